This is an optimization exercise on Yosys and OpenROAD, whose aim is small area, not a production implementation. Where RTL was checked, it was by simulation tests only, not by an equivalence proof against the original. The runs stand in the order in which they began. Some may have run side by side, so a run need not build on the results above it, and the first need not be the original design. The series may have gaps, and a smaller design here may also do less where the tests do not look. Only the layout flow was run in runs 1, 7 and 8; the RTL was not checked for function there. The clock port is modelled as an ideal driver; clocking choices that lean on that would not hold on a real chip. Power and IR drop assume default switching activity.

**design/flow/run.sh**
```bash
#!/bin/bash
# synth_recipe.tcl (not shown) runs the flow's synth.tcl, then flattens the netlist and writes it again
# the make line also repeats each setting of config.mk as NAME=value (left out here)
make -C /OpenROAD-flow-scripts/flow DESIGN_CONFIG=/design/flow/config.mk WORK_HOME=/design/flow/orfs CLKGATE_MAP_FILE= SYNTH_SCRIPT=/design/flow/synth_recipe.tcl finish
```
**design/flow/config.mk**
```make
export PLATFORM = sky130hd
export DESIGN_NAME = UART_TOP
export DESIGN_NICKNAME = UART_TOP
export VERILOG_FILES = /design/flow/design.v
export SDC_FILE = /design/flow/constraint.sdc
export NUM_CORES = 4
export LEC_CHECK = 0
export CAP_MARGIN = 20
export CORE_MARGIN = 2
export CORE_UTILIZATION = 40
export SLEW_MARGIN = 20
```
**design/flow/constraint.sdc**
```tcl
create_clock -name core_clock -period 10.0 [get_ports {sys_clk}]
set_input_delay 2.0000 -clock core_clock [delete_from_list [all_inputs] [get_ports {sys_clk}]]
set_output_delay 2.0000 -clock core_clock [all_outputs]
set_load 0.01 [all_outputs]
```
**design/flow/design.v**
```verilog
module BAUD_RATE_GEN(clk, rst, baud_tick);
input clk, rst;
output baud_tick;
reg [9:0] q;
wire fb = ~(q[9] ^ q[6]);
assign baud_tick = (q & 10'h3fd) == (10'h03c & 10'h3fd);
always @(posedge clk)
begin
    if (rst)
        q <= 10'h200;
    else if (baud_tick)
        q <= 10'h000;
    else
        q <= {q[8:0], fb};
end
endmodule
module DEBOUNCER(sys_clk, in, out);
input sys_clk, in;
output out;
reg [23:0] q;
wire fb = ~(q[23] ^ q[18]);
assign out = (q & 24'hfbdfff) == (24'ha691e4 & 24'hfbdfff);
always @(posedge sys_clk)
begin
    if (!in)
        q <= 24'h800000;
    else if (out)
        q <= 24'h000000;
    else
        q <= {q[22:0], fb};
end
endmodule
module UART_TX(clk, rst, baud_tick, tx_start, data_in, tx, tx_done);
input clk, rst, baud_tick, tx_start;
input [7:0] data_in;
output reg tx;
output tx_done;
reg [3:0] ph;
reg [3:0] bc;
reg [7:0] tx_data;
wire idle = ph[3] & ~ph[2] & ph[0];
assign tx_done = idle & ~ph[1];
always @(posedge clk)
begin
    if (rst)
        ph <= 4'd11;
    else if (idle)
    begin
        if (tx_start)
            ph <= 4'd15;
    end
    else if (baud_tick && bc == 4'd15)
        ph <= ph + 4'd1;
end
always @(posedge clk)
begin
    if (idle)
        bc <= 4'd0;
    else if (baud_tick)
        bc <= bc + 4'd1;
end
always @(posedge clk)
begin
    if (idle && tx_start)
        tx_data <= data_in;
end
always @(posedge clk)
begin
    if (ph[3])
        tx <= ~(ph[2] & ph[1] & ph[0]);
    else if (baud_tick)
        tx <= tx_data[ph[2:0]];
end
endmodule
module UART_RX(clk, rst, rx, baud_tick, rx_done, data_out);
input clk, rst, rx, baud_tick;
output rx_done;
output reg [7:0] data_out;
reg [3:0] ph;
reg [3:0] bc;
reg [7:0] rx_data;
wire idle = ph[3] & ~ph[2] & ph[0];
assign rx_done = idle & ~ph[1];
wire last = baud_tick && bc == 4'd15;
always @(posedge clk)
begin
    if (rst)
        ph <= 4'd11;
    else if (idle)
        ph <= rx ? 4'd11 : 4'd15;
    else if (last)
        ph <= ph + 4'd1;
end
always @(posedge clk)
begin
    if (idle)
        bc <= 4'd8;
    else if (baud_tick)
        bc <= bc + 4'd1;
end
always @(posedge clk)
begin
    if (last && !ph[3])
        rx_data <= {rx, rx_data[7:1]};
end
always @(posedge clk)
begin
    if (rst)
        data_out <= 8'd0;
    else if (baud_tick && ph == 4'd8)
        data_out <= rx_data;
end
endmodule
module MULTI_SEG_DISP(sys_clk, rst, din, dout, AN, display_out);
input sys_clk, rst;
input [7:0] din, dout;
output [7:0] AN;
output [7:0] display_out;
reg [16:0] p;
wire pfb = ~(p[16] ^ p[13]);
wire step = (p & 17'h1ffdf) == (17'h0546b & 17'h1ffdf);
always @(posedge sys_clk)
begin
    if (rst)
        p <= 17'h05de1;
    else if (step)
        p <= 17'h00000;
    else
        p <= {p[15:0], pfb};
end
reg [2:0] c;
wire [2:0] sel = c + {2'b00, step};
always @(posedge sys_clk)
begin
    if (rst)
        c <= 3'd0;
    else
        c <= sel;
end
assign AN = ~(8'b00000001 << c);
reg [4:0] t1, t2;
always @(posedge sys_clk)
begin
    t1[4] <= sel[2] ^ sel[1];
    t1[3:0] <= sel[2] ? (sel[0] ? dout[7:4] : dout[3:0])
                      : (sel[0] ? din[7:4] : din[3:0]);
    t2 <= t1;
end
reg [6:0] seg;
always @(*)
begin
    case (t2[3:0])
        4'h0: seg = 7'b0000001;
        4'h1: seg = 7'b1001111;
        4'h2: seg = 7'b0010010;
        4'h3: seg = 7'b0000110;
        4'h4: seg = 7'b1001100;
        4'h5: seg = 7'b0100100;
        4'h6: seg = 7'b0100000;
        4'h7: seg = 7'b0001111;
        4'h8: seg = 7'b0000000;
        4'h9: seg = 7'b0000100;
        4'ha: seg = 7'b0001000;
        4'hb: seg = 7'b1100000;
        4'hc: seg = 7'b0110001;
        4'hd: seg = 7'b1000010;
        4'he: seg = 7'b0110000;
        default: seg = 7'b0111000;
    endcase
end
assign display_out = {seg | {7{t2[4]}}, 1'b1};
endmodule
module UART_TOP #(parameter data_bits=8)(sys_clk,rst,data_in,start_btn,tx,tx_done,rx,data_out,rx_done,AN,display_out);
input sys_clk,rst,start_btn;
input [data_bits-1:0] data_in;
input rx;
output tx,tx_done,rx_done;
output[data_bits-1:0] data_out;
output [7:0]AN,display_out;
wire tx_start;
wire baud_tick;
DEBOUNCER DEBOUNCING_CKT(sys_clk,start_btn,tx_start);
BAUD_RATE_GEN BAUD_GEN(sys_clk,rst,baud_tick);
UART_TX TRANSMITTER(sys_clk,rst,baud_tick,tx_start,data_in,tx,tx_done);
UART_RX RECEIVER(sys_clk,rst,rx,baud_tick,rx_done,data_out);
MULTI_SEG_DISP SEVEN_SEG_DISP(sys_clk,rst,data_in,data_out,AN,display_out);
endmodule
```
==> results of run 1 <==
flip-flops by register name (all words and copies together), names as in the netlist, 5 cells and up:
name	cells
SEVEN_SEG_DISP.t1	5
RECEIVER.rx_data	8
RECEIVER.data_out	8
DEBOUNCING_CKT.q	24
SEVEN_SEG_DISP.seg	7
TRANSMITTER.tx_data	8
SEVEN_SEG_DISP.p	17
BAUD_GEN.q	10
per-stage QoR:
step,instances,instance area (sq um)
after floorplan,354,4120
after global placement,514,4600
after detailed placement,514,4600
after CTS,530,4790
after global routing,530,4790
final,530,4790
final cells by class:
cell class,count,area share
flip-flops and latches,108,0.486
multi-input cells,224,0.354
repair buffers,38,0.0788
well taps,136,0.0355
clock buffers,11,0.0295
clock inverters,5,0.00966
inverters,8,0.00626
cell usage after synthesis (all sizes together) (5+ instances only):
master | n | share of area
nor2b | 9 | 0.014
inv | 8 | 0.0073
dfxtp | 91 | 0.44
mux4 | 7 | 0.038
nor2 | 29 | 0.026
edfxtp | 17 | 0.12
nand3 | 8 | 0.0097
nor3 | 6 | 0.0085
clkbuf | 9 | 0.0082
nand3b | 8 | 0.015
ha | 13 | 0.039
buf | 5 | 0.0094
nor4 | 7 | 0.018
mux2i | 15 | 0.036
or2 | 13 | 0.020
nand2 | 10 | 0.0091
and2 | 35 | 0.053
xnor2 | 11 | 0.023
cell families after synthesis:
logic type	count (synthesis)
AO/OA/AOI/OAI	23
AND/OR/NAND/NOR	153
XOR/XNOR	12
multiplexers	22
adder cells (fa/ha/maj)	13
other	1
buffers and inverters	22
flip-flops	108
final timing paths:
check | startpoint | endpoint | slack, ps | cells past startpoint
max reg2reg | BAUD_GEN.q[8] | RECEIVER.rx_data[2] | 7560 | 3
min reg2reg | SEVEN_SEG_DISP.t1[4] | SEVEN_SEG_DISP.t2[4] | 340 | 0
max | SEVEN_SEG_DISP.c[1] | AN[2] | 6240 | 2
min | SEVEN_SEG_DISP.t1[4] | SEVEN_SEG_DISP.t2[4] | 340 | 0
report_power, final:
group          total, mW  internal, mW  switching, mW  leakage [nW]
logic             0.0346        0.0201         0.0146         0.820
clock network      0.249         0.102          0.147        0.0960
registers          0.455         0.449        0.00568         0.895
total              0.738         0.571          0.167          1.81
routing by layer:
layer	vias up	wire (um)	global-route usage	share of wire
met2	41	3240	0.223	0.46
met3	5	238	0.0390	0.034
met4	0	68	0.0489	0.0097
met5	-	0	0	0
li1	1297	-	-	-
met1	1202	3500	0.176	0.50
==> summary.txt, run 1 <==
row count 37; setup ws final 6240 ps; CP Cell Sequence or3b_2 -> clkdlybuf4s50_1; Worst slew margin 0.492; outcome no timing/DRC/antenna violations; clk buf depth 2; # resized after CTS 0; total CTS buffers 9; CTS Sinks 108; asr flop ratio synth 0; Die Y-Extent 106 um; htree depth 3; Clock Latency Late Sink 360 ps; Tcrit/Tclk final 0.376; critical path startpoint category register; Post-synth EDFFs 17; Slew Limit Fails 0; Avg Cell Area, Syn 11.6 sq um; ANT nets after route 0; DR WL/cell 13.3 um; GR Util All Layers 0.137; Area growth syn-to-layout 16.3%; minimum clock period 3760 ps; maximum VDD drop 0.0881 mV; die area 0.0111 sq mm; I/O pin cnt 39; number of global-route vias before repair 2505; PortBufs 37; main combinational cell family by area after synthesis simple AND/OR/NAND/NOR gates; setup TNS 0 ps; final WL 7.04 mm; mux contribution to synthesized area 0.0747; DRC violations left 0; Syn. warnings 5; layout cells sized above 1 0.117; Tightest Hold Check Type reg2reg; Root Driver clkbuf_8; most frequent cells in the layout 91 x dfxtp_1, 37 x clkdlybuf4s50_1, 35 x and2_1; Cells after Synth 354; CP bufs+invs 1; post-detail-place hpwl 5.00 mm; synthesis-stage register bit count 108; leakage 1.81 nW; Worst Setup End Kind output port; max incr delay on CP 490 ps; post-synthesis compound-gate area fraction 0.0407; hold slack 335 ps; via count 2545; GP Congestion 0.769; Critical Path Fanout Max 9; # Max-Cap Violations 0; Power, Total 738 uW; dpl ws 6620 ps; initial core utilization 0.405; Setup Buffers After CTS 0; most common cell after layout, fill and taps aside dfxtp_1; Worst EP arrival 1760 ps; Power Density 154 mW/mm^2; register area 0.00233 sq mm; XOR/XNOR Fraction of Synth Area 0.0255; Final setup violation count 0; Post-Synth Adder-Cell Area 0.0395; Synth Flop Type dfxtp_1; syn nets 379; clk_skew 16.6 ps; Post-Synth Simple-Gate Area 0.228; largest net degree at the start of global routing 38; Core Area 0.0102 sq mm; Slew @ Worst Pin 758 ps; CTS tree yes; Pre-antenna DRT Iters 4; RSZ-0062 raised after global routing no; final hold viol count 0; die span in x 106 um; layout filler cell count 936; CP delay by family, top buffers and inverters; mapped cell area 0.00412 sq mm; Fmax achieved 0.266 GHz; sequential-to-total area share from yosys stat 0.566; ant diodes 0; Yosys cell types 52; initial antenna violation count 0; DR vias/cell 4.80; required time worst endpoint 8000 ps; Multi-input gate area 0.00170 sq mm; Final Util 0.471; CP Class reg2out; first-pass GRT wire length 12.1 mm; DRT iter0 DRCs 113; CTS hold repair buffers 0; Slowest-stage cell, CP clkdlybuf4s50_1; final-stage net count 414; clock slew at reported path FFs 100 ps; gr ovfl total 0
==> inputs of run 2 (changes only) <==
--- a/design/flow/design.v
+++ b/design/flow/design.v
@@ -2,32 +2,42 @@
 input clk, rst;
 output baud_tick;
-reg [9:0] q;
+localparam [9:0] POL = 10'b1010101010;
+reg [9:0] r;
+wire [9:0] q = r ^ POL;
 wire fb = ~(q[9] ^ q[6]);
 assign baud_tick = (q & 10'h3fd) == (10'h03c & 10'h3fd);
-always @(posedge clk)
+reg [9:0] qn;
+always @(*)
 begin
     if (rst)
-        q <= 10'h200;
+        qn = 10'h200;
     else if (baud_tick)
-        q <= 10'h000;
+        qn = 10'h000;
     else
-        q <= {q[8:0], fb};
+        qn = {q[8:0], fb};
 end
+always @(posedge clk)
+    r <= qn ^ POL;
 endmodule
 module DEBOUNCER(sys_clk, in, out);
 input sys_clk, in;
 output out;
-reg [23:0] q;
+localparam [23:0] POL = 24'haaaaaa;
+reg [23:0] r;
+wire [23:0] q = r ^ POL;
 wire fb = ~(q[23] ^ q[18]);
 assign out = (q & 24'hfbdfff) == (24'ha691e4 & 24'hfbdfff);
-always @(posedge sys_clk)
+reg [23:0] qn;
+always @(*)
 begin
     if (!in)
-        q <= 24'h800000;
+        qn = 24'h800000;
     else if (out)
-        q <= 24'h000000;
+        qn = 24'h000000;
     else
-        q <= {q[22:0], fb};
+        qn = {q[22:0], fb};
 end
+always @(posedge sys_clk)
+    r <= qn ^ POL;
 endmodule
 module UART_TX(clk, rst, baud_tick, tx_start, data_in, tx, tx_done);
@@ -117,16 +127,21 @@
 output [7:0] AN;
 output [7:0] display_out;
+localparam [16:0] PPOL = 17'h0aaaa;
 reg [16:0] p;
-wire pfb = ~(p[16] ^ p[13]);
-wire step = (p & 17'h1ffdf) == (17'h0546b & 17'h1ffdf);
-always @(posedge sys_clk)
+wire [16:0] pq = p ^ PPOL;
+wire pfb = ~(pq[16] ^ pq[13]);
+wire step = (pq & 17'h1ffdf) == (17'h0546b & 17'h1ffdf);
+reg [16:0] pn;
+always @(*)
 begin
     if (rst)
-        p <= 17'h05de1;
+        pn = 17'h05de1;
     else if (step)
-        p <= 17'h00000;
+        pn = 17'h00000;
     else
-        p <= {p[15:0], pfb};
+        pn = {pq[15:0], pfb};
 end
+always @(posedge sys_clk)
+    p <= pn ^ PPOL;
 reg [2:0] c;
 wire [2:0] sel = c + {2'b00, step};
@@ -147,26 +162,16 @@
     t2 <= t1;
 end
-reg [6:0] seg;
-always @(*)
-begin
-    case (t2[3:0])
-        4'h0: seg = 7'b0000001;
-        4'h1: seg = 7'b1001111;
-        4'h2: seg = 7'b0010010;
-        4'h3: seg = 7'b0000110;
-        4'h4: seg = 7'b1001100;
-        4'h5: seg = 7'b0100100;
-        4'h6: seg = 7'b0100000;
-        4'h7: seg = 7'b0001111;
-        4'h8: seg = 7'b0000000;
-        4'h9: seg = 7'b0000100;
-        4'ha: seg = 7'b0001000;
-        4'hb: seg = 7'b1100000;
-        4'hc: seg = 7'b0110001;
-        4'hd: seg = 7'b1000010;
-        4'he: seg = 7'b0110000;
-        default: seg = 7'b0111000;
-    endcase
-end
+localparam [15:0] SEG7 = 16'h2812, SEG6 = 16'hd860, SEG5 = 16'hd004,
+                  SEG4 = 16'h8492, SEG3 = 16'h02ba, SEG2 = 16'h208e,
+                  SEG1 = 16'h1083;
+wire [15:0] hot;
+genvar h;
+generate
+    for (h = 0; h < 16; h = h + 1) begin : dec
+        assign hot[h] = (t2[3:0] == h);
+    end
+endgenerate
+wire [6:0] seg = {|(SEG7 & hot), |(SEG6 & hot), |(SEG5 & hot), |(SEG4 & hot),
+                  |(SEG3 & hot), |(SEG2 & hot), |(SEG1 & hot)};
 assign display_out = {seg | {7{t2[4]}}, 1'b1};
 endmodule
==> run 2 against run 1 <==
Against the previous run: combinational power down 6.9%; hold slack worse by 2.1 ps; clock-buffer cell count down 1; core utilization up 0.77 points; sequential share of layout area up 0.62 points; critical path type unchanged; highest routed layer unchanged.
==> summary.txt, run 2 <==
outcome no timing/DRC/antenna violations; Synth area leader dfxtp_1; clock slew at reported path FFs 90 ps; critical path startpoint category register; max incr delay on CP 550 ps; Power, Total 773 uW; CTS tree yes; die span in x 103 um; Yosys cell types 59; Worst slew margin 0.510; maximum VDD drop 0.0900 mV; layout cells sized above 1 0.0848; top post-synthesis cells by area dfxtp_1 45%, edfxtp_1 13%, nor2_1 4.1%; Critical Path Fanout Max 7; Reg with most FFs DEBOUNCING_CKT.r; Setup Buffers After CTS 0; number of global-route vias before repair 2384; most common cell in the netlist dfxtp_1; Pre-antenna DRT Iters 4; synthesis-stage register bit count 105; largest net degree at the start of global routing 40; die area 0.0106 sq mm; Power Density 168 mW/mm^2; Clock Latency Late Sink 360 ps; Post-synth EDFFs 17; Final setup violation count 0; DRC violations left 0; CTS Sinks 105; syn nets 371; most common cell after layout, fill and taps aside dfxtp_1; initial antenna violation count 0; asr flop ratio synth 0; most used cell, CP nor3_1; top flop regs DEBOUNCING_CKT.r (24), SEVEN_SEG_DISP.p (17), BAUD_GEN.r (10); ANT nets after route 0; row count 36; DR vias/cell 4.83; RSZ-0062 raised after global routing no; minimum clock period 4080 ps; DR WL/cell 13.0 um; Core Area 0.00964 sq mm; setup TNS 0 ps; final-stage net count 403; final hold viol count 0; Root Driver clkbuf_8; Slew Limit Fails 0; most frequent cells in the layout 88 x dfxtp_1, 43 x nor2_1, 37 x clkdlybuf4s50_1; Slew @ Worst Pin 732 ps; Tightest Hold Check Type reg2reg; GP Congestion 0.758; PortBufs 37; initial core utilization 0.407; Avg Cell Area, Syn 11.1 sq um; I/O pin cnt 39; Worst EP arrival 2080 ps; final WL 6.78 mm; # Max-Cap Violations 0; Die Y-Extent 103 um; CP Class reg2out; Slowest-stage cell, CP clkdlybuf4s50_1; CTS hold repair buffers 0; first-pass GRT wire length 11.7 mm; CP bufs+invs 2; Worst Setup End Kind output port; Final Util 0.478; leakage 1.82 nW; layout filler cell count 911; mapped cell area 0.00392 sq mm; clk buf depth 2; required time worst endpoint 8000 ps; DRT iter0 DRCs 85; sequential-to-total area share from yosys stat 0.579; Fmax achieved 0.245 GHz; htree depth 3; post-detail-place hpwl 4.77 mm; GR Util All Layers 0.143; CP delay by family, top buffers and inverters; clk_skew 11.7 ps; Cells after Synth 352; Tcrit/Tclk final 0.408; max reg flops 24; Syn. warnings 5; gr ovfl total 0; Commonest cells post-synth 88 x dfxtp_1, 43 x nor2_1, 29 x nand2_1; CP Cell Sequence inv_1 -> nor3_1 -> nor3_1 -> o21bai_1 -> clkdlybuf4s50_1; total CTS buffers 9; via count 2522; Area growth syn-to-layout 17.6%; ant diodes 0; # resized after CTS 0; Synth top area share 0.449; Synth Flop Type dfxtp_1
-- run 2: cell types whose count changed after synthesis, moves of 4 or more --
cell      before  now
nor3_1         5   11
a21oi_1        4   11
nor4b_1        4    0
nor2_1        29   43
o21bai_1       0    4
or2_2         13    1
nand2_1       10   29
and3_1         2    9
and2_1        35    0
mux2i_1       15   10
ha_1          13    7
-- run 2: through the flow --
stage / hold WS (ps) / cells / setup slack [ps] / area, sq um
floorplan: 310 / 352 / 6820 / 3920
global placement: 310 / 506 / 6340 / 4380
detailed placement: 313 / 506 / 6320 / 4380
CTS: 335 / 522 / 5910 / 4610
global route: 343 / 522 / 5670 / 4610
finish: 333 / 522 / 5920 / 4610
-- run 2: worst paths after layout --
| path | from | end | slack, ps | cells past startpoint |
|---|---|---|---|---|
| max reg2reg | SEVEN_SEG_DISP.p[4] | SEVEN_SEG_DISP.t1[3] | 7540 | 6 |
| min reg2reg | SEVEN_SEG_DISP.t1[4] | SEVEN_SEG_DISP.t2[4] | 330 | 0 |
| min | SEVEN_SEG_DISP.t1[4] | SEVEN_SEG_DISP.t2[4] | 330 | 0 |
| max | SEVEN_SEG_DISP.t2[2] | display_out[4] | 5920 | 5 |
-- run 2: cell type report --
| class | count | area (sq um) | share of cell area |
|---|---|---|---|
| Sequential cell | 105 | 2270 | 0.493 |
| Multi-Input combinational cell | 222 | 1530 | 0.332 |
| Timing Repair Buffer | 38 | 378 | 0.0819 |
| Tap cell | 133 | 166 | 0.0361 |
| Clock buffer | 10 | 128 | 0.0277 |
| Clock inverter | 6 | 108 | 0.0233 |
| Inverter | 8 | 30.0 | 0.00651 |
-- run 2: report_power, final --
group,switching (mW),internal (mW)
registers,0.00585,0.435
clock network,0.134,0.165
logic,0.0148,0.0173
-- run 2: per-layer routing --
| metal | vias up | part of all wire | GRT usage |
|---|---|---|---|
| li1 | 1298 | - | - |
| met1 | 1180 | 0.50 | 0.197 |
| met2 | 32 | 0.45 | 0.214 |
| met3 | 12 | 0.031 | 0.0366 |
| met4 | 0 | 0.021 | 0.0628 |
| met5 | - | 0 | 0 |
-- run 2: worst register-to-register path, delay by kind of cell, from the launching register on --
family | cells | cell delay, ps
simple gates | 2 | 890
mux | 1 | 430
fa+ha+maj | 2 | 370
xor+xnor | 1 | 330
flops | 1 | 320
-- run 2: logic make-up (layout without fill, tap and decap cells) --
logic type / Yosys count / count (layout) / share of synthesized area
compound gates: 36 / 36 / 0.0632
simple gates: 148 / 148 / 0.212
mux: 16 / 16 / 0.0600
fa+ha+maj: 8 / 8 / 0.0249
xor+xnor: 13 / 13 / 0.0290
other cells: 1 / 1 / 0.000956
buf+inv: 25 / 62 / 0.0303
flops: 105 / 105 / 0.579
==> inputs of run 3 (changes only) <==
==> design/flow/flow/run.sh (new file) <==
#!/bin/bash
# Own layout flow: the standard flow with three changes.
#  1. After the standard synthesis, the combinational gates are re-mapped for
#     area with yosys/ABC (resyn.tcl, area.abc). Every register instance of
#     the standard synthesis is kept unchanged (name, cell type, nets).
#  2. Port buffers are sky130_fd_sc_hd__buf_1 (every input and output port
#     still gets its own buffer).
#  3. CTS inserts no dummy clock loads.
# Each tool's full output goes to a log file in this folder.
set -euo pipefail
WORK=$(pwd)
RES=$WORK/orfs/results/$FLOW_PLATFORM/UART_TOP/base
LIB=$FLOW_HOME/platforms/$FLOW_PLATFORM/lib/sky130_fd_sc_hd__tt_025C_1v80.lib
YOSYS=$FLOW_HOME/../tools/install/yosys/bin/yosys
[ -x "$YOSYS" ] || YOSYS=yosys

bash standard.sh synth > $WORK/log_1_standard_synth.log 2>&1

cp $RES/1_2_yosys.v $WORK/standard_1_2_yosys.v
LIB=$LIB NETLIST=$WORK/standard_1_2_yosys.v TOP=$FLOW_TOP ABC_SCRIPT=$WORK/flow/area.abc \
  OUTNET=$WORK/resyn_1_2_yosys.v $YOSYS -c $WORK/flow/resyn.tcl > $WORK/log_2_resyn_yosys.log 2>&1
cp $WORK/resyn_1_2_yosys.v $RES/1_2_yosys.v
rm -f $RES/1_synth.odb $RES/1_synth.sdc

export BUFFER_PORTS_ARGS="-buffer_cell sky130_fd_sc_hd__buf_1"
export CTS_ARGS="-sink_clustering_enable -repair_clock_nets -dont_use_dummy_load -sink_clustering_size 100 -sink_clustering_max_diameter 500 -buf_list sky130_fd_sc_hd__clkbuf_16"
bash standard.sh > $WORK/log_3_standard_layout.log 2>&1
==> design/flow/flow/area.abc (new file) <==
strash
balance
rewrite
refactor
balance
rewrite
rewrite -z
balance
refactor -z
rewrite -z
balance
dch -f
amap
==> design/flow/flow/resyn.tcl (new file) <==
# Re-map the combinational logic of the standard synthesis netlist for area.
# Every register instance of the standard synthesis is kept as it is (same
# instance, cell type and nets); only the gates between registers change.
set lib $::env(LIB)
set net $::env(NETLIST)
yosys read_liberty -ignore_miss_func $lib
yosys blackbox sky130_fd_sc_hd__df* sky130_fd_sc_hd__edf* sky130_fd_sc_hd__sdf* sky130_fd_sc_hd__dl* sky130_fd_sc_hd__conb_1
yosys read_verilog $net
yosys hierarchy -top $::env(TOP)
yosys stat -liberty $lib
yosys flatten
yosys opt_clean -purge
yosys abc -liberty $lib -script $::env(ABC_SCRIPT) -dont_use *probe* -dont_use *lpflow* -dont_use *clkdly* -dont_use *dlygate* -dont_use *clkbuf* -dont_use *clkinv* -dont_use *dlymetal*
yosys opt_clean -purge
yosys hierarchy -top $::env(TOP) -purge_lib
yosys stat -liberty $lib
yosys write_verilog -noattr -nohex -nodec $::env(OUTNET)
==> design/flow/standard.sh (new file) <==
#!/bin/bash
# synth_recipe.tcl (not shown) runs the flow's synth.tcl, then flattens the netlist and writes it again
# the make line also repeats each setting of config.mk as NAME=value (left out here)
make -C /OpenROAD-flow-scripts/flow DESIGN_CONFIG=/design/flow/config.mk WORK_HOME=/design/flow/orfs CLKGATE_MAP_FILE= SYNTH_SCRIPT=/design/flow/synth_recipe.tcl "${@:-finish}"
removed: design/flow/run.sh
==> run 3 against run 2 <==
Against the previous run: still clean on timing, DRC and antenna; synthesized cell count is 2.6% higher; hold slack worse by 6.3 ps; register-to-register slack worse by 690 ps; largest power group unchanged.
==> summary.txt, run 3 <==
Final setup violation count 0; DRT iter0 DRCs 188; required time worst endpoint 8000 ps; hold_sp SEVEN_SEG_DISP.t1[4]; max reg flops 24; Comb pwr share 0.032; GR Util All Layers 0.159; outcome no timing/DRC/antenna violations; Final Instance Area 0.00407 sq mm; final hold viol count 0; total CTS buffers 9; CTS hold repair buffers 0; syn nets 373; first-pass GRT wire length 12.3 mm; Clock Latency Late Sink 340 ps; CP Cell Sequence inv_1 -> nor3_1 -> inv_1 -> nor2_1 -> buf_1; Avg Cell Area, Syn 9.84 sq um; CP Class reg2out; Net Sw Power 149 uW; RSZ-0062 raised after global routing no; Reg2Reg Depth 10; R2R Path End SEVEN_SEG_DISP.t1[3]; GP Congestion 0.854; die span in x 98.2 um; Reg with most FFs DEBOUNCING_CKT.r; Worst EP arrival 1690 ps; top flop regs DEBOUNCING_CKT.r (24), SEVEN_SEG_DISP.p (17), BAUD_GEN.r (10); Die Y-Extent 98.2 um; most used cell, CP inv_1; initial core utilization 0.409; Root Driver clkbuf_16; # Max-Cap Violations 0; Tightest Hold Check Type reg2reg; Slew @ Worst Pin 971 ps; Critical Path Fanout Max 5; clock power share 0.382; row count 34; DRC violations left 0; mapped cell area 0.00355 sq mm; die area 0.00965 sq mm; hold slack 327 ps; Internal 603 uW; leakage 1.52 nW; # resized after CTS 0; Reg power frac 0.586; largest net degree at the start of global routing 23; final-stage net count 423; DR vias/cell 5.23; clock slew at reported path FFs 60 ps; Setup Buffers After CTS 0; clk buf depth 2; initial antenna violation count 0; Area growth syn-to-layout 14.5%; most frequent cells in the layout 88 x dfxtp_1, 65 x nor2_1, 39 x inv_1; reg-to-reg slack, setup 6850 ps; post-detail-place hpwl 5.25 mm; minimum clock period 3690 ps; Pre-antenna DRT Iters 4; PortBufs 37; maximum VDD drop 0.102 mV; CP Launch Point TRANSMITTER.ph[3]; Tcrit/Tclk final 0.369; gr ovfl total 0; Worst Setup End Kind output port; Power Density 185 mW/mm^2; number of global-route vias before repair 2626; Final Util 0.468; clk_skew 23.0 ps; R2R Path Start SEVEN_SEG_DISP.p[13]; ant diodes 0; Cells after Synth 361; CTS Sinks 105; Slew Limit Fails 0; Fmax achieved 0.271 GHz; max incr delay on CP 470 ps; Core Area 0.00868 sq mm; final WL 7.19 mm; Worst slew margin 0.346; DR WL/cell 13.9 um; crit path to tx_done; Syn. warnings 5; layout cells sized above 1 0.0269; htree depth 3; via count 2706; Slowest-stage cell, CP nor3_1; Placed Area 0.00384 sq mm; most common cell after layout, fill and taps aside dfxtp_1; I/O pin cnt 39; critical path startpoint category register; ANT nets after route 0; CTS tree yes; setup TNS 0 ps; Net Sw Frac 0.198
[run 3: worst min-delay path by stage]
stage | endpoint | slack (ps) | depth (start not counted)
finish | SEVEN_SEG_DISP.t2[4] | 330 | 0
global route | SEVEN_SEG_DISP.t2[0] | 340 | 0
CTS | SEVEN_SEG_DISP.t2[4] | 330 | 0
detailed placement | SEVEN_SEG_DISP.t2[4] | 320 | 0
global placement | SEVEN_SEG_DISP.t2[1] | 310 | 0
floorplan | SEVEN_SEG_DISP.t2[0] | 310 | 0
[run 3: layout make-up]
class	count	area, sq um
fillers	856	4610
flip-flops and latches	105	2270
multi-input cells	217	1130
clock buffers	9	225
repair buffers	39	154
inverters	39	146
well taps	108	135
[run 3: power by group through the flow]
stage | Clock (mW) | Sequential [mW] | Combinational [mW]
floorplan | 0 | 0.448 | 0.0148
global placement | 0 | 0.450 | 0.0241
detailed placement | 0 | 0.450 | 0.0244
CTS | 0.296 | 0.440 | 0.0245
global route | 0.314 | 0.441 | 0.0277
finish | 0.288 | 0.440 | 0.0242
[run 3: per-layer routing]
layer | up-vias | GRT usage | part of all wire
li1 | 1354 | - | -
met1 | 1271 | 0.203 | 0.47
met2 | 73 | 0.260 | 0.47
met3 | 8 | 0.0508 | 0.046
met4 | 0 | 0.0495 | 0.012
met5 | - | 0 | 0
[run 3: worst max-delay path: cells and delay by family (launching register included)]
family	cells	cell delay, ps
DFF	1	360
buffers and inverters	3	430
and+or+nand+nor	2	580
[run 3: stage by stage]
step                      std cells  power (mW)  setup WS, ps
after detailed placement        508       0.474          6650
after CTS                       517       0.761          6280
final                           517       0.752          6310
after global routing            517       0.783          6110
after global placement          508       0.474          6690
after floorplan                 361       0.463          6820
==> inputs of run 4 (changes only) <==
--- a/design/flow/flow/run.sh
+++ b/design/flow/flow/run.sh
@@ -24,4 +24,4 @@
 
 export BUFFER_PORTS_ARGS="-buffer_cell sky130_fd_sc_hd__buf_1"
-export CTS_ARGS="-sink_clustering_enable -repair_clock_nets -dont_use_dummy_load -sink_clustering_size 100 -sink_clustering_max_diameter 500 -buf_list sky130_fd_sc_hd__clkbuf_16"
+export CTS_ARGS="-sink_clustering_enable -repair_clock_nets -dont_use_dummy_load -root_buf sky130_fd_sc_hd__clkbuf_8 -buf_list sky130_fd_sc_hd__clkbuf_4 -sink_clustering_size 12 -sink_clustering_max_diameter 60"
 bash standard.sh > $WORK/log_3_standard_layout.log 2>&1
==> run 4 against run 3 <==
Against the previous run: clock power is 31% lower; die area stayed put; sequential share of layout area is 1.4 points higher; fmax is 0.50% lower; critical path type unchanged; critical endpoint unchanged; largest cell class unchanged; largest power group unchanged.
==> summary.txt, run 4 <==
outcome no timing/DRC/antenna violations; post-detail-place hpwl 5.25 mm; gr ovfl total 0; max incr delay on CP 480 ps; I/O pin cnt 39; CP Cell Sequence inv_1 -> nor3_1 -> inv_1 -> nor2_1 -> buf_1; DRT iter0 DRCs 174; Power Density 168 mW/mm^2; top flop regs DEBOUNCING_CKT.r (24), SEVEN_SEG_DISP.p (17), BAUD_GEN.r (10); DRC violations left 0; GP Congestion 0.854; Final setup violation count 0; clock slew at reported path FFs 80 ps; clk buf depth 2; Slowest-stage cell, CP nor3_1; Worst Setup End Kind output port; max reg flops 24; final WL 7.16 mm; layout cells sized above 1 0.0269; Core Area 0.00868 sq mm; Root Driver clkbuf_8; Tightest Hold Check Type reg2reg; Setup Buffers After CTS 0; most used cell, CP inv_1; initial antenna violation count 0; Reg with most FFs DEBOUNCING_CKT.r; clk_skew 34.0 ps; CTS Sinks 105; Worst slew margin 0.350; first-pass GRT wire length 12.3 mm; row count 34; Pre-antenna DRT Iters 5; die span in x 98.2 um; Clock Latency Late Sink 360 ps; Syn. warnings 5; GR Util All Layers 0.159; CP bufs+invs 3; most frequent cells in the layout 88 x dfxtp_1, 65 x nor2_1, 39 x inv_1; maximum VDD drop 0.0681 mV; DR vias/cell 5.25; Die Y-Extent 98.2 um; Avg Cell Area, Syn 9.84 sq um; PortBufs 37; CP Class reg2out; hold slack 332 ps; # resized after CTS 0; # Max-Cap Violations 0; htree depth 3; most common cell after layout, fill and taps aside dfxtp_1; RSZ-0062 raised after global routing no; ant diodes 0; final hold viol count 0; Fmax achieved 0.270 GHz; Cells after Synth 361; final-stage net count 423; Slew @ Worst Pin 965 ps; Slew Limit Fails 0; critical path startpoint category register; initial core utilization 0.409; Area growth syn-to-layout 11.6%; via count 2716; setup TNS 0 ps; CTS hold repair buffers 0; Critical Path Fanout Max 6; die area 0.00965 sq mm; ANT nets after route 0; Worst EP arrival 1710 ps; required time worst endpoint 8000 ps; number of global-route vias before repair 2632; largest net degree at the start of global routing 23; CTS tree yes; CP delay by family, top simple AND/OR/NAND/NOR gates; mapped cell area 0.00355 sq mm; Tcrit/Tclk final 0.371; DR WL/cell 13.8 um; syn nets 373; minimum clock period 3710 ps; total CTS buffers 9; leakage 1.47 nW
run 4: through the flow:
step | setup slack (ps) | area, sq um | power (mW) | cells | utilization
2_1_floorplan | 6820 | 3550 | 0.463 | 361 | -
3_5_place_dp | 6650 | 3840 | 0.474 | 508 | 0.442
4_1_cts | 6250 | 3960 | 0.672 | 517 | 0.457
6_report | 6290 | 3960 | 0.664 | 517 | 0.457
5_1_grt | 6080 | 3960 | 0.695 | 517 | 0.457
3_3_place_gp | 6690 | 3840 | 0.474 | 508 | 0.442
run 4: metal layers:
| layer | track usage | vias to the layer above | share of wire |
|---|---|---|---|
| li1 | - | 1354 | - |
| met1 | 0.201 | 1264 | 0.47 |
| met2 | 0.256 | 83 | 0.47 |
| met3 | 0.0537 | 15 | 0.052 |
| met4 | 0.0548 | 0 | 0.016 |
| met5 | 0 | - | 0 |
run 4: power by group:
group / switching, mW / total, mW / internal (mW)
Clock: 0.119 / 0.200 / 0.0810
Combinational: 0.0159 / 0.0243 / 0.00837
Sequential: 0.00451 / 0.440 / 0.435
Total: 0.139 / 0.664 / 0.525
run 4: layout make-up:
cell class / instances / area, sq um
sequential: 105 / 2270
fill: 876 / 4710
inverter: 39 / 146
timing repair buffer: 39 / 154
multi-input combinational: 217 / 1130
tap: 108 / 135
clock buffer: 9 / 124
run 4: worst register-to-register path, stage by stage (launching register included):
cell     delay [ps]
dfxtp_1         370
nand2_1          80
or4_1           460
nor3_1          420
inv_1           320
nor2_1          230
inv_1            70
o21ai_0         350
inv_1           330
a22oi_1         260
o22ai_1         100
run 4: worst paths after layout:
kind / from / endpoint / slack [ps] / cells past startpoint
setup reg to reg: SEVEN_SEG_DISP.p[13] / SEVEN_SEG_DISP.t1[3] / 6860 / 10
hold reg to reg: SEVEN_SEG_DISP.t1[4] / SEVEN_SEG_DISP.t2[4] / 330 / 0
hold / removal: SEVEN_SEG_DISP.t1[4] / SEVEN_SEG_DISP.t2[4] / 330 / 0
setup / recovery: TRANSMITTER.ph[0] / tx_done / 6290 / 5
==> inputs of run 5 (changes only) <==
--- a/design/flow/flow/run.sh
+++ b/design/flow/flow/run.sh
@@ -24,4 +24,4 @@
 
 export BUFFER_PORTS_ARGS="-buffer_cell sky130_fd_sc_hd__buf_1"
-export CTS_ARGS="-sink_clustering_enable -repair_clock_nets -dont_use_dummy_load -root_buf sky130_fd_sc_hd__clkbuf_8 -buf_list sky130_fd_sc_hd__clkbuf_4 -sink_clustering_size 12 -sink_clustering_max_diameter 60"
+export CTS_ARGS="-sink_clustering_enable -repair_clock_nets -dont_use_dummy_load -buf_list {sky130_fd_sc_hd__clkbuf_2 sky130_fd_sc_hd__clkbuf_4 sky130_fd_sc_hd__clkbuf_8}"
 bash standard.sh > $WORK/log_3_standard_layout.log 2>&1
==> run 5 against run 4 <==
Against the previous run: via count unchanged; critical path depth unchanged; combinational power is essentially flat; still clean on timing, DRC and antenna.
==> summary.txt, run 5 <==
Tcrit/Tclk final 0.371; Root Driver clkbuf_8; Worst slew margin 0.350; DRC violations left 0; Net Sw Power 139 uW; die span in x 98.2 um; DR vias/cell 5.25; ant diodes 0; Worst Setup End Kind output port; mapped cell area 0.00355 sq mm; minimum clock period 3710 ps; final hold viol count 0; hold path endpoint SEVEN_SEG_DISP.t2[4]; clock slew at reported path FFs 80 ps; most common cell after layout, fill and taps aside dfxtp_1; maximum VDD drop 0.0681 mV; layout filler cell count 876; number of global-route vias before repair 2632; Avg Cell Area, Syn 9.84 sq um; required time worst endpoint 8000 ps; Setup Buffers After CTS 0; gr ovfl total 0; Slew Limit Fails 0; htree depth 3; Cells after Synth 361; CTS hold repair buffers 0; max reg flops 24; leakage 1.47 nW; critical path startpoint category register; clock power share 0.301; DRT iter0 DRCs 174; R2R Path End SEVEN_SEG_DISP.t1[3]; final std cells w/o fill 517; reg-to-reg slack, setup 6860 ps; hold_sp SEVEN_SEG_DISP.t1[4]; CTS tree yes; Slew @ Worst Pin 965 ps; Final setup violation count 0; CP Class reg2out; syn nets 373; I/O pin cnt 39; Inst Count DP 508; Comb pwr share 0.037; Critical Path Fanout Max 6; largest net degree at the start of global routing 23; post-detail-place hpwl 5.25 mm; clk_skew 34.0 ps; Internal 525 uW; total CTS buffers 9; GP Congestion 0.854; setup TNS 0 ps; Area growth syn-to-layout 11.6%; first-pass GRT wire length 12.3 mm; Syn. warnings 5; # resized after CTS 0; Reg with most FFs DEBOUNCING_CKT.r; Clock Latency Late Sink 360 ps; Worst EP arrival 1710 ps; final WL 7.16 mm; Pre-antenna DRT Iters 5; outcome no timing/DRC/antenna violations; GR Util All Layers 0.159; final-stage net count 423; clk buf depth 2; R2R Path Start SEVEN_SEG_DISP.p[13]; Reg2Reg Depth 10; Power Density 168 mW/mm^2; DR WL/cell 13.8 um; layout cells sized above 1 0.0269; Tightest Hold Check Type reg2reg; Core Area 0.00868 sq mm; CP Launch Point TRANSMITTER.ph[0]; ANT nets after route 0; via count 2716; Net Sw Frac 0.210; Die Y-Extent 98.2 um; Worst Hold Path Cells 0; die area 0.00965 sq mm; row count 34; Fmax achieved 0.270 GHz; most frequent cells in the layout 88 x dfxtp_1, 65 x nor2_1, 39 x inv_1; # Max-Cap Violations 0; top flop regs DEBOUNCING_CKT.r (24), SEVEN_SEG_DISP.p (17), BAUD_GEN.r (10); PortBufs 37; initial core utilization 0.409; initial antenna violation count 0; RSZ-0062 raised after global routing no; Reg power frac 0.662; CTS Sinks 105
[run 5: per-layer routing]
metal	GRT usage	wire, um	vias to the layer above
li1	-	-	1354
met1	0.201	3330	1264
met4	0.0548	115	0
met3	0.0537	371	15
met2	0.256	3340	83
met5	0	0	-
[run 5: layout make-up]
cell class | instances | area [sq um] | share of cell area
Inverter | 39 | 146 | 0.0369
Timing Repair Buffer | 39 | 154 | 0.0388
Clock buffer | 9 | 124 | 0.0313
Multi-Input combinational cell | 217 | 1130 | 0.286
Tap cell | 108 | 135 | 0.0341
Sequential cell | 105 | 2270 | 0.573
[run 5: how the worst max path moves through the flow]
stage	to	cells past startpoint
final	tx_done	5
after global routing	tx_done	5
after CTS	tx_done	5
after detailed placement	tx_done	5
after global placement	tx_done	5
after floorplan	display_out[4]	4
[run 5: critical path, cell delays in order, from the launching register on]
cell and delay [ps]:
dfxtp_1 350, inv_1 100, nor3_1 480, inv_1 140, nor2_1 110, buf_1 170
[run 5: power by group through the flow]
stage	Sequential, mW	Combinational (mW)	Clock, mW
finish	0.440	0.0243	0.200
CTS	0.440	0.0245	0.207
detailed placement	0.450	0.0244	0
global placement	0.450	0.0241	0
global route	0.441	0.0276	0.226
floorplan	0.448	0.0148	0
[run 5: through the flow]
step                      cell area [sq um]  utilization  power (mW)  hold slack (ps)  worst slack [ps]
after floorplan                        3550            -       0.463              310              6820
after global placement                 3840        0.442       0.474              313              6690
after detailed placement               3840        0.442       0.474              315              6650
after CTS                              3960        0.457       0.672              337              6250
after global routing                   3960        0.457       0.695              335              6080
final                                  3960        0.457       0.664              332              6290
==> inputs of run 6 (changes only) <==
--- a/design/flow/flow/run.sh
+++ b/design/flow/flow/run.sh
@@ -24,4 +24,4 @@
 
 export BUFFER_PORTS_ARGS="-buffer_cell sky130_fd_sc_hd__buf_1"
-export CTS_ARGS="-sink_clustering_enable -repair_clock_nets -dont_use_dummy_load -buf_list {sky130_fd_sc_hd__clkbuf_2 sky130_fd_sc_hd__clkbuf_4 sky130_fd_sc_hd__clkbuf_8}"
+export CTS_ARGS="-sink_clustering_enable -repair_clock_nets -dont_use_dummy_load"
 bash standard.sh > $WORK/log_3_standard_layout.log 2>&1
==> run 6 against run 5 <==
Against the previous run: hold slack stayed put; core utilization stayed put; register-to-register slack hardly changed; sequential cell count stayed put; still clean; sequential share of layout area stayed put; clock skew stayed put; design area stayed put; via count stayed put; clock-buffer cell count stayed put; final cell count stayed put; non-clock buffer count stayed put; critical path type unchanged.
==> summary.txt, run 6 <==
outcome no timing/DRC/antenna violations; layout cells sized above 1 0.0269; final hold viol count 0; Slowest-stage cell, CP nor3_1; initial antenna violation count 0; Fmax achieved 0.270 GHz; CTS hold repair buffers 0; CTS tree yes; leakage 1.47 nW; DRC violations left 0; Tcrit/Tclk final 0.371; Setup Buffers After CTS 0; Top Usage Layer GRT met2; CP delay by family, top simple AND/OR/NAND/NOR gates; I/O pin cnt 39; CTS Sinks 105; die span in x 98.2 um; Core Area 0.00868 sq mm; clock slew at reported path FFs 80 ps; PortBufs 37; Area growth syn-to-layout 11.6%; minimum clock period 3710 ps; die area 0.00965 sq mm; max incr delay on CP 480 ps; Reg power frac 0.662; maximum VDD drop 0.0681 mV; largest net degree at the start of global routing 23; most common cell after layout, fill and taps aside dfxtp_1; critical path startpoint category register; met1 GRT Util 0.201; DR WL/cell 13.8 um; first-pass GRT wire length 12.3 mm; CP Cell Sequence inv_1 -> nor3_1 -> inv_1 -> nor2_1 -> buf_1; Tightest Hold Check Type reg2reg; number of global-route vias before repair 2632; Pre-antenna DRT Iters 5; Die Y-Extent 98.2 um; top flop regs DEBOUNCING_CKT.r (24), SEVEN_SEG_DISP.p (17), BAUD_GEN.r (10); row count 34; Slew @ Worst Pin 965 ps; post-detail-place hpwl 5.25 mm; Cells after Synth 361; Internal 525 uW; Worst Setup End Kind output port; mapped cell area 0.00355 sq mm; final WL 7.16 mm; met2 usage 0.256; DRT iter0 DRCs 174; Final setup violation count 0; clk_skew 34.0 ps; total CTS buffers 9; DR vias/cell 5.25; setup TNS 0 ps; via count 2716; # Max-Cap Violations 0; Avg Cell Area, Syn 9.84 sq um; Net Sw Power 139 uW; Power Density 168 mW/mm^2; met3 usage 0.0537; ANT nets after route 0; clk buf depth 2; Root Driver clkbuf_8; ant diodes 0; Worst slew margin 0.350; syn nets 373; Inst Count DP 508; Clock Latency Late Sink 360 ps; Critical Path Fanout Max 6; most frequent cells in the layout 88 x dfxtp_1, 65 x nor2_1, 39 x inv_1; Slew Limit Fails 0; final-stage net count 423; required time worst endpoint 8000 ps; GR Util All Layers 0.159; Reg with most FFs DEBOUNCING_CKT.r; Syn. warnings 5; Worst EP arrival 1710 ps; CP bufs+invs 3; Net Sw Frac 0.210; Comb pwr share 0.037; GP Congestion 0.854; CP Class reg2out; final std cells w/o fill 517; # resized after CTS 0; RSZ-0062 raised after global routing no; htree depth 3; gr ovfl total 0; clock power share 0.301; most used cell, CP inv_1; initial core utilization 0.409; max reg flops 24
==> run 6: power by group through the flow <==
stage                     clock network [mW]  registers [mW]  logic [mW]
after CTS                              0.207           0.440      0.0245
after floorplan                            0           0.448      0.0148
after global placement                     0           0.450      0.0241
final                                  0.200           0.440      0.0243
after global routing                   0.226           0.441      0.0276
after detailed placement                   0           0.450      0.0244
==> run 6: worst paths after layout <==
path / cells past startpoint / slack [ps] / from / end
worst min register to register: 0 / 330 / SEVEN_SEG_DISP.t1[4] / SEVEN_SEG_DISP.t2[4]
worst max-delay path: 5 / 6290 / TRANSMITTER.ph[0] / tx_done
worst min-delay path: 0 / 330 / SEVEN_SEG_DISP.t1[4] / SEVEN_SEG_DISP.t2[4]
worst max register to register: 10 / 6860 / SEVEN_SEG_DISP.p[13] / SEVEN_SEG_DISP.t1[3]
==> run 6: metal layers <==
layer	share of wire	up-vias
li1	-	1354
met1	0.47	1264
met2	0.47	83
met3	0.052	15
met4	0.016	0
met5	0	-
==> run 6: through the flow <==
step | power (mW) | cell area [sq um] | worst slack, ps | utilization | hold WS [ps]
after global routing | 0.695 | 3960 | 6080 | 0.457 | 335
after CTS | 0.672 | 3960 | 6250 | 0.457 | 337
final | 0.664 | 3960 | 6290 | 0.457 | 332
after global placement | 0.474 | 3840 | 6690 | 0.442 | 313
after detailed placement | 0.474 | 3840 | 6650 | 0.442 | 315
after floorplan | 0.463 | 3550 | 6820 | - | 310
==> run 6: area by class of cell <==
type,instances,area (sq um)
Clock buffer,9,124
Fill cell,876,4710
Inverter,39,146
Multi-Input combinational cell,217,1130
Sequential cell,105,2270
Tap cell,108,135
Timing Repair Buffer,39,154
==> run 6: worst register-to-register path, stage by stage (launching register included) <==
cell	delay, ps
dfxtp_1	370
nand2_1	80
or4_1	460
nor3_1	420
inv_1	320
nor2_1	230
inv_1	70
o21ai_0	350
inv_1	330
a22oi_1	260
o22ai_1	100
==> inputs of run 7 (changes only) <==
--- a/design/flow/design.v
+++ b/design/flow/design.v
@@ -49,10 +49,10 @@
 reg [3:0] bc;
 reg [7:0] tx_data;
-wire idle = ph[3] & ~ph[2] & ph[0];
-assign tx_done = idle & ~ph[1];
+wire idle = ph[3] & ~ph[1] & ph[0];
+assign tx_done = idle & ~ph[2];
 always @(posedge clk)
 begin
     if (rst)
-        ph <= 4'd11;
+        ph <= 4'd13;
     else if (idle)
     begin
@@ -72,5 +72,5 @@
 always @(posedge clk)
 begin
-    if (idle && tx_start)
+    if (idle)
         tx_data <= data_in;
 end
@@ -90,13 +90,13 @@
 reg [3:0] bc;
 reg [7:0] rx_data;
-wire idle = ph[3] & ~ph[2] & ph[0];
-assign rx_done = idle & ~ph[1];
+wire idle = ph[3] & ~ph[1] & ph[0];
+assign rx_done = idle & ~ph[2];
 wire last = baud_tick && bc == 4'd15;
 always @(posedge clk)
 begin
     if (rst)
-        ph <= 4'd11;
+        ph <= 4'd13;
     else if (idle)
-        ph <= rx ? 4'd11 : 4'd15;
+        ph <= rx ? 4'd13 : 4'd15;
     else if (last)
         ph <= ph + 4'd1;
--- a/design/flow/config.mk
+++ b/design/flow/config.mk
@@ -8,4 +8,5 @@
 export CAP_MARGIN = 20
 export CORE_MARGIN = 2
-export CORE_UTILIZATION = 40
+export CORE_UTILIZATION = 60
+export PLACE_DENSITY = 0.7
 export SLEW_MARGIN = 20
==> run 7 against run 6 <==
Against the previous run: still clean; sequential power about the same; fmax up 1.3%; design area fell by 1.9%; clock-buffer cell count unchanged; area after synthesis shrank 0.46%; worst setup slack improved by 49 ps; sequential cell count did not move; core utilization grew 24 points; register-to-register slack worse by 130 ps; first-iteration DRC count fell by 32%; synthesized cell count increased by 0.28%; critical path type unchanged; critical endpoint is now rx_done; largest cell class unchanged; highest routed layer unchanged.
==> summary.txt, run 7 <==
die span in x 80.8 um; DR vias/cell 5.45; GP Congestion 0.820; Worst EP arrival 1660 ps; DRT iter0 DRCs 118; total CTS buffers 9; Top Usage Layer GRT met2; row count 27; Pre-antenna DRT Iters 4; Worst Setup End Kind output port; outcome no timing/DRC/antenna violations; Power Density 170 mW/mm^2; leakage 1.50 nW; Tightest Hold Check Type reg2reg; Cells after Synth 362; setup TNS 0 ps; most common cell after layout, fill and taps aside dfxtp_1; critical path startpoint category register; gr ovfl total 0; Slew @ Worst Pin 1020 ps; met1 GRT Util 0.312; Power, Total 662 uW; Tcrit/Tclk final 0.366; setup ws final 6340 ps; Area growth syn-to-layout 9.98%; I/O pin cnt 39; final std cells w/o fill 480; syn nets 374; clk buf depth 2; CP Launch Point RECEIVER.ph[3]; Final Instance Area 0.00389 sq mm; R2R Path Start BAUD_GEN.r[5]; RSZ-0062 raised after global routing no; required time worst endpoint 8000 ps; ant diodes 0; Root Driver clkbuf_8; Critical Path Fanout Max 4; clock slew at reported path FFs 90 ps; initial core utilization 0.630; # resized after CTS 0; initial antenna violation count 0; GR Util All Layers 0.224; # Max-Cap Violations 0; clk_skew 24.5 ps; top flop regs DEBOUNCING_CKT.r (24), SEVEN_SEG_DISP.p (17), BAUD_GEN.r (10); final hold viol count 0; CTS hold repair buffers 0; post-detail-place hpwl 4.94 mm; Final Util 0.693; Fmax achieved 0.273 GHz; PortBufs 37; Reg with most FFs DEBOUNCING_CKT.r; maximum VDD drop 0.110 mV; met2 usage 0.338; CP Class reg2out; final WL 6.78 mm; DR WL/cell 14.1 um; dpl ws 6320 ps; ANT nets after route 0; mapped cell area 0.00353 sq mm; Final setup violation count 0; CTS Sinks 105; Placed Area 0.00376 sq mm; Die Y-Extent 80.8 um; Slew Limit Fails 0; Syn. warnings 5; Worst slew margin 0.314; layout cells sized above 1 0.0221; Avg Cell Area, Syn 9.76 sq um; most frequent cells in the layout 88 x dfxtp_1, 67 x nor2_1, 49 x nand2_1; htree depth 3; number of global-route vias before repair 2420; die area 0.00652 sq mm; CTS tree yes; Inst Count DP 471; first-pass GRT wire length 11.0 mm; largest net degree at the start of global routing 22; minimum clock period 3660 ps; max reg flops 24; met3 usage 0.0756; via count 2616; hold_sp SEVEN_SEG_DISP.t1[1]; hold slack 327 ps; Setup Buffers After CTS 0; Clock Latency Late Sink 350 ps; DRC violations left 0; final-stage net count 422; Core Area 0.00561 sq mm
## run 7: final timing paths
kind	slack, ps	depth (start not counted)	endpoint
worst max-delay path	6340	5	rx_done
worst min-delay path	330	0	SEVEN_SEG_DISP.t2[1]
worst max register to register	6730	6	RECEIVER.rx_data[0]
worst min register to register	330	0	SEVEN_SEG_DISP.t2[1]
## run 7: area by class of cell
| class | count | area, sq um |
|---|---|---|
| timing repair buffer | 37 | 139 |
| inverter | 35 | 131 |
| sequential | 105 | 2270 |
| clock buffer | 9 | 124 |
| tap | 72 | 90.1 |
| multi-input combinational | 222 | 1130 |
| fill | 474 | 1720 |
## run 7: metal layers
layer,vias up,wire (um)
li1,1337,-
met1,1204,3400
met2,69,2950
met3,6,362
met4,0,74
met5,-,0
## run 7: power breakdown
group / switching [mW] / total, mW / internal (mW)
combinational: 0.0150 / 0.0230 / 0.00801
sequential: 0.00523 / 0.442 / 0.437
clock: 0.116 / 0.197 / 0.0810
## run 7: worst max-delay path, stage by stage (launching register included)
cell     delay, ps
dfxtp_1        390
inv_1           90
nor3_1         430
inv_1          130
nor2_1         110
buf_1          160
==> inputs of run 8 (changes only) <==
--- a/design/flow/config.mk
+++ b/design/flow/config.mk
@@ -8,5 +8,5 @@
 export CAP_MARGIN = 20
 export CORE_MARGIN = 2
-export CORE_UTILIZATION = 60
-export PLACE_DENSITY = 0.7
+export CORE_UTILIZATION = 80
+export PLACE_DENSITY = 0.9
 export SLEW_MARGIN = 20
==> run 8 against run 7 <==
Against the previous run: sequential power about the same; first-iteration DRC count grew 97%; worst setup slack lost 89 ps; synthesized cell count unchanged; area after synthesis stayed put; still clean.
==> summary.txt, run 8 <==
outcome no timing/DRC/antenna violations; Net Sw Frac 0.216; Tcrit/Tclk final 0.375; mapped cell area 0.00353 sq mm; RSZ-0062 raised after global routing no; ant diodes 0; PortBufs 37; layout filler cell count 179; CTS tree yes; total CTS buffers 9; top flop regs DEBOUNCING_CKT.r (24), SEVEN_SEG_DISP.p (17), BAUD_GEN.r (10); post-detail-place hpwl 5.16 mm; DR WL/cell 16.7 um; # resized after CTS 0; Worst slew margin 0.349; Final Instance Area 0.00386 sq mm; initial core utilization 0.823; Net Sw Power 145 uW; row count 24; number of global-route vias before repair 2629; clk_skew 29.9 ps; Reg2Reg Depth 6; Worst EP arrival 1750 ps; setup TNS 0 ps; critical path startpoint category register; Reg power frac 0.660; largest net degree at the start of global routing 22; first-pass GRT wire length 12.4 mm; CP Class reg2out; R2R Path End RECEIVER.rx_data[2]; htree depth 3; die span in x 70.5 um; Slew @ Worst Pin 967 ps; Area growth syn-to-layout 9.27%; DRC violations left 0; Root Driver clkbuf_8; final-stage net count 422; max reg flops 24; # Max-Cap Violations 0; Fmax achieved 0.267 GHz; crit path to display_out[3]; Final setup violation count 0; required time worst endpoint 8000 ps; R2R Path Start BAUD_GEN.r[5]; most common cell after layout, fill and taps aside dfxtp_1; GR Util All Layers 0.326; layout cells sized above 1 0.0221; DR vias/cell 6.18; I/O pin cnt 39; Die Y-Extent 70.5 um; hold slack 328 ps; Reg with most FFs DEBOUNCING_CKT.r; Critical Path Fanout Max 10; register area 0.00227 sq mm; CP Launch Point SEVEN_SEG_DISP.t2[1]; Tightest Hold Check Type reg2reg; reg-to-reg slack, setup 6530 ps; Slew Limit Fails 0; via count 2842; Setup Buffers After CTS 0; final hold viol count 0; maximum VDD drop 0.142 mV; Placed Area 0.00374 sq mm; die area 0.00497 sq mm; leakage 1.50 nW; Worst Setup End Kind output port; clock slew at reported path FFs 60 ps; Clock Latency Late Sink 370 ps; clk buf depth 2; syn nets 374; initial antenna violation count 0; GP Congestion 0.977; Final Util 0.899; gr ovfl total 0; minimum clock period 3750 ps; Syn. warnings 5; Comb pwr share 0.036; Power Density 174 mW/mm^2; ANT nets after route 0; Cells after Synth 362; Pre-antenna DRT Iters 5; final WL 7.67 mm; DRT iter0 DRCs 232; Internal 526 uW; CTS Sinks 105; most frequent cells in the layout 88 x dfxtp_1, 67 x nor2_1, 49 x nand2_1; Core Area 0.00429 sq mm; Multi-input gate area 0.00113 sq mm; clock power share 0.305; Avg Cell Area, Syn 9.76 sq um; CTS hold repair buffers 0
run 8: power groups by stage:
stage / Clock [mW] / Sequential (mW) / Combinational [mW]
after CTS: 0.203 / 0.442 / 0.0234
after detailed placement: 0 / 0.452 / 0.0232
after global placement: 0 / 0.452 / 0.0217
final: 0.204 / 0.442 / 0.0239
after floorplan: 0 / 0.450 / 0.0145
after global routing: 0.217 / 0.444 / 0.0266
run 8: area by class of cell:
type | instances | share of cell area
Inverter | 35 | 0.0340
Tap cell | 52 | 0.0168
Multi-Input combinational cell | 222 | 0.293
Clock buffer | 9 | 0.0321
Timing Repair Buffer | 37 | 0.0360
Sequential cell | 105 | 0.588
run 8: worst min-delay path by stage:
| stage | startpoint | to | cells past startpoint |
|---|---|---|---|
| after floorplan | SEVEN_SEG_DISP.t1[0] | SEVEN_SEG_DISP.t2[0] | 0 |
| after global placement | SEVEN_SEG_DISP.t1[4] | SEVEN_SEG_DISP.t2[4] | 0 |
| after detailed placement | SEVEN_SEG_DISP.t1[0] | SEVEN_SEG_DISP.t2[0] | 0 |
| after CTS | SEVEN_SEG_DISP.t1[3] | SEVEN_SEG_DISP.t2[3] | 0 |
| after global routing | SEVEN_SEG_DISP.t1[1] | SEVEN_SEG_DISP.t2[1] | 0 |
| final | SEVEN_SEG_DISP.t1[3] | SEVEN_SEG_DISP.t2[3] | 0 |
run 8: metal layers:
metal	vias up	GRT usage	share of wire
met5	-	0	0
met2	145	0.527	0.50
met1	1335	0.419	0.40
li1	1345	-	-
met4	0	0.113	0.020
met3	17	0.0981	0.081
run 8: worst max-delay path, stage by stage (launching register included):
cell and delay, ps:
dfxtp_1 480, inv_1 100, nor2_1 190, inv_1 110, a311o_1 390, buf_1 140
run 8: metrics by stage:
step	worst slack (ps)	total power, mW	instances
2_1_floorplan	6820	0.465	362
6_report	6250	0.671	460
3_3_place_gp	6420	0.473	451
3_5_place_dp	6300	0.475	451
4_1_cts	6310	0.668	460
5_1_grt	6150	0.687	460
==> inputs of run 9 (changes only) <==
--- a/design/flow/design.v
+++ b/design/flow/design.v
@@ -7,14 +7,6 @@
 wire fb = ~(q[9] ^ q[6]);
 assign baud_tick = (q & 10'h3fd) == (10'h03c & 10'h3fd);
-reg [9:0] qn;
-always @(*)
-begin
-    if (rst)
-        qn = 10'h200;
-    else if (baud_tick)
-        qn = 10'h000;
-    else
-        qn = {q[8:0], fb};
-end
+wire [9:0] qn = (rst) ? 10'h200 :
+                (baud_tick) ? 10'h000 : {q[8:0], fb};
 always @(posedge clk)
     r <= qn ^ POL;
@@ -28,14 +20,6 @@
 wire fb = ~(q[23] ^ q[18]);
 assign out = (q & 24'hfbdfff) == (24'ha691e4 & 24'hfbdfff);
-reg [23:0] qn;
-always @(*)
-begin
-    if (!in)
-        qn = 24'h800000;
-    else if (out)
-        qn = 24'h000000;
-    else
-        qn = {q[22:0], fb};
-end
+wire [23:0] qn = (!in) ? 24'h800000 :
+                 (out) ? 24'h000000 : {q[22:0], fb};
 always @(posedge sys_clk)
     r <= qn ^ POL;
@@ -132,14 +116,6 @@
 wire pfb = ~(pq[16] ^ pq[13]);
 wire step = (pq & 17'h1ffdf) == (17'h0546b & 17'h1ffdf);
-reg [16:0] pn;
-always @(*)
-begin
-    if (rst)
-        pn = 17'h05de1;
-    else if (step)
-        pn = 17'h00000;
-    else
-        pn = {pq[15:0], pfb};
-end
+wire [16:0] pn = (rst) ? 17'h05de1 :
+                 (step) ? 17'h00000 : {pq[15:0], pfb};
 always @(posedge sys_clk)
     p <= pn ^ PPOL;
--- a/design/flow/config.mk
+++ b/design/flow/config.mk
@@ -8,5 +8,5 @@
 export CAP_MARGIN = 20
 export CORE_MARGIN = 2
-export CORE_UTILIZATION = 80
-export PLACE_DENSITY = 0.9
+export CORE_UTILIZATION = 60
+export PLACE_DENSITY = 0.7
 export SLEW_MARGIN = 20
==> run 9 against run 8 <==
Against the previous run: design area rose by 0.26%; register-to-register slack gained 640 ps; final cell count increased by 3.9%; core utilization fell by 20 points; critical path depth unchanged; first-iteration DRC count shrank 46%; non-clock buffer count is 2 higher; largest cell class unchanged; critical path type unchanged.
==> summary.txt, run 9 <==
outcome no timing/DRC/antenna violations; max reg flops 24; setup TNS 0 ps; Clock Latency Late Sink 350 ps; minimum clock period 3670 ps; Inst Count DP 468; DR vias/cell 5.49; syn nets 370; Power Density 171 mW/mm^2; setup ws final 6330 ps; Root Driver clkbuf_8; via count 2622; PortBufs 37; DRT iter0 DRCs 125; total CTS buffers 9; leakage 1.47 nW; DRC violations left 0; number of global-route vias before repair 2411; htree depth 3; die area 0.00647 sq mm; met2 usage 0.333; post-detail-place hpwl 4.71 mm; die span in x 80.5 um; hold slack 331 ps; DR WL/cell 13.6 um; Setup Buffers After CTS 0; clock slew at reported path FFs 80 ps; required time worst endpoint 8000 ps; CTS Sinks 105; most common cell after layout, fill and taps aside dfxtp_1; largest net degree at the start of global routing 22; I/O pin cnt 39; CTS hold repair buffers 0; Area growth syn-to-layout 10.4%; Core Area 0.00557 sq mm; Die Y-Extent 80.5 um; # resized after CTS 0; clk buf depth 2; initial core utilization 0.629; GR Util All Layers 0.220; Tightest Hold Check Type reg2reg; dpl ws 6720 ps; Final setup violation count 0; final hold viol count 0; row count 27; gr ovfl total 0; Avg Cell Area, Syn 9.80 sq um; most frequent cells in the layout 88 x dfxtp_1, 69 x nor2_1, 40 x nand2_1; maximum VDD drop 0.126 mV; reg-to-reg slack, setup 7170 ps; Top Usage Layer GRT met2; RSZ-0062 raised after global routing no; Reg with most FFs DEBOUNCING_CKT.r; final WL 6.52 mm; Cells after Synth 358; Tcrit/Tclk final 0.367; final-stage net count 420; Pre-antenna DRT Iters 5; Critical Path Fanout Max 10; mapped cell area 0.00351 sq mm; CP Class reg2out; ANT nets after route 0; Fmax achieved 0.273 GHz; # Max-Cap Violations 0; Power, Total 664 uW; GP Congestion 0.849; ant diodes 0; initial antenna violation count 0; critical path startpoint category register; met3 usage 0.0742; CTS tree yes; Worst Setup End Kind output port; Slew Limit Fails 0; top flop regs DEBOUNCING_CKT.r (24), SEVEN_SEG_DISP.p (17), BAUD_GEN.r (10); layout cells sized above 1 0.0271; Worst Hold Path Cells 0; met1 GRT Util 0.299; Reg2Reg Depth 6; final std cells w/o fill 478; first-pass GRT wire length 10.8 mm; Syn. warnings 5; clk_skew 17.5 ps; Worst EP arrival 1670 ps; Worst slew margin 0.370; Slew @ Worst Pin 937 ps
[run 9: layer usage]
layer / part of all wire / vias up
met5: 0 / -
met4: 0.015 / 0
met3: 0.044 / 7
met2: 0.45 / 62
met1: 0.49 / 1213
li1: - / 1340
[run 9: through the flow]
step	util	area, sq um
floorplan	-	3510
global placement	0.672	3740
detailed placement	0.672	3740
CTS	0.694	3870
global route	0.695	3870
finish	0.695	3870
[run 9: area by class of cell]
class / instances / area, sq um
clock buffers: 9 / 124
fillers: 451 / 1700
well taps: 72 / 90.1
flip-flops and latches: 105 / 2270
repair buffers: 39 / 151
inverters: 35 / 131
multi-input cells: 218 / 1100
[run 9: worst paths after layout]
| check | from | end |
|---|---|---|
| worst min-delay path | SEVEN_SEG_DISP.t1[1] | SEVEN_SEG_DISP.t2[1] |
| worst max register to register | BAUD_GEN.r[0] | RECEIVER.data_out[2] |
| worst max-delay path | SEVEN_SEG_DISP.t2[1] | display_out[3] |
| worst min register to register | SEVEN_SEG_DISP.t1[1] | SEVEN_SEG_DISP.t2[1] |
[run 9: report_power, final]
part | switching [mW] | internal, mW
sequential | 0.00511 | 0.437
combinational | 0.0160 | 0.00871
clock | 0.116 | 0.0809
total | 0.137 | 0.527
[run 9: critical path: stages (launching register included)]
cell,delay (ps)
dfxtp_1,490
inv_1,90
nor2_1,180
inv_1,80
a311o_1,350
buf_1,130
==> inputs of run 10 (changes only) <==
==> design/flow/flow/run.sh (replaced) <==
#!/bin/bash
# Own layout flow: the standard flow with three changes.
#  1. After the standard synthesis, the combinational gates are re-mapped for
#     area with yosys/ABC (resyn.tcl with the ABC scripts area*.abc): a few
#     rounds, each trying every script on the smallest netlist so far and
#     keeping the smallest result. Every register instance of the standard
#     synthesis is kept unchanged (name, cell type, nets).
#  2. Port buffers are sky130_fd_sc_hd__buf_1 (every input and output port
#     still gets its own buffer).
#  3. CTS inserts no dummy clock loads.
# Each tool's full output goes to a log file in this folder.
set -euo pipefail
WORK=$(pwd)
RES=$WORK/orfs/results/$FLOW_PLATFORM/UART_TOP/base
LIB=$FLOW_HOME/platforms/$FLOW_PLATFORM/lib/sky130_fd_sc_hd__tt_025C_1v80.lib
YOSYS=$FLOW_HOME/../tools/install/yosys/bin/yosys
[ -x "$YOSYS" ] || YOSYS=yosys

bash standard.sh synth > $WORK/log_1_standard_synth.log 2>&1

cp $RES/1_2_yosys.v $WORK/resyn_0.v
area_of() { grep "Chip area" "$1" | tail -1 | awk '{print $NF}'; }
best=$WORK/resyn_0.v
bestarea=1e9
n=0
for round in 1 2 3; do
  start=$best
  for s in $WORK/flow/area*.abc; do
    n=$((n+1))
    LIB=$LIB NETLIST=$start TOP=$FLOW_TOP ABC_SCRIPT=$s OUTNET=$WORK/resyn_$n.v \
      $YOSYS -c $WORK/flow/resyn.tcl > $WORK/log_2_resyn_yosys_$n.log 2>&1 || continue
    a=$(area_of $WORK/log_2_resyn_yosys_$n.log)
    [ -n "$a" ] || continue
    echo "round $round $(basename $s) from $(basename $start): $a" >> $WORK/log_2_resyn_summary.log
    if awk -v a="$a" -v b="$bestarea" 'BEGIN { exit !(a < b) }'; then
      best=$WORK/resyn_$n.v; bestarea=$a
    fi
  done
  [ "$best" = "$start" ] && break
done
echo "chosen $(basename $best): $bestarea" >> $WORK/log_2_resyn_summary.log
cp $best $RES/1_2_yosys.v
rm -f $RES/1_synth.odb $RES/1_synth.sdc

export BUFFER_PORTS_ARGS="-buffer_cell sky130_fd_sc_hd__buf_1"
export CTS_ARGS="-sink_clustering_enable -repair_clock_nets -dont_use_dummy_load"
bash standard.sh > $WORK/log_3_standard_layout.log 2>&1
==> design/flow/flow/area1.abc (new file) <==
strash
balance
rewrite
refactor
balance
rewrite
rewrite -z
balance
refactor -z
rewrite -z
balance
dch -f
amap
==> design/flow/flow/area2.abc (new file) <==
strash
balance
rewrite
refactor
balance
rewrite
rewrite -z
balance
refactor -z
rewrite -z
balance
dch -f
amap
strash
balance
rewrite
refactor
balance
rewrite
rewrite -z
balance
refactor -z
rewrite -z
balance
dch -f
amap
==> design/flow/flow/area3.abc (new file) <==
strash
balance
rewrite
refactor
balance
rewrite
rewrite -z
balance
refactor -z
rewrite -z
balance
dch -f
amap -F 3 -A 10
==> design/flow/flow/area4.abc (new file) <==
strash
dc2
balance
rewrite
refactor
balance
rewrite
rewrite -z
balance
refactor -z
rewrite -z
balance
dc2
dch -f
amap
strash
dch -f
amap
removed: design/flow/flow/area.abc
==> run 10 against run 9 <==
Against the previous run: sequential share of layout area rose by 0.21 points; hold slack about the same; wire length rose by 0.98%; sequential cell count did not move; worst setup slack better by 5.0 ps; global-route usage increased by 0.64 points; largest cell class unchanged; highest routed layer unchanged.
==> summary.txt, run 10 <==
outcome no timing/DRC/antenna violations; die area 0.00644 sq mm; Final setup violation count 0; Tcrit/Tclk final 0.366; leakage 1.43 nW; GP Congestion 0.856; die span in x 80.3 um; met3 usage 0.0831; CTS Sinks 105; clock slew at reported path FFs 80 ps; clk buf depth 2; R2R Path End SEVEN_SEG_DISP.t1[3]; GR Util All Layers 0.226; Die Y-Extent 80.3 um; Area growth syn-to-layout 10.5%; htree depth 3; clk_skew 16.4 ps; Setup Buffers After CTS 0; first-pass GRT wire length 11.1 mm; layout cells sized above 1 0.0277; CP Class reg2out; Power Density 172 mW/mm^2; Worst Setup End Kind output port; RSZ-0062 raised after global routing no; DRC violations left 0; CTS hold repair buffers 0; Slew Limit Fails 0; minimum clock period 3660 ps; DR WL/cell 14.0 um; most frequent cells in the layout 88 x dfxtp_1, 65 x nor2_1, 38 x nand2_1; reg-to-reg slack, setup 6990 ps; Worst EP arrival 1660 ps; Tightest Hold Check Type reg2reg; gr ovfl total 0; met2 usage 0.366; Reg2Reg Depth 7; R2R Path Start SEVEN_SEG_DISP.p[16]; Worst slew margin 0.355; Pre-antenna DRT Iters 4; most common cell after layout, fill and taps aside dfxtp_1; initial antenna violation count 0; ANT nets after route 0; initial core utilization 0.626; dpl ws 6720 ps; setup ws final 6340 ps; number of global-route vias before repair 2536; Clock Latency Late Sink 350 ps; Cells after Synth 349; critical path startpoint category register; # Max-Cap Violations 0; via count 2599; CP Launch Point SEVEN_SEG_DISP.t2[3]; Power, Total 663 uW; Slew @ Worst Pin 957 ps; PortBufs 37; Reg with most FFs DEBOUNCING_CKT.r; hold_sp SEVEN_SEG_DISP.t1[4]; ant diodes 0; Avg Cell Area, Syn 10.0 sq um; I/O pin cnt 39; syn nets 361; Root Driver clkbuf_8; Critical Path Fanout Max 5; maximum VDD drop 0.130 mV; # resized after CTS 0; met1 GRT Util 0.286; row count 27; Fmax achieved 0.273 GHz; DRT iter0 DRCs 156; crit path to display_out[5]; CTS tree yes; post-detail-place hpwl 4.79 mm; required time worst endpoint 8000 ps; top flop regs DEBOUNCING_CKT.r (24), SEVEN_SEG_DISP.p (17), BAUD_GEN.r (10); final-stage net count 411; mapped cell area 0.00349 sq mm; final WL 6.58 mm; Top Usage Layer GRT met2; DR vias/cell 5.54; setup TNS 0 ps; Core Area 0.00557 sq mm; largest net degree at the start of global routing 22; max reg flops 24; Syn. warnings 5; final hold viol count 0; total CTS buffers 9
-- run 10: cell type report --
cell class              count  area [sq um]
inverters                  30           113
repair buffers             39           154
well taps                  72          90.1
multi-input cells         214          1110
flip-flops and latches    105          2270
fillers                   448          1720
clock buffers               9           124
-- run 10: where the power goes --
group / internal, mW / switching (mW)
Sequential: 0.437 / 0.00497
Combinational: 0.00860 / 0.0157
Clock: 0.0809 / 0.116
Total: 0.526 / 0.137
-- run 10: how the worst min path moves through the flow --
stage	endpoint	slack (ps)	depth (start not counted)
floorplan	SEVEN_SEG_DISP.t2[0]	310	0
global placement	SEVEN_SEG_DISP.t2[4]	310	0
detailed placement	SEVEN_SEG_DISP.t2[4]	310	0
CTS	SEVEN_SEG_DISP.t2[4]	330	0
global route	SEVEN_SEG_DISP.t2[2]	340	0
finish	SEVEN_SEG_DISP.t2[4]	330	0
-- run 10: routing by layer --
| metal | up-vias | share of wire |
|---|---|---|
| met5 | - | 0 |
| met4 | 0 | 0.0070 |
| met3 | 6 | 0.050 |
| met2 | 72 | 0.46 |
| met1 | 1203 | 0.48 |
| li1 | 1318 | - |
-- run 10: metrics by stage --
step / cell area [sq um] / instances / util / hold slack [ps]
after detailed placement: 3730 / 460 / 0.670 / 312
final: 3860 / 469 / 0.692 / 331
after floorplan: 3490 / 349 / - / 310
after global routing: 3860 / 469 / 0.692 / 339
after CTS: 3860 / 469 / 0.692 / 331
after global placement: 3730 / 460 / 0.670 / 314
-- run 10: critical path: stages, from the launching register on --
cell,delay [ps]
dfxtp_1,400
inv_1,90
nor2_1,280
nor2_1,70
o311ai_0,290
buf_1,190
==> inputs of run 11 (changes only) <==
--- a/design/flow/config.mk
+++ b/design/flow/config.mk
@@ -6,7 +6,7 @@
 export NUM_CORES = 4
 export LEC_CHECK = 0
-export CAP_MARGIN = 20
+export CAP_MARGIN = 0
 export CORE_MARGIN = 2
 export CORE_UTILIZATION = 60
 export PLACE_DENSITY = 0.7
-export SLEW_MARGIN = 20
+export SLEW_MARGIN = 0
==> run 11 against run 10 <==
Against the previous run: design area unchanged; worst setup slack unchanged; core utilization unchanged; global-route usage unchanged; critical path depth unchanged; register-to-register slack about the same; sequential power about the same; highest routed layer unchanged; combinational power about the same; sequential cell count unchanged.
==> summary.txt, run 11 <==
Final setup violation count 0; Net Sw Power 137 uW; top flop regs DEBOUNCING_CKT.r (24), SEVEN_SEG_DISP.p (17), BAUD_GEN.r (10); most frequent cells in the layout 88 x dfxtp_1, 65 x nor2_1, 38 x nand2_1; Comb pwr share 0.037; Internal 526 uW; DRC violations left 0; total CTS buffers 9; Reg power frac 0.666; GR Util All Layers 0.226; Root Driver clkbuf_8; clk_skew 16.4 ps; most common cell after layout, fill and taps aside dfxtp_1; Clock Latency Late Sink 350 ps; Worst slew margin 0.355; I/O pin cnt 39; Reg2Reg Depth 7; ant diodes 0; syn nets 361; critical path startpoint category register; mapped cell area 0.00349 sq mm; clk buf depth 2; die span in x 80.3 um; htree depth 3; final-stage net count 411; clock power share 0.297; DRT iter0 DRCs 156; final hold viol count 0; Fmax achieved 0.273 GHz; PortBufs 37; row count 27; # resized after CTS 0; DR vias/cell 5.54; Area growth syn-to-layout 10.5%; ANT nets after route 0; die area 0.00644 sq mm; outcome no timing/DRC/antenna violations; RSZ-0062 raised after global routing no; Reg with most FFs DEBOUNCING_CKT.r; initial antenna violation count 0; setup TNS 0 ps; Power Density 172 mW/mm^2; minimum clock period 3660 ps; Die Y-Extent 80.3 um; Worst Hold Path Cells 0; dpl ws 6720 ps; DR WL/cell 14.0 um; required time worst endpoint 8000 ps; Core Area 0.00557 sq mm; GP Congestion 0.856; Setup Buffers After CTS 0; Tightest Hold Check Type reg2reg; setup ws final 6340 ps; Tcrit/Tclk final 0.366; maximum VDD drop 0.130 mV; max reg flops 24; Worst Setup End Kind output port; CTS Sinks 105; via count 2599; CP Class reg2out; Slew @ Worst Pin 957 ps; Slew Limit Fails 0; clock slew at reported path FFs 80 ps; Worst EP arrival 1660 ps; initial core utilization 0.626; first-pass GRT wire length 11.1 mm; leakage 1.43 nW; Critical Path Fanout Max 5; Net Sw Frac 0.206; number of global-route vias before repair 2536; # Max-Cap Violations 0; Avg Cell Area, Syn 10.0 sq um; Cells after Synth 349; gr ovfl total 0; Syn. warnings 5; layout cells sized above 1 0.0277; CTS hold repair buffers 0; CTS tree yes; post-detail-place hpwl 4.79 mm; largest net degree at the start of global routing 22; final WL 6.58 mm; Pre-antenna DRT Iters 4
[run 11: worst paths after layout]
check	startpoint	end	slack [ps]
worst min-delay path	SEVEN_SEG_DISP.t1[4]	SEVEN_SEG_DISP.t2[4]	330
worst max-delay path	SEVEN_SEG_DISP.t2[3]	display_out[5]	6340
worst max register to register	SEVEN_SEG_DISP.p[16]	SEVEN_SEG_DISP.t1[3]	6990
worst min register to register	SEVEN_SEG_DISP.t1[4]	SEVEN_SEG_DISP.t2[4]	330
[run 11: per-layer routing]
metal | up-vias | track usage | part of all wire
met1 | 1203 | 0.286 | 0.48
met4 | 0 | 0.0627 | 0.0070
li1 | 1318 | - | -
met2 | 72 | 0.366 | 0.46
met3 | 6 | 0.0831 | 0.050
met5 | - | 0 | 0
[run 11: power groups by stage]
stage	combinational [mW]	sequential, mW	clock [mW]
global route	0.0279	0.443	0.221
CTS	0.0244	0.442	0.204
detailed placement	0.0243	0.452	0
global placement	0.0236	0.452	0
floorplan	0.0153	0.450	0
finish	0.0243	0.442	0.197
[run 11: final cells by class]
| class | count | area, sq um |
|---|---|---|
| flip-flops and latches | 105 | 2270 |
| fillers | 448 | 1720 |
| multi-input cells | 214 | 1110 |
| repair buffers | 39 | 154 |
| clock buffers | 9 | 124 |
| inverters | 30 | 113 |
| well taps | 72 | 90.1 |
[run 11: through the flow]
step / hold slack, ps / utilization / instance area [sq um] / std cells / total power, mW
3_3_place_gp: 314 / 0.670 / 3730 / 460 / 0.475
6_report: 331 / 0.692 / 3860 / 469 / 0.663
5_1_grt: 339 / 0.692 / 3860 / 469 / 0.692
4_1_cts: 331 / 0.692 / 3860 / 469 / 0.671
2_1_floorplan: 310 / - / 3490 / 349 / 0.466
3_5_place_dp: 312 / 0.670 / 3730 / 460 / 0.476
[run 11: critical path, cell delays in order (launching register included)]
cell	delay (ps)
dfxtp_1	400
inv_1	90
nor2_1	280
nor2_1	70
o311ai_0	290
buf_1	190
==> inputs of run 12 (changes only) <==
--- a/design/flow/flow/run.sh
+++ b/design/flow/flow/run.sh
@@ -8,5 +8,7 @@
 #  2. Port buffers are sky130_fd_sc_hd__buf_1 (every input and output port
 #     still gets its own buffer).
-#  3. CTS inserts no dummy clock loads.
+#  3. CTS inserts no dummy clock loads, and clkdown.tcl then downsizes the
+#     clock buffers that can be smaller while every flip-flop clock-pin slew
+#     stays at most 105 ps.
 # Each tool's full output goes to a log file in this folder.
 set -euo pipefail
@@ -45,3 +47,4 @@
 export BUFFER_PORTS_ARGS="-buffer_cell sky130_fd_sc_hd__buf_1"
 export CTS_ARGS="-sink_clustering_enable -repair_clock_nets -dont_use_dummy_load"
+export POST_CTS_TCL=$WORK/flow/clkdown.tcl
 bash standard.sh > $WORK/log_3_standard_layout.log 2>&1
==> design/flow/flow/clkdown.tcl (new file) <==
proc clk_pin_worst_slew {} {
  estimate_parasitics -placement
  set w 0
  foreach p [all_registers -clock_pins] {
    set s [get_property $p slew_max]
    if { $s > $w } { set w $s }
  }
  return $w
}
set limit 0.105
set bufs [concat [get_cells clkbuf_3*] [get_cells clkbuf_2*] [get_cells clkbuf_1*]]
foreach inst $bufs {
  set orig [get_property $inst ref_name]
  if { $orig ne "sky130_fd_sc_hd__clkbuf_8" } { continue }
  replace_cell $inst sky130_fd_sc_hd__clkbuf_4
  set w [clk_pin_worst_slew]
  if { $w > $limit } {
    replace_cell $inst $orig
    puts "clkdown: [get_name $inst] stays $orig (would give $w)"
  } else {
    puts "clkdown: [get_name $inst] -> sky130_fd_sc_hd__clkbuf_4 (worst $w)"
  }
}
puts "clkdown: worst clock-pin slew [clk_pin_worst_slew]"
==> design/flow/config.mk (replaced) <==
export PLATFORM = sky130hd
export DESIGN_NAME = UART_TOP
export DESIGN_NICKNAME = UART_TOP
export VERILOG_FILES = /design/flow/design.v
export SDC_FILE = /design/flow/constraint.sdc
export NUM_CORES = 4
export LEC_CHECK = 0
export CAP_MARGIN = 20
export CORE_MARGIN = 2
export CORE_UTILIZATION = 85
export PLACE_DENSITY = 0.92
export SLEW_MARGIN = 20
==> run 12 against run 11 <==
Against the previous run: worst setup slack got worse by 490 ps; design area is 0.84% lower; hold slack better by 4.4 ps.
==> summary.txt, run 12 <==
Worst EP arrival 2150 ps; CTS tree yes; register area 0.00227 sq mm; Pre-antenna DRT Iters 11; Slew Limit Fails 0; leakage 1.43 nW; R2R Path Start SEVEN_SEG_DISP.p[16]; die span in x 68.1 um; Critical Path Fanout Max 5; Tightest Hold Check Type reg2reg; final hold viol count 0; met1 GRT Util 0.627; top flop regs DEBOUNCING_CKT.r (24), SEVEN_SEG_DISP.p (17), BAUD_GEN.r (10); CTS Sinks 105; clk_skew 17.3 ps; Clock Latency Late Sink 380 ps; critical path startpoint category register; die area 0.00464 sq mm; initial core utilization 0.879; Reg with most FFs DEBOUNCING_CKT.r; met2 usage 0.862; most common cell after layout, fill and taps aside dfxtp_1; layout cells sized above 1 0.0253; Avg Cell Area, Syn 10.0 sq um; Reg2Reg Depth 7; Multi-input gate area 0.00111 sq mm; post-detail-place hpwl 6.18 mm; initial antenna violation count 1; clock slew at reported path FFs 90 ps; row count 23; final WL 12.5 mm; mapped cell area 0.00349 sq mm; I/O pin cnt 39; setup TNS 0 ps; minimum clock period 4150 ps; Worst Setup End Kind output port; maximum VDD drop 0.144 mV; PortBufs 37; GP Congestion 0.827; DRC violations left 0; setup ws final 5850 ps; Worst slew margin 0.185; Fmax achieved 0.241 GHz; # Max-Cap Violations 0; Syn. warnings 5; layout filler cell count 84; most frequent cells in the layout 88 x dfxtp_1, 65 x nor2_1, 38 x nand2_1; final-stage net count 410; dpl ws 6200 ps; Final Util 0.963; outcome no timing/DRC/antenna violations; DR WL/cell 28.0 um; number of global-route vias before repair 3369; largest net degree at the start of global routing 22; R2R Path End SEVEN_SEG_DISP.t1[2]; Power Density 180 mW/mm^2; GR Util All Layers 0.597; gr ovfl total 0; Die Y-Extent 68.1 um; crit path to display_out[5]; first-pass GRT wire length 19.2 mm; Area growth syn-to-layout 9.61%; CP Class reg2out; RSZ-0062 raised after global routing no; DR vias/cell 7.86; via count 3514; ANT nets after route 0; hold slack 335 ps; syn nets 361; Tcrit/Tclk final 0.415; Final setup violation count 0; Slew @ Worst Pin 1210 ps; Top Usage Layer GRT met2; Cells after Synth 349; DRT iter0 DRCs 917; required time worst endpoint 8000 ps; met3 usage 0.332; max reg flops 24; Core Area 0.00397 sq mm; reg-to-reg slack, setup 6390 ps; CP Launch Point SEVEN_SEG_DISP.t2[3]
[run 12: changes by cell type in the layout (fill, tap and decap cells not counted), sizes merged]
cell,previous run,this run
diode,0,1
buf,39,38
[run 12: where the power goes]
| part | internal (mW) | total (mW) | switching (mW) |
|---|---|---|---|
| clock | 0.0812 | 0.212 | 0.131 |
| combinational | 0.00835 | 0.0309 | 0.0226 |
| sequential | 0.437 | 0.445 | 0.00777 |
| total | 0.527 | 0.688 | 0.161 |
[run 12: routing by layer]
layer  routed length (um)  vias up  part of all wire
met4                 1510        0              0.12
met3                 1930      197              0.15
met1                 3650     1496              0.29
met2                 5430      504              0.43
li1                     -     1317                 -
met5                    0        -                 0
[run 12: worst max-delay path: stages (launching register included)]
cell      delay (ps)
dfxtp_1          440
inv_1            120
nor2_1           390
nor2_1           130
o311ai_0         440
buf_1            260
[run 12: final cells by class]
class | count | area share
sequential | 105 | 0.594
multi-input combinational | 214 | 0.289
timing repair buffer | 38 | 0.0383
clock buffer | 9 | 0.0324
inverter | 30 | 0.0294
tap | 50 | 0.0164
antenna | 1 | 0.000654
[run 12: how the worst min path moves through the flow]
stage / from / endpoint / slack [ps] / cells past startpoint
after floorplan: SEVEN_SEG_DISP.t1[0] / SEVEN_SEG_DISP.t2[0] / 310 / 0
after global placement: SEVEN_SEG_DISP.t1[1] / SEVEN_SEG_DISP.t2[1] / 310 / 0
after detailed placement: SEVEN_SEG_DISP.t1[3] / SEVEN_SEG_DISP.t2[3] / 320 / 0
after global routing: SEVEN_SEG_DISP.t1[3] / SEVEN_SEG_DISP.t2[3] / 350 / 0
final: SEVEN_SEG_DISP.t1[4] / SEVEN_SEG_DISP.t2[4] / 340 / 0
[run 12: through the flow]
step                instance area, sq um  std cells  power, mW
finish                              3830        447      0.688
global route                        3830        447      0.697
detailed placement                  3700        437      0.478
global placement                    3700        437      0.475
floorplan                           3490        349      0.466
==> inputs of run 13 (changes only) <==
--- a/design/flow/config.mk
+++ b/design/flow/config.mk
@@ -8,5 +8,5 @@
 export CAP_MARGIN = 20
 export CORE_MARGIN = 2
-export CORE_UTILIZATION = 85
-export PLACE_DENSITY = 0.92
+export CORE_UTILIZATION = 60
+export PLACE_DENSITY = 0.7
 export SLEW_MARGIN = 20
==> run 13 against run 12 <==
Against the previous run: sequential share of layout area decreased by 0.40 points; critical endpoint unchanged; power decreased by 4.5%; register-to-register slack improved by 640 ps; clock power decreased by 9.9%; non-clock buffer count increased by 1; largest power group unchanged; wire length decreased by 48%; critical path type unchanged; final cell count increased by 4.9%; via count decreased by 26%; core utilization decreased by 27 points; fmax increased by 14%; clock-buffer cell count unchanged.
==> summary.txt, run 13 <==
post-detail-place hpwl 4.79 mm; die area 0.00644 sq mm; first-pass GRT wire length 11.1 mm; register area 0.00227 sq mm; met2 usage 0.365; Fmax achieved 0.274 GHz; R2R Path End SEVEN_SEG_DISP.t1[3]; GR Util All Layers 0.226; max incr delay on CP 400 ps; row count 27; Worst Setup End Kind output port; Slew Limit Fails 0; Syn. warnings 5; largest net degree at the start of global routing 22; ant diodes 0; hold_sp SEVEN_SEG_DISP.t1[4]; final hold viol count 0; leakage 1.43 nW; GP Congestion 0.856; Multi-input gate area 0.00111 sq mm; Power Density 171 mW/mm^2; reg-to-reg slack, setup 7030 ps; syn nets 361; final WL 6.52 mm; Tightest Hold Check Type reg2reg; Pre-antenna DRT Iters 4; Clock Latency Late Sink 360 ps; DRC violations left 0; DR WL/cell 13.9 um; initial antenna violation count 0; CP delay by family, top flip-flops; Core Area 0.00557 sq mm; number of global-route vias before repair 2533; Worst slew margin 0.362; Reg with most FFs DEBOUNCING_CKT.r; clk_skew 23.4 ps; maximum VDD drop 0.130 mV; DR vias/cell 5.52; Die Y-Extent 80.3 um; Reg2Reg Depth 7; Final setup violation count 0; initial core utilization 0.626; met1 GRT Util 0.286; die span in x 80.3 um; Avg Cell Area, Syn 10.0 sq um; gr ovfl total 0; RSZ-0062 raised after global routing no; Worst EP arrival 1650 ps; met3 usage 0.0831; Final Util 0.691; CP Cell Sequence inv_1 -> nor2_1 -> nor2_1 -> o311ai_0 -> buf_1; Critical Path Fanout Max 5; # Max-Cap Violations 0; max reg flops 24; CTS tree yes; Area growth syn-to-layout 10.4%; Tcrit/Tclk final 0.365; outcome no timing/DRC/antenna violations; ANT nets after route 0; PortBufs 37; top flop regs DEBOUNCING_CKT.r (24), SEVEN_SEG_DISP.p (17), BAUD_GEN.r (10); final-stage net count 411; Top Usage Layer GRT met2; critical path startpoint category register; Worst Hold Path Cells 0; CP Class reg2out; setup TNS 0 ps; required time worst endpoint 8000 ps; CTS Sinks 105; DRT iter0 DRCs 143; Cells after Synth 349; Slowest-stage cell, CP dfxtp_1; Slew @ Worst Pin 946 ps; layout cells sized above 1 0.0277; most common cell after layout, fill and taps aside dfxtp_1; I/O pin cnt 39; layout filler cell count 449; minimum clock period 3650 ps; most used cell, CP nor2_1; most frequent cells in the layout 88 x dfxtp_1, 65 x nor2_1, 38 x nand2_1; mapped cell area 0.00349 sq mm; clock slew at reported path FFs 80 ps; CP bufs+invs 2; R2R Path Start SEVEN_SEG_DISP.p[16]; CP Launch Point SEVEN_SEG_DISP.t2[3]; via count 2589; hold path endpoint SEVEN_SEG_DISP.t2[4]
==> run 13: how the worst max path moves through the flow <==
stage,endpoint,depth (start not counted)
floorplan,display_out[2],4
global placement,display_out[2],5
detailed placement,display_out[5],5
global route,display_out[5],5
finish,display_out[5],5
==> run 13: per-layer routing <==
| metal | vias to the layer above | wire length, um | share of wire |
|---|---|---|---|
| li1 | 1319 | - | - |
| met1 | 1196 | 3060 | 0.47 |
| met2 | 67 | 3020 | 0.46 |
| met3 | 7 | 367 | 0.056 |
| met4 | 0 | 67 | 0.010 |
| met5 | - | 0 | 0 |
==> run 13: cell type report <==
| class | instances | share of cell area |
|---|---|---|
| Clock buffer | 9 | 0.0305 |
| Tap cell | 72 | 0.0234 |
| Sequential cell | 105 | 0.590 |
| Multi-Input combinational cell | 214 | 0.287 |
| Timing Repair Buffer | 39 | 0.0399 |
| Inverter | 30 | 0.0292 |
==> run 13: report_power, final <==
part	internal (mW)	switching (mW)	total (mW)
Clock	0.0767	0.114	0.191
Combinational	0.00860	0.0157	0.0243
Sequential	0.437	0.00494	0.442
==> run 13: through the flow <==
stage	instances	area, sq um	hold slack [ps]	setup slack (ps)	total power, mW
final	469	3850	330	6350	0.657
after global routing	469	3850	339	6160	0.688
after detailed placement	460	3730	312	6720	0.476
after global placement	460	3730	314	6790	0.475
after floorplan	349	3490	310	6790	0.466
==> run 13: worst register-to-register path, stage by stage, from the launching register on <==
cell	delay, ps
dfxtp_1	320
or4b_1	520
nor4_1	630
nand2_1	210
o21ai_0	410
inv_1	330
o22ai_1	290
o22ai_1	120

==> re-timing with driven ports <==
The results above use ideal ports. As a check the final layouts listed here were re-extracted and re-timed, cells and wires unchanged. Step 1: set_driving_cell puts a clkbuf_16 on sys_clk and a buf_2 on each other input, an assumption about the parent block. Step 2 times the ports against the registers' clock, not the clock port: input delays grow and output delays shrink by t, the midpoint of the rising clock arrivals with the driver on. Three values: ideal ports, drivers, drivers and shift; two values: the first two.
| run | t (ns) | setup WS [ns] | worst slew at a driven data input, ns |
|---|---|---|---|
| run 1 | 0.385 | 6.236 / 6.203 / 6.588 | 0.04 |
| run 2 | 0.391 | 5.921 / 5.887 / 6.277 | 0.04 |
| run 3 | 0.367 | 6.313 / 6.275 / 6.642 | 0.04 |
| run 4 | 0.379 | 6.295 / 6.263 / 6.642 | 0.04 |
| run 5 | 0.379 | 6.295 / 6.263 / 6.642 | 0.04 |
| run 6 | 0.379 | 6.295 / 6.263 / 6.642 | 0.04 |
| run 7 | 0.371 | 6.343 / 6.312 / 6.313 | 0.04 |
| run 8 | 0.385 | 6.254 / 6.224 / 6.258 | 0.03 |
| run 9 | 0.375 | 6.331 / 6.302 / 6.677 | 0.03 |
| run 10 | 0.370 | 6.336 / 6.308 / 6.678 | 0.03 |
| run 11 | 0.370 | 6.336 / 6.308 / 6.678 | 0.03 |
| run 12 | 0.399 | 5.847 / 5.816 / 5.871 | 0.07 |
| run 13 | 0.379 | 6.347 / 6.319 / 6.698 | 0.03 |
After both steps every run listed still meets setup and hold. The setup slack of run 7, which loses most, moves by -0.031 ns with the drivers and by -0.030 ns with both steps.
